Source: an optimization exercise on an open RTL-to-GDS flow (aim: small area). Production flows keep margins and buffers that such runs may drop.
RTL that was checked went through simulation tests only; none was proved equivalent to the original.
The runs stand in the order in which they began. Some may have run side by side, so a run need not build on the results above it, and the first need not be the original design.
Some runs may be left out. An edit can pass the tests and still lose a function that they never use.
Function not checked in run 2: the RTL went through the layout flow alone.
No driver is modelled on the clock port, so clock power and skew are understated where the tree is cut down; a real chip needs a root buffer or a tree.
No activity file was given, so power comes from the tool's default toggle rates.

$ cat flow/config.mk
export PLATFORM = sky130hd
export DESIGN_NAME = final_RRB
export DESIGN_NICKNAME = final_RRB
export VERILOG_FILES = /design/flow/design.v
export SDC_FILE = /design/flow/constraint.sdc
export NUM_CORES = 4
export LEC_CHECK = 0
export CAP_MARGIN = 20
export CORE_AREA = 5 5 145 145
export DIE_AREA = 0 0 150 150
export SLEW_MARGIN = 20
$ cat flow/run.sh
#!/bin/bash
# synth_recipe.tcl (not shown) runs the flow's synth.tcl, then flattens the netlist and writes it again
# the make line also repeats each setting of config.mk as NAME=value (left out here)
make -C /OpenROAD-flow-scripts/flow DESIGN_CONFIG=/design/flow/config.mk WORK_HOME=/design/flow/orfs CLKGATE_MAP_FILE= SYNTH_SCRIPT=/design/flow/synth_recipe.tcl finish
$ cat flow/constraint.sdc
create_clock -name core_clock -period 5.0 [get_ports {clk}]
set_input_delay 1.0000 -clock core_clock [delete_from_list [all_inputs] [get_ports {clk}]]
set_output_delay 1.0000 -clock core_clock [all_outputs]
set_load 0.01 [all_outputs]
$ cat flow/design.v
module MUX(
    reset,
    clk,
    sel_one_hot,
    data_in_bus,
    data_out
);
    parameter channels=8,width=32;
    input reset,clk;
    input [channels-1:0]sel_one_hot;
    input [channels*width-1:0]data_in_bus;
    output reg [width-1:0]data_out;
    integer i;
    always @(*)
    begin
        data_out=data_in_bus[width-1:0];
        for (i=0;i<channels;i=i+1)
            if(sel_one_hot[i])
                data_out=data_in_bus[i*width+:width];
    end
endmodule
module next_grant_pre_calculator(
    request,
    grant,
    next_grant,
    reset,
    clk,
    priorities
);
    parameter channels=8;
    input reset;
    input clk;
    input [channels-1:0]request;
    input [channels-1:0]grant;
    output reg [channels-1:0]next_grant;
    output reg [channels-1:0]priorities;
    parameter Reset=2'b01;
    parameter Next_grant=2'b10;
    reg [1:0]state;
    reg [channels-1:0]priorities_c;
    reg [channels-1:0]next_grant_c;
    always @(posedge clk)
    begin
        if(reset)
        begin
            state<=Reset;
        end
        else
        begin
            case(state)
                Reset:
                begin
                    state<=Next_grant;
                end
                Next_grant:
                begin
                    state<=state;
                end
                default:
                begin
                    state<=Reset;
                end
            endcase
        end
    end
    always @(*)
    begin
        priorities_c=(~{grant[channels-2:0],grant[channels-1]})+1'b1;
        if(priorities_c==0)
        begin
            priorities_c=~0;
        end
        next_grant_c=request&priorities_c;
        if((next_grant_c==0)&& (request!=0))
        begin
            next_grant_c=request;
        end
    end
    always @(posedge clk)
    begin
        if(reset)
        begin
            next_grant<=0;
            priorities<=0;
        end
        else
        begin
            case(state)
                Reset:
                begin
                    priorities<=~0;
                    next_grant<=0;
                end
                Next_grant:
                begin
                    priorities<=priorities_c;
                    next_grant<=next_grant_c;
                end
                default:
                begin
                    priorities<=priorities;
                    next_grant<=next_grant;
                end
            endcase
        end
    end
endmodule
module grant_request(
    request,
    next_grant,
    clk,
    reset,
    grant,
    priorities,
    weight
);
    parameter channels=8;
    parameter width=32;
    parameter max_weight=16;
    input reset;
    input clk;
    input [channels-1:0] request;
    input [channels-1:0] next_grant;
    input [channels-1:0] priorities;
    input [width-1:0] weight;
    output reg [channels-1:0]grant;
    reg [1:0]state;
    reg [channels-1:0] blk_request;
    reg [width-1:0] blk_weight;
    reg [width-1:0] blk_counting;
    parameter Reset=2'b00;
    parameter Granting_process=2'b01;
    parameter get_weight=2'b10;
    parameter counting=2'b11;
    always @(posedge clk)
    begin
        if(reset)
        begin
            blk_request<=0;
        end
        else
        begin
            blk_request<=request;
        end
    end
    always @(posedge clk)
    begin
        if(reset)
        begin
            state<=Reset;
        end
        else
        begin
            case(state)
                Reset:
                begin
                    state<=Granting_process;
                end
                Granting_process:
                begin
                    if(grant!=0)
                    begin
                        state<=get_weight;
                    end
                    else
                    begin
                        state<=state;
                    end
                end
                get_weight:
                begin
                    state<=counting;
                end
                counting:
                begin
                    if(blk_counting>=blk_weight)
                    begin
                        state<=Granting_process;
                    end
                    else if(blk_counting>=max_weight)
                    begin
                        state<=Granting_process;
                    end
                    else
                    begin
                        state<=state;
                    end
                end
                default:
                begin
                    state<=Reset;
                end
            endcase
        end
    end
    always @(posedge clk)
    begin
        if(reset)
        begin
            grant<=0;
        end
        else
        begin
            case(state)
                Reset:
                begin
                    grant<=0;
                    blk_counting<=0;
                    blk_weight<=0;
                end
                Granting_process:
                begin
                    grant<=request&next_grant&(~next_grant+1'b1);
                    blk_counting<=32'd2;
                end 
                get_weight:
                begin
                    blk_weight<=weight;
                end
                counting:
                begin
                    blk_counting<=blk_counting+1;
                    grant<=grant;
                end
                default:
                begin
                    blk_counting<=blk_counting;
                    grant<=grant;
                end
            endcase
        end
    end
endmodule
module final_RRB(
    reset,
    clk,
    request,
    weight,
    grant
);
    parameter width=32;
    parameter channels=8;
    input reset;
    input clk;
    input [channels-1:0] request;
    input[channels*width-1:0]weight;
    output wire [channels-1:0] grant;
    wire [width-1:0]get_weight;
    wire [channels-1:0] next_grant;
    wire [channels-1:0] priorities;
    MUX m0(
        .reset(reset),
        .clk(clk),
        .sel_one_hot(grant),
        .data_in_bus(weight),
        .data_out(get_weight)
    );
    next_grant_pre_calculator N0(
        .reset(reset),
        .clk(clk),
        .request(request),
        .grant(grant),
        .next_grant(next_grant),
        .priorities(priorities)
    );
    grant_request g0(
        .reset(reset),
        .clk(clk),
        .request(request),
        .grant(grant),
        .next_grant(next_grant),
        .priorities(priorities),
        .weight(get_weight)
    );
endmodule
==> summary.txt, run 1 <==
Status
  • Status: finished clean

Place
  • Global placer's final weighted congestion: 0.919
  • Count of input and output buffers: 273
  • Final HPWL DP: 21.5 mm
  • # placed instances: 1,389

Final layout
  • Fillers: 1,856
  • Area grow syn2layout: 42.8%
  • Layout cell share with drive strength beyond 1: 7.28%
  • Area of the multi-input gates: 0.00460 sq mm
  • FF+latch area: 0.00233 sq mm
  • Nets: 1,445
  • Most frequent cells in the layout: 273 x clkdlybuf4s50_1, 115 x inv_1, 83 x a21oi_1
  • Commonest non-fill, non-tap cell in the layout: clkdlybuf4s50_1
  • Fin util: 55.9%
  • Finished Layout Cells: 1,406

Global route
  • First-pass GRT wire length: 39.8 mm
  • GRT Total Usage: 23.0%
  • Largest net degree at the start of global routing: 54
  • Vias in the first global route: 7,152
  • Antenna violations before repair: 3
  • GRT overflow: 0

Setup path
  • Reg2Reg Setup Slack: 2.22 ns
  • CP Launch Type: flop
  • Worst Path Required: 4.00 ns
  • Critical Path End Type: primary output
  • Arr. time, crit path: 1.98 ns
  • Cells along the critical path: clkdlybuf4s50_1
  • CP peak stage delay: 0.94 ns
  • Slowest library cell on the worst path: dfxtp_2
  • Crit-path max FO: 39
  • Worst path buffer plus inverter count: 1
  • Top delay family on crit path: flip-flops
  • Crit Path Class: reg -> out

Drt
  • Final WL: 26.5 mm
  • Initial DRC count: 386
  • DRC: 0
  • Vias per std cell: 5.24
  • Drt pass-1 iters: 5
  • Vias: 7,365
  • Final ANT Viol Nets: 0
  • Wire length per cell: 18.9 um

Timing
  • Final min period: 2.98 ns
  • Final hold violation count: 0
  • FMAX: 335 MHz
  • Setup tns final: 0 ns
  • Final Skew: 0.00865 ns
  • Measured slew at the worst slew-check pin: 0.920 ns
  • RSZ-0062 raised after global routing: no
  • Fin crit share: 59.7%
  • Slew Limit Fails: 0
  • Headroom to the max-slew limit: 38.7%
  • Hold WS: 0.509 ns
  • Final setup violation count: 0

Clock network
  • Hold-fix buffers at CTS: 0
  • Reg clk slew, reported paths: 0.07 ns
  • CTS root buf: clkbuf_16
  • Clock sinks: 84
  • Worst-Skew Late Latency: 0.34 ns
  • Cts bufs inserted: 9
  • Post-CTS Setup Bufs: 0
  • Post_cts resized: 0
  • CTS Buffer Depth: 2
  • CTS tree: done
  • H-tree levels: 3

Floorplan
  • Die Ht: 150 um
  • Cell Rows: 51
  • Initial Util: 39.1%
  • Die X-Extent: 150 um
  • Die area: 0.0225 sq mm
  • I/O Pins: 274
  • Core Box Area: 0.0194 sq mm

Yosys
  • Synth Instances: 900
  • Netlist cell types: 63
  • Top FF cell, synth: edfxtp_1
  • Ys Warns: 3
  • Number of synthesized flops with an enable pin: 64
  • Synthesized net count: 1,210
  • Register area share after synthesis: 30.6%
  • Synth async-reset ratio: 0%
  • Yosys reg bits: 84
  • Post-Syn Area: 0.00759 sq mm
  • Avg Cell Area, Syn: 8.44 sq um

Power
  • PwrDens: 253 mW/mm^2
  • LEAKAGE: 4.08 nW
  • VDD IR max: 135 uV

Run
  • Max-cap violation count: 0

Worst hold path
  • Hold Crit Class: reg -> reg
[synth_stat cells, types with 4 or more instances]
master	number	area [sq um]
a211oi_1	8	60.1
a21boi_0	4	30.0
a21o_1	6	45.0
a21oi_1	83	415
a221oi_1	34	298
a22oi_1	7	52.6
and2_1	57	357
and4_1	5	43.8
buf_1	7	26.3
buf_2	6	30.0
clkbuf_1	44	165
dfxtp_1	20	400
edfxtp_1	64	1920
ha_1	44	551
inv_1	115	432
mux2_2	33	372
mux2i_1	34	340
nand2_1	54	203
nand2b_1	5	31.3
nand3_1	13	65.1
nand4_1	18	113
nor2_1	29	109
nor2b_1	6	37.5
nor3_1	7	35.0
nor4_1	8	50.1
o21a_1	34	255
o21ai_0	69	345
xnor2_1	23	201
xor2_1	10	87.6
[cell families (layout without fill, tap and decap cells)]
family,after synthesis,in the layout,synth area share [%]
flops,84,84,30.6
fa+ha+maj,44,44,7.25
xor+xnor,33,33,3.81
simple gates,228,228,17.2
other cells,0,1,0
compound gates,269,269,22.8
mux,67,67,9.38
buf+inv,175,415,8.95
[worst register-to-register path: cells and delay by family (launching register included)]
kind            cells  cell delay (ns)
buf+inv             1             0.45
flops               1             0.78
compound gates      4             0.79
mux                 2             0.51
[per-layer routing]
metal	part of all wire, %	GRT usage, %	up-vias
met1	41	28.9	3414
li1	-	-	3687
met5	0.12	0	-
met3	7.5	6.69	27
met2	50	38.8	233
met4	1.6	5.63	4
[power by group]
group / internal, W / switching, W
combinational: 0.000468 / 0.000442
sequential: 0.000949 / 0.000135
clock: 0.000456 / 0.000289
total: 0.00187 / 0.000866
[cell type report]
type                    instances  area share (%)
multi-input cells             641            42.4
repair buffers                284            26.0
flip-flops and latches         84            21.5
inverters                     115            3.98
well taps                     265            3.06
clock buffers                  10            2.20
clock inverters                 6           0.866
diodes                          1          0.0231
[path summary, 6_finish.rpt]
kind | cells past startpoint | start | endpoint
worst min register to register | 1 | N0.state[0] | N0.state[0]
worst max-delay path | 1 | g0.grant[3] | grant[3]
worst max register to register | 7 | g0.grant[1] | g0.blk_weight[4]
worst min-delay path | 1 | N0.state[0] | N0.state[0]
[state kept, by name (all words and copies together), names as in the netlist]
register and cells:
g0.grant 8, N0.next_grant 8, N0.state 2, g0.blk_counting 32
g0.state 2, g0.blk_weight 32
[metrics by stage]
stage	power [W]	worst slack, ns	area (sq um)
final	0.00274	2.02	10800
after global routing	0.00292	1.93	10800
after CTS	0.00276	1.98	10800
after detailed placement	0.00202	1.85	10500
after global placement	0.00200	1.89	10500
after floorplan	0.00159	2.00	7590
==> inputs of run 2 (changes only) <==
==> flow/design.v (replaced) <==
module final_RRB(
    reset,
    clk,
    request,
    weight,
    grant
);
    parameter width=32;
    parameter channels=8;
    input reset;
    input clk;
    input [channels-1:0] request;
    input [channels*width-1:0] weight;
    output reg [channels-1:0] grant;
    reg       m;
    reg [3:0] x;
    reg       gv;
    reg [2:0] gi;
    reg [7:0] mask;
    reg [2:0] lo_idx, hi_idx, ni;
    reg       hi_any;
    wire      nv = |request;
    integer i;
    always @(*) begin
        for (i=0;i<8;i=i+1)
            mask[i] = gv && (i > gi);
        lo_idx = 3'd0;
        for (i=7;i>=0;i=i-1)
            if (request[i]) lo_idx = i;
        hi_idx = 3'd0;
        hi_any = 1'b0;
        for (i=7;i>=0;i=i-1)
            if (request[i] & mask[i]) begin hi_idx = i; hi_any = 1'b1; end
        ni = hi_any ? hi_idx : lo_idx;
    end
    reg [7:0] big;
    reg [3:0] wlo;
    reg       whi;
    reg [3:0] wload;
    always @(*) begin
        for (i=0;i<8;i=i+1)
            big[i] = |weight[i*width+4 +: width-4];
        wlo = weight[gi*width +: 4];
        whi = big[gi];
        if (whi)
            wload = 4'd0;
        else if (wlo <= 4'd2)
            wload = 4'd2;
        else
            wload = wlo;
    end
    wire x_is1 = (x == 4'd1);
    wire req_sel = request[x[2:0]];
    wire new_gv = x[3] & req_sel;
    always @(posedge clk) begin
        if (reset) begin
            m  <= 1'b0;
            x  <= 4'd1;
            gv <= 1'b0;
            gi <= 3'd0;
        end else if (!m) begin
            gv <= new_gv;
            gi <= new_gv ? x[2:0] : 3'd0;
            m  <= gv;
            if (gv)
                x <= 4'd1;
            else if (x_is1)
                x <= 4'd0;
            else
                x <= {nv, ni};
        end else begin
            if (x_is1)
                x <= wload;
            else if (x == 4'd2) begin
                m <= 1'b0;
                x <= {nv, ni};
            end else
                x <= x - 4'd1;
        end
    end
    always @(*) begin
        grant = 8'd0;
        grant[gi] = gv;
    end
endmodule
==> run 2 against run 1 <==
Compared with the run above: core utilization down 31 points; non-clock buffer count down 10; global-route usage fell by 12 points; still clean on timing, DRC and antenna; total power down 80%; combinational power is 66% lower; clock power fell by 81%; highest routed layer is now met4; worst hold slack better by 0.15 ns; design area decreased by 55%; largest cell class is now buffers; area after synthesis shrank 77%.
==> summary.txt, run 2 <==
Status
  • Status: finished clean

Setup path
  • Worst path buffer plus inverter count: 2
  • Slowest library cell on the worst path: dfxtp_1
  • CP Launch Type: flop
  • Critical Path End Type: primary output
  • Worst Path Required: 4.00 ns
  • Crit-path max FO: 14
  • Reg2Reg Setup Slack: 2.39 ns
  • RR Endpoint: x[1]
  • CP peak stage delay: 0.76 ns
  • Crit path depth: 5
  • Reg-to-Reg Start: gi[2]
  • CP endpoint: grant[5]
  • Worst Setup SP: gi[2]
  • Arr. time, crit path: 2.86 ns
  • Crit Path Class: reg -> out
  • Top delay family on crit path: buffers and inverters
  • R2R depth: 8
  • Cells along the critical path: clkinv_1 > ha_1 > nand2b_1 > nor2_1 > clkdlybuf4s50_1

Timing
  • Setup tns final: 0 ns
  • FMAX: 259 MHz
  • Final setup violation count: 0
  • Measured slew at the worst slew-check pin: 1.04 ns
  • Final min period: 3.86 ns
  • Final hold violation count: 0
  • Worst Setup Slack, final: 1.14 ns
  • Slew Limit Fails: 0
  • Headroom to the max-slew limit: 30.2%
  • Final Skew: 0.00349 ns
  • Fin crit share: 77.2%
  • RSZ-0062 raised after global routing: no

Clock network
  • CTS tree: done
  • Hold-fix buffers at CTS: 0
  • CTS root buf: clkbuf_16
  • H-tree levels: 1
  • Worst-Skew Late Latency: 0.24 ns
  • Post_cts resized: 0
  • Clock sinks: 9
  • Cts bufs inserted: 3
  • Reg clk slew, reported paths: 0.04 ns
  • Post-CTS Setup Bufs: 0
  • CTS Buffer Depth: 2

Yosys
  • Synth Instances: 247
  • Synthesized net count: 521
  • Yosys reg bits: 9
  • Ys Warns: 1
  • Top FF cell, synth: dfxtp_1
  • Synth async-reset ratio: 0%
  • Synth top area share: 16.5%
  • Avg Cell Area, Syn: 7.21 sq um
  • Register area share after synthesis: 10.1%
  • Netlist cell types: 45
  • Number of synthesized flops with an enable pin: 0
  • Post-Syn Area: 0.00178 sq mm
  • Area contributors post-synth: nor4_1 17%, mux4_2 13%, dfxtp_1 10%, nand4_1 7.7%, nor2_1 7.6%
  • Top-count cell post-synth: nor4_1
  • Synth top cells by count: 47 x nor4_1, 36 x nor2_1, 22 x nand4_1
  • Area leader, netlist: nor4_1

Place
  • # placed instances: 776
  • Dpl ws: 1.32 ns
  • Global placer's final weighted congestion: 0.865
  • Count of input and output buffers: 273
  • Final HPWL DP: 11.8 mm

Drt
  • Initial DRC count: 78
  • DRC: 0
  • Wire length per cell: 16.7 um
  • Final ANT Viol Nets: 0
  • Vias: 3,131
  • Drt pass-1 iters: 4
  • Final WL: 13.0 mm
  • Vias per std cell: 4.01

Final layout
  • Area grow syn2layout: 174%
  • Max reg flops: 4
  • Fillers: 2,109
  • Commonest non-fill, non-tap cell in the layout: clkdlybuf4s50_1
  • Finished Layout Cells: 780
  • Layout cell share with drive strength beyond 1: 3.69%
  • Most frequent cells in the layout: 273 x clkdlybuf4s50_1, 47 x nor4_1, 36 x nor2_1
  • Diodes inserted: 0
  • Nets: 790
  • Reg with most FFs: x
  • Largest regs: x x4, gi x3

Floorplan
  • Die X-Extent: 150 um
  • Core Box Area: 0.0194 sq mm
  • Initial Util: 9.18%
  • Die Ht: 150 um
  • Die area: 0.0225 sq mm
  • Cell Rows: 51
  • I/O Pins: 274

Global route
  • GRT overflow: 0
  • Antenna violations before repair: 0
  • Vias in the first global route: 3,378
  • First-pass GRT wire length: 18.9 mm
  • Largest net degree at the start of global routing: 19
  • GRT Total Usage: 11.0%

Power
  • VDD IR max: 78.2 uV
  • LEAKAGE: 1.57 nW
  • PwrDens: 111 mW/mm^2

Worst hold path
  • Hold Crit Class: reg -> reg
  • HP Start: x[1]

Run
  • Max-cap violation count: 0
==> run 2: cell types whose count changed in the layout (fill, tap and decap cells not counted), moves of 40 or more <==
cell / previous run / this run
and2_1: 57 / 0
inv_1: 115 / 8
o21ai_0: 69 / 6
nand2_1: 54 / 14
edfxtp_1: 64 / 0
a21oi_1: 83 / 7
==> run 2: cell type report <==
cell class / count / area [sq um] / area share [%]
clock inverter: 1 / 5.00 / 0.102
timing repair buffer: 274 / 2740 / 56.1
inverter: 9 / 33.8 / 0.692
multi-input combinational: 219 / 1520 / 31.1
tap: 265 / 332 / 6.79
clock buffer: 3 / 75.1 / 1.54
sequential: 9 / 180 / 3.69
==> run 2: layer usage <==
metal,part of all wire [%],vias up,global-route usage [%]
met3,9.2,4,3.33
li1,-,1547,-
met1,40,1420,12.8
met2,50,160,20.5
met4,0.31,0,0.686
met5,0,-,0
==> run 2: worst min path at each step <==
| stage | end | cells after the start |
|---|---|---|
| finish | gi[1] | 2 |
| global route | gi[0] | 2 |
| CTS | gi[0] | 2 |
| detailed placement | gi[0] | 2 |
| global placement | gi[0] | 2 |
| floorplan | gi[1] | 2 |
==> run 2: logic make-up (layout without fill, tap and decap cells) <==
kind of cell,Yosys count,count (layout),synth area share (%)
and+or+nand+nor,159,159,49.4
AOI/OAI and AO/OA,37,37,14.9
buffers and inverters,19,287,4.63
muxes,14,14,14.9
DFF,9,9,10.1
adders and majority gates,8,8,5.62
xor gates and xnor gates,1,1,0.492
==> run 2: power by group <==
| group | switching [W] | internal, W | total (W) | leakage [nW] |
|---|---|---|---|---|
| logic | 0.0000866 | 0.000223 | 0.000310 | 1.46 |
| registers | 0.0000115 | 0.0000764 | 0.0000879 | 0.0731 |
| clock network | 0.0000371 | 0.000106 | 0.000143 | 0.0409 |
==> run 2: through the flow <==
step | total power [W] | hold slack (ns) | utilization [%] | instance area [sq um]
2_1_floorplan | 0.000162 | 0.586 | - | 1780
3_3_place_gp | 0.000398 | 0.655 | 24.8 | 4800
3_5_place_dp | 0.000399 | 0.649 | 24.8 | 4800
4_1_cts | 0.000544 | 0.664 | 25.2 | 4880
5_1_grt | 0.000570 | 0.696 | 25.2 | 4880
6_report | 0.000540 | 0.657 | 25.2 | 4880
==> run 2: worst reg2reg max path: cells and delay by family, from the launching register on <==
family	cells	cell delay, ns
AOI/OAI and AO/OA	4	0.47
adders and majority gates	1	0.34
buffers and inverters	1	0.49
DFF	1	0.76
and+or+nand+nor	2	0.42
==> inputs of run 3 (changes only) <==
==> flow/design.v (replaced) <==
module final_RRB(
    reset,
    clk,
    request,
    weight,
    grant
);
    parameter width=32;
    parameter channels=8;
    input reset;
    input clk;
    input [channels-1:0] request;
    input [channels*width-1:0] weight;
    output wire [channels-1:0] grant;
    reg       m;
    reg [3:0] x;
    reg       gv;
    reg [2:0] gi;
    integer i;
    wire [7:0] t;
    assign t[0] = ~gi[2] & ~gi[1] & ~gi[0];
    assign t[1] = ~gi[2] & ~gi[1] &  gi[0];
    assign t[2] = ~gi[2] &  gi[1] & ~gi[0];
    assign t[3] = ~gi[2] &  gi[1] &  gi[0];
    assign t[4] =  gi[2] & ~gi[1] & ~gi[0];
    assign t[5] =  gi[2] & ~gi[1] &  gi[0];
    assign t[6] =  gi[2] &  gi[1] & ~gi[0];
    assign t[7] =  gi[2] &  gi[1] &  gi[0];
    assign grant = t & {8{gv}};
    wire [7:0] above;
    assign above[0] = 1'b0;
    genvar k;
    generate
        for (k=1;k<8;k=k+1) begin : g_above
            assign above[k] = above[k-1] | grant[k-1];
        end
    endgenerate
    wire [7:0] rh = request & above;
    wire       hi_any = |rh;
    wire [7:0] rs = hi_any ? rh : request;
    reg  [2:0] ni;
    always @(*) begin
        ni = 3'd0;
        for (i=7;i>=0;i=i-1)
            if (rs[i]) ni = i;
    end
    wire nv = |request;
    reg [7:0] big;
    reg [3:0] wlo;
    reg       whi;
    always @(*) begin
        wlo = 4'd0;
        whi = 1'b0;
        for (i=0;i<8;i=i+1) begin
            big[i] = |weight[i*width+4 +: width-4];
            wlo = wlo | (weight[i*width +: 4] & {4{t[i]}});
            whi = whi | (big[i] & t[i]);
        end
    end
    wire wsmall = ~wlo[3] & ~wlo[2] & ~(wlo[1] & wlo[0]);
    wire [3:0] wload = {~whi & wlo[3], ~whi & wlo[2],
                        ~whi & (wlo[1] | wsmall), ~whi & wlo[0] & ~wsmall};
    wire [3:0] xdec = {x[3] ^ ~(x[2] | x[1] | x[0]),
                       x[2] ^ ~(x[1] | x[0]),
                       x[1] ^ ~x[0],
                       ~x[0]};
    wire x_is1 = (x == 4'd1);
    wire x_is2 = (x == 4'd2);
    wire req_sel = request[x[2:0]];
    wire new_gv = x[3] & req_sel;
    always @(posedge clk) begin
        if (reset) begin
            m  <= 1'b0;
            x  <= 4'd1;
            gv <= 1'b0;
            gi <= 3'd0;
        end else if (!m) begin
            gv <= new_gv;
            gi <= x[2:0] & {3{new_gv}};
            m  <= gv;
            if (gv)
                x <= 4'd1;
            else if (x_is1)
                x <= 4'd0;
            else
                x <= {nv, ni};
        end else begin
            if (x_is1)
                x <= wload;
            else if (x_is2) begin
                m <= 1'b0;
                x <= {nv, ni};
            end else
                x <= xdec;
        end
    end
endmodule
==> flow/flow/run.sh (new file) <==
#!/bin/bash
# Standard ORFS layout, with the smallest buffer (buf_1) on every input and output port
# instead of the one buffer_ports picks by default.
set -euo pipefail
bash standard.sh 'BUFFER_PORTS_ARGS=-buffer_cell sky130_fd_sc_hd__buf_1' finish > standard.log 2>&1
==> flow/standard.sh (new file) <==
#!/bin/bash
# synth_recipe.tcl (not shown) runs the flow's synth.tcl, then flattens the netlist and writes it again
# the make line also repeats each setting of config.mk as NAME=value (left out here)
make -C /OpenROAD-flow-scripts/flow DESIGN_CONFIG=/design/flow/config.mk WORK_HOME=/design/flow/orfs CLKGATE_MAP_FILE= SYNTH_SCRIPT=/design/flow/synth_recipe.tcl "${@:-finish}"
--- a/flow/config.mk
+++ b/flow/config.mk
@@ -8,4 +8,5 @@
 export CAP_MARGIN = 20
-export CORE_AREA = 5 5 145 145
-export DIE_AREA = 0 0 150 150
+export CORE_AREA = 3 3 97 97
+export CTS_BUF_LIST = sky130_fd_sc_hd__clkbuf_1 sky130_fd_sc_hd__clkbuf_2
+export DIE_AREA = 0 0 100 100
 export SLEW_MARGIN = 20
removed: flow/run.sh
==> run 3 against run 2 <==
Compared with the run above: sequential power is 22% higher; total power is 28% lower; critical path depth is 1 lower; highest routed layer unchanged; design area is 41% lower.
==> summary.txt, run 3 <==
Yosys
  • Area contributors post-synth: nor4_1 21%, dfxtp_1 10%, nor2_1 4.0%, nand3_1 3.7%, nand4_1 3.5%
  • Register area share after synthesis: 10.2%
  • Number of synthesized flops with an enable pin: 0
  • Avg Cell Area, Syn: 7.09 sq um
  • Synth top cells by count: 59 x nor4_1, 19 x nor2_1, 13 x nand2_1, 13 x nand3_1
  • Synth top area share: 20.9%
  • Top-count cell post-synth: nor4_1
  • Synth Instances: 249
  • Post-Syn Area: 0.00177 sq mm
  • Synth async-reset ratio: 0%
  • Ys Warns: 1
  • Area leader, netlist: nor4_1
  • Top FF cell, synth: dfxtp_1
  • Synthesized net count: 518
  • Netlist cell types: 56
  • Yosys reg bits: 9

Setup path
  • Critical Path End Type: primary output
  • Reg-to-Reg Start: gi[1]
  • Crit-path max FO: 17
  • Worst Setup SP: gi[0]
  • Reg2Reg Setup Slack: 2.43 ns
  • R2R depth: 7
  • CP endpoint: grant[1]
  • Arr. time, crit path: 2.06 ns
  • CP Launch Type: flop
  • Crit Path Class: reg -> out
  • Worst Path Required: 4.00 ns
  • RR Endpoint: x[3]

Final layout
  • Layout cell share with drive strength beyond 1: 3.11%
  • Largest regs: x x4, gi x3
  • Commonest non-fill, non-tap cell in the layout: buf_1
  • Area grow syn2layout: 62.4%
  • Diodes inserted: 0
  • Reg with most FFs: x
  • Max reg flops: 4
  • Finished Layout Cells: 620
  • Most frequent cells in the layout: 273 x buf_1, 59 x nor4_1, 19 x nor2_1
  • Nets: 785

Drt
  • Vias per std cell: 5.18
  • Initial DRC count: 130
  • DRC: 0
  • Wire length per cell: 17.4 um
  • Final ANT Viol Nets: 0
  • Drt pass-1 iters: 4
  • Final WL: 10.8 mm
  • Vias: 3,210

Run
  • Max-cap violation count: 0

Clock network
  • Cts bufs inserted: 3
  • Hold-fix buffers at CTS: 0
  • Worst-Skew Late Latency: 0.26 ns
  • CTS tree: done
  • CTS root buf: clkbuf_2
  • H-tree levels: 1
  • CTS Buffer Depth: 2
  • Reg clk slew, reported paths: 0.10 ns
  • Post_cts resized: 0
  • Clock sinks: 9
  • Post-CTS Setup Bufs: 0

Worst hold path
  • Hold Crit Class: reg -> reg

Global route
  • First-pass GRT wire length: 15.7 mm
  • Antenna violations before repair: 0
  • GRT overflow: 0
  • Vias in the first global route: 3,208
  • Largest net degree at the start of global routing: 34
  • GRT Total Usage: 20.0%

Place
  • # placed instances: 616
  • Dpl ws: 2.14 ns
  • Global placer's final weighted congestion: 0.886
  • Final HPWL DP: 9.72 mm
  • Count of input and output buffers: 273

Floorplan
  • Die X-Extent: 100 um
  • Initial Util: 21.1%
  • Core Box Area: 0.00838 sq mm
  • Cell Rows: 33
  • Die Ht: 100 um
  • I/O Pins: 274
  • Die area: 0.0100 sq mm

Power
  • Clk pwr share: 12.3%
  • VDD IR max: 63.1 uV
  • Sequential share of power: 27.6%
  • Sw frac: 44.9%
  • PwrDens: 135 mW/mm^2
  • Combinational share of power: 60.1%
  • LEAKAGE: 0.851 nW
  • Switching power total: 0.000174 W
  • Pint: 0.000214 W

Status
  • Status: finished clean

Timing
  • Slew Limit Fails: 0
  • RSZ-0062 raised after global routing: no
  • Fin crit share: 61.3%
  • Final min period: 3.06 ns
  • Setup tns final: 0 ns
  • Final hold violation count: 0
  • Final setup violation count: 0
  • Final Skew: 0.00631 ns
  • Headroom to the max-slew limit: 50.8%
  • FMAX: 326 MHz
  • Measured slew at the worst slew-check pin: 0.737 ns
  • Worst Setup Slack, final: 1.94 ns
## run 3: cell types whose count changed after synthesis, sizes merged, moves of 7 or more
cell / before / now
mux4: 10 / 2
nand3: 6 / 13
nand4: 22 / 10
nor2: 36 / 20
nor3: 12 / 2
nor4: 48 / 59
## run 3: cell type report
class,count,area (sq um)
clock buffer,4,18.8
fill,943,5510
multi-input combinational,220,1480
sequential,9,181
inverter,9,33.8
timing repair buffer,273,1020
tap,105,131
## run 3: power groups by stage
stage                     combinational, W  sequential [W]  clock (W)
after floorplan                   0.000129       0.0000925          0
after global placement            0.000231        0.000109          0
after detailed placement          0.000231        0.000109          0
after CTS                         0.000234        0.000107  0.0000485
after global routing              0.000260        0.000111  0.0000535
final                             0.000234        0.000107  0.0000476
## run 3: critical path, cell delays in order, from the launching register on
cell,delay (ns)
dfxtp_1,0.72
nor2b_1,0.53
nor2b_1,0.25
and2_1,0.14
buf_1,0.16
## run 3: metrics by stage
step / util [%] / power [W] / hold slack (ns) / area (sq um)
global route: 34.2 / 0.000424 / 0.702 / 2870
finish: 34.2 / 0.000389 / 0.669 / 2870
global placement: 34.0 / 0.000341 / 0.655 / 2850
detailed placement: 34.0 / 0.000340 / 0.659 / 2850
floorplan: - / 0.000222 / 0.579 / 1770
CTS: 34.2 / 0.000389 / 0.676 / 2870
## run 3: cell families (layout without fill, tap and decap cells)
group           count (synthesis)  in the layout  synth area share, %
compound gates                 62             62                 27.4
xor+xnor                        2              2                0.992
fa+ha+maj                       3              3                 2.13
buf+inv                        20            286                 6.09
flops                           9              9                 10.2
mux                             9              9                 7.09
simple gates                  144            144                 46.1
## run 3: worst min-delay path by stage
stage | from | to | cells past startpoint
floorplan | x[1] | gi[1] | 2
global placement | x[1] | gi[1] | 2
detailed placement | x[1] | gi[1] | 2
CTS | x[1] | gi[1] | 2
global route | x[1] | gi[1] | 2
finish | x[1] | gi[1] | 2
## run 3: routing by layer
layer	track usage (%)	wire (um)	vias to the layer above	share of wire, %
met3	1.60	949	9	8.8
met1	22.5	3900	1448	36
li1	-	-	1557	-
met4	2.49	89	0	0.83
met2	41.1	5830	196	54
met5	0	0	-	0
==> inputs of run 4 (changes only) <==
--- a/flow/design.v
+++ b/flow/design.v
@@ -28,11 +28,8 @@
     assign t[7] =  gi[2] &  gi[1] &  gi[0];
-    assign grant = t & {8{gv}};
-    wire [7:0] above;
-    assign above[0] = 1'b0;
-    genvar k;
-    generate
-        for (k=1;k<8;k=k+1) begin : g_above
-            assign above[k] = above[k-1] | grant[k-1];
-        end
-    endgenerate
+    assign grant = {t[7] & gv, t[6:0]};
+    wire [7:0] u = {t[7] & gv, t[6:1], t[0] | ~gv};
+    reg [7:0] above;
+    always @(*)
+        for (i=0;i<8;i=i+1)
+            above[i] = (i > gi);
     wire [7:0] rh = request & above;
@@ -55,4 +52,4 @@
             big[i] = |weight[i*width+4 +: width-4];
-            wlo = wlo | (weight[i*width +: 4] & {4{t[i]}});
-            whi = whi | (big[i] & t[i]);
+            wlo = wlo | (weight[i*width +: 4] & {4{u[i]}});
+            whi = whi | (big[i] & u[i]);
         end
@@ -75,6 +72,6 @@
             gv <= 1'b0;
-            gi <= 3'd0;
+            gi <= 3'd7;
         end else if (!m) begin
             gv <= new_gv;
-            gi <= x[2:0] & {3{new_gv}};
+            gi <= x[2:0] | {3{~new_gv}};
             m  <= gv;
@@ -82,6 +79,4 @@
                 x <= 4'd1;
-            else if (x_is1)
-                x <= 4'd0;
             else
-                x <= {nv, ni};
+                x <= {nv & ~x_is1, ni[2:1], ni[0] & ~x_is1};
         end else begin
==> flow/flow/run.sh (replaced) <==
#!/bin/bash
# Standard ORFS layout with three changes:
#  - synthesis maps the logic with area-oriented ABC scripts (flow/synth.tcl),
#    and without Yosys's half/full-adder extraction (ADDER_MAP_FILE empty);
#  - every input and output port gets the smallest buffer, buf_1, instead of
#    the one buffer_ports picks by default.
set -euo pipefail
export MY_FLOW_DIR=$PWD/flow
bash standard.sh SYNTH_SCRIPT=$PWD/flow/synth.tcl ADDER_MAP_FILE= \
  'BUFFER_PORTS_ARGS=-buffer_cell sky130_fd_sc_hd__buf_1' finish > standard.log 2>&1
==> flow/flow/abc_1.script (new file) <==
strash
&get -n
&st
&dch -f
&nf -a -R 1000
&put
==> flow/flow/abc_2.script (new file) <==
strash
&get -n
&st
&deepsyn -T 20
&dch -f
&nf -a -R 1000
&put
==> flow/flow/abc_3.script (new file) <==
strash
&get -n
&st
&deepsyn -T 20 -S 7
&dch -f
&nf -a -R 1000
&put
==> flow/flow/abc_4.script (new file) <==
strash
ifraig
dc2
dch -f
map -a
==> flow/flow/synth.tcl (new file) <==
# The standard flow's synthesis script (synth_recipe.tcl), except that the combinational
# mapping step (yosys abc) is run with several area-oriented ABC scripts,
# flow/abc_*.script, and the smallest result is kept. Registers are not
# touched by abc, so their names and cells are those of the standard synthesis.
proc synth {args} { yosys synth -nofsm -noshare {*}$args }
proc abc {args} {
  set i [lsearch -exact $args -script]
  if { $i < 0 || ![info exists ::env(MY_FLOW_DIR)] } {
    yosys abc {*}$args
    return
  }
  yosys design -save pre_abc
  set best_area -1
  set best ""
  foreach sc [lsort [glob $::env(MY_FLOW_DIR)/abc_*.script]] {
    yosys design -load pre_abc
    lset args [expr {$i + 1}] $sc
    yosys abc {*}$args
    set rpt $::env(RESULTS_DIR)/[file rootname [file tail $sc]].stat
    yosys tee -q -o $rpt stat {*}$::lib_args
    set fh [open $rpt r]
    set txt [read $fh]
    close $fh
    if { [regexp {Chip area for module[^:]*:\s*([0-9.]+)} $txt -> area] } {
      puts "abc script [file tail $sc]: area $area"
      if { $best_area < 0 || $area < $best_area } {
        set best_area $area
        set best $sc
        yosys design -save best_abc
      }
    }
  }
  puts "abc: keeping [file tail $best] (area $best_area)"
  yosys design -load best_abc
}
source $::env(SCRIPTS_DIR)/synth.tcl
# left out here: clear keep_hierarchy, flatten, clean up, hide names made inside functions, write 1_2_yosys.v
==> run 4 against run 3 <==
Compared with the run above: still clean; fmax down 2.3%; final cell count decreased by 6.0%; core utilization shrank 4.9 points; critical path depth shrank 1; design area fell by 14%; clock-buffer cell count stayed put; sequential share of layout area grew 1.0 points; sequential power grew 23%; worst setup slack got worse by 0.071 ns; critical endpoint is now grant[4]; largest power group unchanged.
==> summary.txt, run 4 <==
Floorplan
  • Die area: 0.0100 sq mm
  • Core Box Area: 0.00838 sq mm
  • Die Ht: 100 um
  • Cell Rows: 33
  • Initial Util: 15.2%
  • I/O Pins: 274
  • Die X-Extent: 100 um

Final layout
  • Commonest non-fill, non-tap cell in the layout: buf_1
  • Reg with most FFs: x
  • Most frequent cells in the layout: 273 x buf_1, 57 x nor4_1, 19 x o21ai_0
  • Fillers: 965
  • Nets: 743
  • Largest regs: x x4, gi x3
  • Max reg flops: 4
  • Layout cell share with drive strength beyond 1: 0.840%
  • Area grow syn2layout: 93.3%

Worst hold path
  • HP Start: gv
  • Hold Crit Class: reg -> reg
  • Hold depth: 2
  • Hold path endpoint: gv

Clock network
  • CTS tree: done
  • Reg clk slew, reported paths: 0.09 ns
  • Post_cts resized: 0
  • CTS Buffer Depth: 2
  • CTS root buf: clkbuf_2
  • Cts bufs inserted: 3
  • Worst-Skew Late Latency: 0.26 ns
  • Hold-fix buffers at CTS: 0
  • H-tree levels: 1
  • Post-CTS Setup Bufs: 0
  • Clock sinks: 9

Timing
  • Hold WS: 0.538 ns
  • Final setup violation count: 0
  • RSZ-0062 raised after global routing: no
  • Slew Limit Fails: 0
  • Fin crit share: 62.7%
  • FMAX: 319 MHz
  • Setup tns final: 0 ns
  • Final min period: 3.14 ns
  • Final Skew: 0.0117 ns
  • Final hold violation count: 0
  • Headroom to the max-slew limit: 26.9%
  • Measured slew at the worst slew-check pin: 1.09 ns

Drt
  • Final WL: 9.88 mm
  • Initial DRC count: 159
  • Final ANT Viol Nets: 0
  • Vias per std cell: 5.02
  • Vias: 2,927
  • DRC: 0
  • Wire length per cell: 16.9 um
  • Drt pass-1 iters: 4

Power
  • VDD IR max: 75.9 uV
  • PwrDens: 217 mW/mm^2
  • LEAKAGE: 0.653 nW

Yosys
  • Post-Syn Area: 0.00127 sq mm
  • Area contributors post-synth: nor4_1 28%, dfxtp_1 14%, o21ai_0 7.5%, nand3_1 5.1%, a21oi_1 4.7%
  • Synth top area share: 28.0%
  • Yosys reg bits: 9
  • Synth top cells by count: 57 x nor4_1, 19 x o21ai_0, 16 x nor2_1
  • Ys Warns: 1
  • Number of synthesized flops with an enable pin: 0
  • Avg Cell Area, Syn: 6.43 sq um
  • Area leader, netlist: nor4_1
  • Top-count cell post-synth: nor4_1
  • Netlist cell types: 28
  • Register area share after synthesis: 14.2%
  • Top FF cell, synth: dfxtp_1
  • Synth Instances: 198
  • Synth async-reset ratio: 0%
  • Synthesized net count: 464

Setup path
  • Arr. time, crit path: 2.14 ns
  • Critical Path End Type: primary output
  • Crit-path max FO: 8
  • RR Endpoint: x[1]
  • CP Launch Type: flop
  • Reg-to-Reg Start: gi[2]
  • Reg2Reg Setup Slack: 2.27 ns
  • Crit Path Class: reg -> out
  • Worst Path Required: 4.00 ns
  • R2R depth: 8

Place
  • Final HPWL DP: 9.10 mm
  • Count of input and output buffers: 273
  • Global placer's final weighted congestion: 0.897

Status
  • Status: finished clean

Run
  • Max-cap violation count: 0

Global route
  • GRT Total Usage: 18.1%
  • First-pass GRT wire length: 14.2 mm
  • Largest net degree at the start of global routing: 10
  • Antenna violations before repair: 1
  • Vias in the first global route: 2,917
  • GRT overflow: 0
-- run 4: cell types whose count changed after synthesis, moves of 4 or more --
cell      previous run  this run
a21oi_1              5        12
a222oi_1             0         4
a22o_1               0         4
a22oi_1              7         2
and2_1               4         0
and3_1               5         1
buf_6                4         0
clkbuf_1             4         0
clkinv_1             0         5
inv_1                9         0
mux2i_1              5         0
nor2b_1              6         0
nor3_1               2         8
o21ai_0             10        19
-- run 4: worst max path at each step --
stage                      startpoint       end  slack, ns  cells after the start
after detailed placement   weight[93]      x[1]       1.90                      9
after global placement     weight[93]      x[1]       1.90                      9
after CTS                       gi[2]  grant[4]       1.86                      3
final                           gi[2]  grant[4]       1.86                      3
after global routing            gi[2]  grant[4]       1.73                      3
after floorplan           weight[205]      x[1]       2.62                      8
-- run 4: metrics by stage --
step	area (sq um)	utilization [%]	instances	setup WS (ns)	total power (W)
final	2460	29.3	583	1.86	0.000534
after global routing	2460	29.3	582	1.73	0.000588
after CTS	2450	29.3	581	1.86	0.000532
after detailed placement	2440	29.1	577	1.90	0.000486
after global placement	2440	29.1	577	1.90	0.000489
after floorplan	1270	-	198	2.62	0.000317
-- run 4: cell type report --
class,count,area (sq um),share of cell area (%)
multi-input combinational,184,1070,43.6
sequential,9,180,7.32
timing repair buffer,274,1030,42.0
antenna,2,5.00,0.203
tap,105,131,5.34
clock buffer,4,18.8,0.763
inverter,5,18.8,0.763
-- run 4: routing by layer --
| metal | vias to the layer above | GRT usage, % | wire [um] |
|---|---|---|---|
| met3 | 14 | 1.11 | 907 |
| met4 | 0 | 5.18 | 246 |
| li1 | 1400 | - | - |
| met2 | 206 | 34.8 | 4940 |
| met1 | 1307 | 21.5 | 3790 |
| met5 | - | 0 | 0 |
-- run 4: kinds of logic (layout without fill, tap and decap cells) --
| family | after synthesis | in the layout | share of synthesized area (%) |
|---|---|---|---|
| and+or+nand+nor | 125 | 125 | 54.0 |
| AOI/OAI and AO/OA | 57 | 57 | 29.0 |
| DFF | 9 | 9 | 14.2 |
| buffers and inverters | 5 | 283 | 1.48 |
| xor gates and xnor gates | 2 | 2 | 1.38 |
| other | 0 | 2 | 0 |
-- run 4: critical path, cell delays in order (launching register included) --
cell	delay [ns]
dfxtp_1	0.52
clkinv_1	0.23
nor3_1	0.92
buf_1	0.23
-- run 4: power breakdown --
group	internal, W	switching (W)
Clock	0.0000194	0.0000277
Combinational	0.000150	0.000204
Sequential	0.0000955	0.0000365
Total	0.000265	0.000269
==> inputs of run 5 (changes only) <==
==> flow/flow/run.sh (replaced) <==
#!/bin/bash
# Standard ORFS layout with these changes:
#  - synthesis maps the logic with area-oriented ABC scripts (flow/synth.tcl),
#    and without Yosys's half/full-adder extraction (ADDER_MAP_FILE empty);
#  - every input and output port gets the smallest buffer, buf_1, instead of
#    the one buffer_ports picks by default;
#  - after CTS, the registers are all driven by the root clock buffer
#    (flow/cts_post.tcl), since there are only a few of them.
set -euo pipefail
export MY_FLOW_DIR=$PWD/flow
bash standard.sh SYNTH_SCRIPT=$PWD/flow/synth.tcl ADDER_MAP_FILE= \
  'BUFFER_PORTS_ARGS=-buffer_cell sky130_fd_sc_hd__buf_1' \
  POST_CTS_TCL=$PWD/flow/cts_post.tcl finish > standard.log 2>&1
==> flow/flow/cts_post.tcl (new file) <==
# After CTS: the design has only a few registers, so drive all of them from
# the root clock buffer (made a clkbuf_4) and remove the buffers CTS put
# below it (and any dummy load cells). The clock port still feeds only the
# root buffer.
set block [ord::get_db_block]
set clk_net [$block findNet clk]
set root ""
foreach it [$clk_net getITerms] {
  set inst [$it getInst]
  if { [string match "sky130_fd_sc_hd__clkbuf_*" [[$inst getMaster] getName]] } {
    set root $inst
  }
}
if { $root ne "" } {
  set root_net [[$root findITerm X] getNet]
  set changed 1
  while { $changed } {
    set changed 0
    foreach it [$root_net getITerms] {
      set inst [$it getInst]
      if { [$inst getName] eq [$root getName] } { continue }
      if { ![string match "sky130_fd_sc_hd__clkbuf_*" [[$inst getMaster] getName]] } { continue }
      set xo [$inst findITerm X]
      set leaf_net [$xo getNet]
      $it disconnect
      if { $leaf_net ne "NULL" } {
        foreach s [$leaf_net getITerms] {
          if { [[$s getInst] getName] ne [$inst getName] } {
            $s disconnect
            $s connect $root_net
          }
        }
        $xo disconnect
        odb::dbNet_destroy $leaf_net
      }
      puts "cts_post: removed [$inst getName]"
      odb::dbInst_destroy $inst
      set changed 1
      break
    }
  }
  set db [ord::get_db]
  $root swapMaster [$db findMaster sky130_fd_sc_hd__clkbuf_4]
  puts "cts_post: [$root getName] drives [llength [$root_net getITerms]] pins"
  # the larger buffer may overlap its neighbours: legalize again
  detailed_placement
  check_placement -verbose
}
--- a/flow/config.mk
+++ b/flow/config.mk
@@ -9,3 +9,3 @@
 export CORE_AREA = 3 3 97 97
-export CTS_BUF_LIST = sky130_fd_sc_hd__clkbuf_1 sky130_fd_sc_hd__clkbuf_2
+export CTS_BUF_LIST = sky130_fd_sc_hd__clkbuf_2
 export DIE_AREA = 0 0 100 100
==> run 5 against run 4 <==
Compared with the run above: fmax grew 2.3%; die area is the same; sequential power is essentially flat; register-to-register slack lost 0.03 ns; largest cell class unchanged; largest power group unchanged.
==> summary.txt, run 5 <==
Yosys
  • Ys Warns: 1
  • Synth async-reset ratio: 0%
  • Netlist cell types: 28
  • Number of synthesized flops with an enable pin: 0
  • Area leader, netlist: nor4_1
  • Synth top area share: 28.0%
  • Synthesized net count: 464
  • Register area share after synthesis: 14.2%
  • Top-count cell post-synth: nor4_1
  • Synth top cells by count: 57 x nor4_1, 19 x o21ai_0, 16 x nor2_1
  • Area contributors post-synth: nor4_1 28%, dfxtp_1 14%, o21ai_0 7.5%, nand3_1 5.1%, a21oi_1 4.7%
  • Top FF cell, synth: dfxtp_1
  • Synth Instances: 198
  • Avg Cell Area, Syn: 6.43 sq um
  • Yosys reg bits: 9
  • Post-Syn Area: 0.00127 sq mm

Drt
  • Initial DRC count: 225
  • Final ANT Viol Nets: 0
  • Vias: 2,923
  • Wire length per cell: 17.0 um
  • Drt pass-1 iters: 4
  • DRC: 0
  • Vias per std cell: 5.05
  • Final WL: 9.86 mm

Timing
  • Final setup violation count: 0
  • Headroom to the max-slew limit: 24.2%
  • Final min period: 3.07 ns
  • Final hold violation count: 0
  • Fin crit share: 61.3%
  • Final Skew: 0.000836 ns
  • RSZ-0062 raised after global routing: no
  • Slew Limit Fails: 0
  • Setup tns final: 0 ns
  • FMAX: 326 MHz
  • Measured slew at the worst slew-check pin: 1.13 ns

Final layout
  • Layout cell share with drive strength beyond 1: 0.423%
  • Area grow syn2layout: 92.2%
  • Reg with most FFs: x
  • Commonest non-fill, non-tap cell in the layout: buf_1
  • Nets: 741
  • Largest regs: x x4, gi x3
  • Most frequent cells in the layout: 273 x buf_1, 57 x nor4_1, 19 x o21ai_0
  • Max reg flops: 4

Run
  • Max-cap violation count: 0

Floorplan
  • I/O Pins: 274
  • Cell Rows: 33
  • Die area: 0.0100 sq mm
  • Die Ht: 100 um
  • Core Box Area: 0.00838 sq mm
  • Die X-Extent: 100 um
  • Initial Util: 15.2%

Status
  • Status: finished clean

Setup path
  • CP endpoint: grant[4]
  • Crit-path max FO: 8
  • Reg-to-Reg Start: gi[2]
  • Critical Path End Type: primary output
  • RR Endpoint: x[1]
  • Cells along the critical path: clkinv_1 > nor3_1 > buf_1
  • Worst Setup SP: gi[2]
  • Arr. time, crit path: 2.07 ns
  • Worst Path Required: 4.00 ns
  • CP peak stage delay: 0.95 ns
  • Reg2Reg Setup Slack: 2.24 ns
  • CP Launch Type: flop
  • Slowest library cell on the worst path: nor3_1
  • Crit Path Class: reg -> out
  • R2R depth: 8

Clock network
  • Worst-Skew Late Latency: 0.16 ns
  • Clock sinks: 9
  • Reg clk slew, reported paths: 0.10 ns

Global route
  • Antenna violations before repair: 0
  • M1 GR Usage: 21.7%
  • GRT overflow: 0
  • Vias in the first global route: 2,910
  • Met2 usage: 35.5%
  • Routing usage on met3: 1.04%
  • Largest net degree at the start of global routing: 10
  • GRT Total Usage: 18.3%
  • First-pass GRT wire length: 14.1 mm
  • Most crowded layer after global routing: met2

Worst hold path
  • Hold depth: 2
  • Hold Crit Class: reg -> reg

Power
  • Tot Pwr: 0.000513 W
  • LEAKAGE: 0.644 nW
  • VDD IR max: 74.1 uV
  • PwrDens: 210 mW/mm^2

Place
  • Final HPWL DP: 9.10 mm
  • Global placer's final weighted congestion: 0.897
  • Count of input and output buffers: 273
==> run 5: stage by stage <==
stage               utilization [%]  hold slack, ns  worst slack [ns]  area, sq um  std cells
floorplan                         -           0.470              2.62         1270        198
global placement               29.1           0.502              1.90         2440        577
finish                         29.2           0.526              1.93         2450        579
detailed placement             29.1           0.508              1.90         2440        577
global route                   29.2           0.563              1.82         2440        578
==> run 5: worst max-delay path, delay by kind of cell (launching register included) <==
kind	cells	cell delay, ns
buf+inv	2	0.45
simple gates	1	0.95
flops	1	0.50
==> run 5: per-layer routing <==
metal / vias to the layer above / part of all wire, %
met4: 0 / 2.3
li1: 1395 / -
met2: 211 / 50
met5: - / 0
met1: 1301 / 38
met3: 16 / 9.5
==> run 5: logic make-up (layout without fill, tap and decap cells) <==
family	count (synthesis)	in the layout	share of synthesized area, %
flip-flops	9	9	14.2
AO/OA/AOI/OAI	57	57	29.0
buffers and inverters	5	280	1.48
other	0	1	0
XOR/XNOR	2	2	1.38
AND/OR/NAND/NOR	125	125	54.0
==> run 5: final cells by class <==
cell class | count | area (sq um)
timing repair buffer | 274 | 1030
antenna | 1 | 2.50
tap | 105 | 131
fill | 967 | 5940
inverter | 5 | 18.8
sequential | 9 | 180
multi-input combinational | 184 | 1070
clock buffer | 1 | 7.51
==> run 5: report_power, final <==
group	total, W	switching, W	internal [W]
clock	0.0000285	0.0000189	0.00000959
sequential	0.000131	0.0000358	0.0000955
combinational	0.000354	0.000203	0.000150
total	0.000513	0.000258	0.000255
==> run 5: worst min path at each step <==
stage          from  end  slack, ns
2_1_floorplan    gv   gv       0.47
3_3_place_gp     gv   gv       0.50
3_5_place_dp     gv   gv       0.51
5_1_grt          gv   gv       0.56
6_report         gv   gv       0.53
==> inputs of run 6 (changes only) <==
==> flow/flow/abc_2.script (replaced) <==
strash
&get -n
&st
&deepsyn -T 20
&dch -f
&nf -a -R 1000 -C 32
&put
==> flow/flow/abc_3.script (replaced) <==
strash
&get -n
&st
&deepsyn -T 20 -S 3
&dch -f
&nf -a -R 1000 -C 32
&put
==> flow/flow/abc_4.script (replaced) <==
strash
&get -n
&st
&deepsyn -T 20
&dch -f
&nf -a -p -R 1000 -C 32
&put
==> flow/flow/abc_5.script (new file) <==
strash
&get -n
&st
&deepsyn -T 20
&dch -f
&nf -a -R 1000
&put
==> run 6 against run 5 <==
Compared with the run above: combinational power about the same; synthesized cell count shrank 3.0%; area after synthesis is 1.6% lower; critical endpoint is now x[1].
==> summary.txt, run 6 <==
Floorplan
  • Die area: 0.0100 sq mm
  • I/O Pins: 274
  • Core Box Area: 0.00838 sq mm
  • Cell Rows: 33
  • Die Ht: 100 um
  • Die X-Extent: 100 um
  • Initial Util: 14.9%

Place
  • # placed instances: 573
  • Global placer's final weighted congestion: 0.907
  • Placed instance area: 0.00243 sq mm
  • Count of input and output buffers: 273
  • Final HPWL DP: 9.14 mm

Drt
  • Vias: 2,859
  • Final ANT Viol Nets: 0
  • Final WL: 9.93 mm
  • Wire length per cell: 17.3 um
  • Drt pass-1 iters: 5
  • Vias per std cell: 4.98
  • Initial DRC count: 189
  • DRC: 0

Setup path
  • CP peak stage delay: 0.74 ns
  • Crit Path Class: in -> reg
  • Arr. time, crit path: 3.56 ns
  • Worst Path Required: 5.10 ns
  • Crit-path max FO: 4
  • R2R depth: 11
  • Cells along the critical path: buf_1 > nor4_1 > nand3_1 > o21ai_0 > nand2_1 > nor4_1 > o21ai_0 > and3_1 > o22ai_1
  • Critical Path End Type: flop
  • Worst path buffer plus inverter count: 1
  • Top delay family on crit path: simple AND/OR/NAND/NOR gates
  • Reg2Reg Setup Slack: 2.23 ns
  • Slowest library cell on the worst path: nor4_1
  • CP Launch Type: primary input
  • RR Endpoint: x[0]
  • Reg-to-Reg Start: gi[2]

Yosys
  • Netlist cell types: 27
  • Area leader, netlist: nor4_1
  • Synthesized net count: 458
  • Area contributors post-synth: nor4_1 29%, dfxtp_1 14%, o21ai_0 7.2%, a222oi_1 6.4%, nand3_1 6.0%
  • Synth top cells by count: 58 x nor4_1, 18 x o21ai_0, 17 x nor2_1
  • Synth Instances: 192
  • Yosys reg bits: 9
  • Top FF cell, synth: dfxtp_1
  • Register area share after synthesis: 14.4%
  • Post-Syn Area: 0.00125 sq mm
  • Number of synthesized flops with an enable pin: 0
  • Avg Cell Area, Syn: 6.52 sq um
  • Synth top area share: 29.0%
  • Top-count cell post-synth: nor4_1
  • Synth async-reset ratio: 0%
  • Ys Warns: 1

Timing
  • Fin crit share: 69.3%
  • Final setup violation count: 0
  • Setup tns final: 0 ns
  • Final min period: 3.46 ns
  • Measured slew at the worst slew-check pin: 0.863 ns
  • Headroom to the max-slew limit: 42.2%
  • Slew Limit Fails: 0
  • Final Skew: 0.000584 ns
  • FMAX: 289 MHz
  • RSZ-0062 raised after global routing: no
  • Final hold violation count: 0

Final layout
  • Finished Layout Cells: 574
  • Area grow syn2layout: 94.7%
  • Nets: 737
  • Reg with most FFs: x
  • Design area: 0.00244 sq mm
  • Largest regs: x x4, gi x3
  • Commonest non-fill, non-tap cell in the layout: buf_1
  • Layout cell share with drive strength beyond 1: 0.853%
  • Diodes inserted: 0
  • Max reg flops: 4
  • Most frequent cells in the layout: 273 x buf_1, 58 x nor4_1, 18 x o21ai_0

Worst hold path
  • HP Start: gv
  • Hold path endpoint: gv
  • Hold Crit Class: reg -> reg
  • Hold depth: 2

Global route
  • Vias in the first global route: 2,968
  • Largest net degree at the start of global routing: 10
  • Antenna violations before repair: 0
  • First-pass GRT wire length: 14.2 mm
  • GRT overflow: 0
  • GRT Total Usage: 18.5%

Power
  • PwrDens: 210 mW/mm^2
  • VDD IR max: 98.9 uV
  • LEAKAGE: 0.653 nW

Clock network
  • Clock sinks: 9
  • Reg clk slew, reported paths: 0.11 ns
  • Worst-Skew Late Latency: 0.16 ns

Run
  • Max-cap violation count: 0

Status
  • Status: finished clean
==> run 6: where the power goes <==
part,internal (W),leakage [nW],switching (W)
combinational,0.000151,0.574,0.000202
clock,0.00000961,0.00460,0.0000206
sequential,0.0000951,0.0740,0.0000337
==> run 6: kinds of logic (layout without fill, tap and decap cells) <==
family	count (synthesis)	after routing	share of synthesized area [%]
AO/OA/AOI/OAI	53	53	28.5
XOR/XNOR	2	2	1.40
buffers and inverters	5	282	1.50
flip-flops	9	9	14.4
AND/OR/NAND/NOR	123	123	54.2
==> run 6: through the flow <==
stage / utilization [%] / hold WS [ns] / power, W / setup WS (ns)
6_report: 29.1 / 0.525 / 0.000512 / 1.54
5_1_grt: 29.1 / 0.542 / 0.000568 / 1.26
3_5_place_dp: 29.0 / 0.503 / 0.000488 / 1.26
3_3_place_gp: 29.0 / 0.506 / 0.000495 / 1.31
2_1_floorplan: - / 0.470 / 0.000311 / 2.52
==> run 6: layout make-up <==
cell class,instances,area [sq um]
fill,983,5940
timing repair buffer,276,1050
inverter,5,18.8
sequential,9,180
clock buffer,1,7.51
tap,105,131
multi-input combinational,178,1050
==> run 6: worst max path at each step <==
| stage | depth (start not counted) | start | slack [ns] | to |
|---|---|---|---|---|
| after floorplan | 8 | weight[205] | 2.52 | x[1] |
| after global placement | 9 | weight[92] | 1.31 | x[1] |
| after detailed placement | 9 | weight[92] | 1.26 | x[1] |
| after global routing | 9 | weight[92] | 1.26 | x[1] |
| final | 9 | weight[92] | 1.54 | x[1] |
==> run 6: worst min-delay path: stages, from the launching register on <==
cell and delay (ns):
dfxtp_1 0.35, clkinv_1 0.06, o21ai_0 0.08
==> run 6: routing by layer <==
layer | GRT usage (%) | part of all wire (%) | up-vias
met1 | 19.8 | 36 | 1266
met2 | 36.2 | 50 | 190
met4 | 5.28 | 3.2 | 0
li1 | - | - | 1385
met3 | 3.68 | 11 | 18
met5 | 0 | 0 | -
==> inputs of run 7 (changes only) <==
--- a/flow/flow/run.sh
+++ b/flow/flow/run.sh
@@ -7,3 +7,5 @@
 #  - after CTS, the registers are all driven by the root clock buffer
-#    (flow/cts_post.tcl), since there are only a few of them.
+#    (flow/cts_post.tcl), since there are only a few of them;
+#  - the buffers timing-driven global placement adds are removed before
+#    the resize step, which adds back the ones needed (flow/resize_pre.tcl).
 set -euo pipefail
@@ -12,2 +14,2 @@
   'BUFFER_PORTS_ARGS=-buffer_cell sky130_fd_sc_hd__buf_1' \
-  POST_CTS_TCL=$PWD/flow/cts_post.tcl finish > standard.log 2>&1
+  PRE_RESIZE_TCL=$PWD/flow/resize_pre.tcl POST_CTS_TCL=$PWD/flow/cts_post.tcl finish > standard.log 2>&1
==> flow/flow/resize_pre.tcl (new file) <==
# Before the resize step: remove the buffers that timing-driven global
# placement added while cells were still spread out (named place*); the
# resize step's repair_design adds back any that the placed design needs.
set bufs [get_cells -quiet place*]
puts "resize_pre: removing [llength $bufs] placement buffers"
if { [llength $bufs] > 0 } {
  remove_buffers $bufs
}
==> run 7 against run 6 <==
Compared with the run above: still clean; core utilization down 12 points; combinational power down 23%; global-route usage down 1.4 points; flip-flop and latch count unchanged; clock skew about the same; final cell count down 48%; fmax up 3.1%; sequential power about the same; design area down 42%; clock-buffer cell count unchanged; critical path type unchanged.
==> summary.txt, run 7 <==
Status
  • Status: finished clean

Yosys
  • Synth top cells by count: 58 x nor4_1, 18 x o21ai_0, 17 x nor2_1
  • Number of synthesized flops with an enable pin: 0
  • Synth Instances: 192
  • Yosys reg bits: 9
  • Avg Cell Area, Syn: 6.52 sq um
  • Area contributors post-synth: nor4_1 29%, dfxtp_1 14%, o21ai_0 7.2%, a222oi_1 6.4%, nand3_1 6.0%
  • Area leader, netlist: nor4_1
  • Register area share after synthesis: 14.4%
  • Netlist cell types: 27
  • Ys Warns: 1
  • Top FF cell, synth: dfxtp_1
  • Top-count cell post-synth: nor4_1
  • Post-Syn Area: 0.00125 sq mm
  • Synth async-reset ratio: 0%
  • Synth top area share: 29.0%
  • Synthesized net count: 458

Place
  • Global placer's final weighted congestion: 0.907
  • Final HPWL DP: 8.57 mm
  • Count of input and output buffers: 273
  • # placed instances: 298

Power
  • Switching power total: 0.000227 W
  • Tot Pwr: 0.000432 W
  • Sequential share of power: 30.0%
  • PwrDens: 306 mW/mm^2
  • LEAKAGE: 0.323 nW
  • VDD IR max: 71.1 uV
  • Pint: 0.000206 W
  • Combinational share of power: 63.2%
  • Sw frac: 52.4%
  • Clk pwr share: 6.7%

Setup path
  • Reg2Reg Setup Slack: 2.18 ns
  • Slowest library cell on the worst path: nor4_1
  • Worst Path Required: 5.10 ns
  • Worst Setup SP: weight[93]
  • CP Launch Type: primary input
  • Critical Path End Type: flop
  • CP peak stage delay: 0.73 ns
  • Arr. time, crit path: 3.46 ns
  • Crit Path Class: in -> reg
  • Reg-to-Reg Start: gi[1]
  • Cells along the critical path: nor4_1 > nand3_1 > o21ai_0 > nand2_1 > nor4_1 > o21ai_0 > and3_1 > o22ai_1
  • Crit-path max FO: 4

Worst hold path
  • HP Start: gv
  • Hold Crit Class: reg -> reg

Drt
  • Final ANT Viol Nets: 0
  • Initial DRC count: 114
  • Final WL: 9.27 mm
  • DRC: 0
  • Vias per std cell: 6.47
  • Wire length per cell: 31.0 um
  • Vias: 1,935
  • Drt pass-1 iters: 6

Run
  • Max-cap violation count: 0

Final layout
  • Commonest non-fill, non-tap cell in the layout: nor4_1
  • Diodes inserted: 0
  • Reg with most FFs: x
  • Area grow syn2layout: 12.9%
  • Layout cell share with drive strength beyond 1: 2.58%
  • Finished Layout Cells: 299
  • Nets: 462
  • Fin util: 16.9%
  • Most frequent cells in the layout: 58 x nor4_1, 18 x o21ai_0, 17 x nor2_1
  • Max reg flops: 4
  • Largest regs: x x4, gi x3

Floorplan
  • Cell Rows: 33
  • Core Box Area: 0.00838 sq mm
  • Die Ht: 100 um
  • I/O Pins: 274
  • Die X-Extent: 100 um
  • Initial Util: 14.9%
  • Die area: 0.0100 sq mm

Global route
  • First-pass GRT wire length: 12.3 mm
  • GRT Total Usage: 17.0%
  • Largest net degree at the start of global routing: 10
  • Vias in the first global route: 2,073
  • Antenna violations before repair: 0
  • GRT overflow: 0

Timing
  • Final hold violation count: 0
  • Headroom to the max-slew limit: 29.0%
  • Slew Limit Fails: 0
  • Final setup violation count: 0
  • Fin crit share: 67.2%
  • RSZ-0062 raised after global routing: no
  • Measured slew at the worst slew-check pin: 1.06 ns
  • Hold WS: 0.555 ns
  • Final Skew: 0.000734 ns
  • Final min period: 3.36 ns
  • Setup tns final: 0 ns
  • FMAX: 298 MHz

Clock network
  • Reg clk slew, reported paths: 0.10 ns
  • Clock sinks: 9
  • Worst-Skew Late Latency: 0.16 ns
run 7: cell counts after synthesis:
No cell type changed its count.
run 7: cell families after synthesis:
logic type / share of synthesized area (%)
compound gates: 28.5
xor+xnor: 1.40
buf+inv: 1.50
flops: 14.4
simple gates: 54.2
run 7: power groups by stage:
| stage | Clock (W) | Sequential, W | Combinational (W) |
|---|---|---|---|
| 2_1_floorplan | 0 | 0.000120 | 0.000191 |
| 3_3_place_gp | 0 | 0.000130 | 0.000365 |
| 3_5_place_dp | 0 | 0.000131 | 0.000277 |
| 5_1_grt | 0.0000334 | 0.000134 | 0.000305 |
| 6_report | 0.0000291 | 0.000130 | 0.000273 |
run 7: worst paths after layout:
| kind | to | cells past startpoint |
|---|---|---|
| max | x[1] | 8 |
| min | gv | 2 |
| max reg2reg | x[2] | 9 |
| min reg2reg | gv | 2 |
run 7: worst max-delay path: cells and delay by family:
family / cells / cell delay (ns)
AO/OA/AOI/OAI: 3 / 0.55
AND/OR/NAND/NOR: 5 / 1.90
run 7: area by class of cell:
cell class | count | area, sq um
Inverter | 5 | 18.8
Tap cell | 105 | 131
Sequential cell | 9 | 180
Timing Repair Buffer | 1 | 7.51
Multi-Input combinational cell | 178 | 1070
Clock buffer | 1 | 7.51
Fill cell | 974 | 6970
run 7: metal layers:
metal	track usage, %	share of wire [%]	up-vias
met1	18.9	35	905
li1	-	-	836
met2	34.0	54	184
met4	2.18	1.5	0
met3	3.34	10	10
met5	0	0	-
run 7: metrics by stage:
| stage | worst slack, ns | cell area [sq um] |
|---|---|---|
| detailed placement | 1.42 | 1410 |
| finish | 1.64 | 1410 |
| floorplan | 2.52 | 1250 |
| global placement | 1.31 | 2430 |
| global route | 1.50 | 1410 |
==> inputs of run 8 (changes only) <==
==> flow/flow/resize_pre.tcl (replaced) <==
# Before the resize step: remove the buffers that timing-driven global
# placement added while cells were still spread out (named place*); the
# resize step's repair_design adds back any that the placed design needs.
# Port buffers are not touched.
set block [ord::get_db_block]
set n 0
foreach inst [$block getInsts] {
  set name [$inst getName]
  if { ![string match "place*" $name] } { continue }
  if { ![string match "sky130_fd_sc_hd__buf_*" [[$inst getMaster] getName]] } { continue }
  set in_net [[$inst findITerm A] getNet]
  set xo [$inst findITerm X]
  set out_net [$xo getNet]
  if { $in_net eq "NULL" || $out_net eq "NULL" } { continue }
  if { [llength [$out_net getBTerms]] > 0 } { continue }
  $xo disconnect
  foreach it [$out_net getITerms] {
    $it disconnect
    $it connect $in_net
  }
  [$inst findITerm A] disconnect
  odb::dbInst_destroy $inst
  odb::dbNet_destroy $out_net
  incr n
}
puts "resize_pre: removed $n placement buffers"
==> run 8 against run 7 <==
Compared with the run above: still clean; non-clock buffer count increased by 272; final cell count increased by 91%; die area unchanged; worst hold slack got worse by 0.0071 ns; critical path type unchanged; critical endpoint unchanged; highest routed layer unchanged.
==> summary.txt, run 8 <==
Power
  • LEAKAGE: 0.640 nW
  • PwrDens: 212 mW/mm^2
  • VDD IR max: 73.9 uV

Timing
  • Final hold violation count: 0
  • Headroom to the max-slew limit: 38.8%
  • RSZ-0062 raised after global routing: no
  • Final Skew: 0.000235 ns
  • FMAX: 295 MHz
  • Final min period: 3.38 ns
  • Slew Limit Fails: 0
  • Fin crit share: 67.7%
  • Final setup violation count: 0
  • Measured slew at the worst slew-check pin: 0.915 ns
  • Hold WS: 0.548 ns
  • Setup tns final: 0 ns

Global route
  • Vias in the first global route: 2,882
  • GRT overflow: 0
  • Largest net degree at the start of global routing: 10
  • GRT Total Usage: 18.5%
  • First-pass GRT wire length: 14.0 mm
  • Antenna violations before repair: 0

Final layout
  • Nets: 734
  • Commonest non-fill, non-tap cell in the layout: buf_1
  • Reg with most FFs: x
  • Most frequent cells in the layout: 273 x buf_1, 58 x nor4_1, 18 x o21ai_0
  • Layout cell share with drive strength beyond 1: 0.858%
  • Area grow syn2layout: 94.1%
  • Diodes inserted: 0
  • Max reg flops: 4
  • Largest regs: x x4, gi x3

Drt
  • DRC: 0
  • Initial DRC count: 203
  • Drt pass-1 iters: 5
  • Final ANT Viol Nets: 0
  • Final WL: 9.95 mm
  • Vias: 2,912
  • Wire length per cell: 17.4 um
  • Vias per std cell: 5.10

Run
  • Max-cap violation count: 0

Clock network
  • Worst-Skew Late Latency: 0.16 ns
  • Clock sinks: 9
  • Reg clk slew, reported paths: 0.11 ns

Yosys
  • Top-count cell post-synth: nor4_1
  • Synth top cells by count: 58 x nor4_1, 18 x o21ai_0, 17 x nor2_1
  • Area leader, netlist: nor4_1
  • Avg Cell Area, Syn: 6.52 sq um
  • Netlist cell types: 27
  • Top FF cell, synth: dfxtp_1
  • Ys Warns: 1
  • Number of synthesized flops with an enable pin: 0
  • Synth top area share: 29.0%
  • Post-Syn Area: 0.00125 sq mm
  • Register area share after synthesis: 14.4%
  • Synthesized net count: 458
  • Area contributors post-synth: nor4_1 29%, dfxtp_1 14%, o21ai_0 7.2%, a222oi_1 6.4%, nand3_1 6.0%
  • Yosys reg bits: 9
  • Synth async-reset ratio: 0%
  • Synth Instances: 192

Setup path
  • Cells along the critical path: buf_1 > nor4_1 > nand3_1 > o21ai_0 > nand2_1 > nor4_1 > o21ai_0 > and3_1 > o22ai_1
  • CP peak stage delay: 0.69 ns
  • Crit Path Class: in -> reg
  • CP Launch Type: primary input
  • Arr. time, crit path: 3.49 ns
  • Slowest library cell on the worst path: nor4_1
  • Worst Path Required: 5.10 ns
  • Crit-path max FO: 4
  • Critical Path End Type: flop

Place
  • Final HPWL DP: 9.06 mm
  • Global placer's final weighted congestion: 0.907
  • Count of input and output buffers: 273

Floorplan
  • Die area: 0.0100 sq mm
  • Core Box Area: 0.00838 sq mm
  • Initial Util: 14.9%
  • Cell Rows: 33
  • I/O Pins: 274
  • Die X-Extent: 100 um
  • Die Ht: 100 um

Worst hold path
  • Hold Crit Class: reg -> reg

Status
  • Status: finished clean
==> run 8: cell families after synthesis <==
kind of cell / count (synthesis) / synth area share, %
flip-flops: 9 / 14.4
AND/OR/NAND/NOR: 123 / 54.2
buffers and inverters: 5 / 1.50
XOR/XNOR: 2 / 1.40
AO/OA/AOI/OAI: 53 / 28.5
==> run 8: final cells by class <==
cell class / instances / area, sq um
Tap cell: 105 / 131
Fill cell: 952 / 5950
Clock buffer: 1 / 7.51
Sequential cell: 9 / 180
Timing Repair Buffer: 273 / 1020
Inverter: 5 / 18.8
Multi-Input combinational cell: 178 / 1070
==> run 8: through the flow <==
stage               cell area, sq um  power (W)  worst slack [ns]  instances  util [%]
floorplan                       1250   0.000311              2.52        192         -
global placement                2430   0.000495              1.31        573      29.0
detailed placement              2420   0.000487              1.33        570      28.9
global route                    2430   0.000569              1.42        571      29.0
finish                          2430   0.000515              1.62        571      29.0
==> run 8: critical path, delay by kind of cell <==
family	cells	cell delay, ns
compound gates	3	0.52
buf+inv	1	0.13
simple gates	5	1.84
==> run 8: power by group <==
| group | internal, W | switching (W) |
|---|---|---|
| registers | 0.0000951 | 0.0000353 |
| logic | 0.000147 | 0.000207 |
| clock network | 0.00000961 | 0.0000207 |
==> run 8: routing by layer <==
| metal | wire length (um) | share of wire (%) | GRT usage (%) | vias to the layer above |
|---|---|---|---|---|
| met4 | 203 | 2.0 | 4.46 | 0 |
| met2 | 5130 | 52 | 36.2 | 198 |
| met1 | 3520 | 35 | 20.6 | 1321 |
| li1 | - | - | - | 1380 |
| met5 | 0 | 0 | 0 | - |
| met3 | 1090 | 11 | 2.92 | 13 |
==> run 8: worst paths after layout <==
kind	cells past startpoint	slack (ns)	from	to
worst min register to register	2	0.55	gv	gv
worst max-delay path	9	1.62	weight[92]	x[1]
worst max register to register	10	2.29	gi[2]	x[0]
worst min-delay path	2	0.55	gv	gv
==> inputs of run 9 (changes only) <==
--- a/flow/flow/run.sh
+++ b/flow/flow/run.sh
@@ -14,2 +14,2 @@
   'BUFFER_PORTS_ARGS=-buffer_cell sky130_fd_sc_hd__buf_1' \
-  PRE_RESIZE_TCL=$PWD/flow/resize_pre.tcl POST_CTS_TCL=$PWD/flow/cts_post.tcl finish > standard.log 2>&1
+  'PLACE_PINS_ARGS=-min_distance 1 -min_distance_in_tracks' PRE_RESIZE_TCL=$PWD/flow/resize_pre.tcl POST_CTS_TCL=$PWD/flow/cts_post.tcl finish > standard.log 2>&1
--- a/flow/config.mk
+++ b/flow/config.mk
@@ -8,5 +8,5 @@
 export CAP_MARGIN = 20
-export CORE_AREA = 3 3 97 97
+export CORE_AREA = 3 3 67 67
 export CTS_BUF_LIST = sky130_fd_sc_hd__clkbuf_2
-export DIE_AREA = 0 0 100 100
+export DIE_AREA = 0 0 70 70
 export SLEW_MARGIN = 20
==> run 9 against run 8 <==
Compared with the run above: clock skew about the same; via count increased by 1.4%; register-to-register slack got worse by 0.10 ns; final cell count decreased by 9.8%; synthesized cell count unchanged; design area decreased by 3.3%; combinational power decreased by 7.6%; sequential share of layout area increased by 0.26 points; still clean on timing, DRC and antenna; clock power increased by about 10%; non-clock buffer count unchanged.
==> summary.txt, run 9 <==
Timing
  • Slew Limit Fails: 0
  • FMAX: 343 MHz
  • Worst Setup Slack, final: 2.08 ns
  • Final hold violation count: 0
  • Setup tns final: 0 ns
  • Measured slew at the worst slew-check pin: 1.01 ns
  • Final setup violation count: 0
  • Final min period: 2.92 ns
  • Fin crit share: 58.4%
  • RSZ-0062 raised after global routing: no
  • Headroom to the max-slew limit: 32.8%
  • Final Skew: 0.000673 ns

Drt
  • Final WL: 8.01 mm
  • Initial DRC count: 180
  • Drt pass-1 iters: 5
  • Vias: 2,952
  • DRC: 0
  • Vias per std cell: 5.73
  • Wire length per cell: 15.5 um
  • Final ANT Viol Nets: 0

Final layout
  • Max reg flops: 4
  • Reg with most FFs: x
  • Area grow syn2layout: 87.6%
  • Layout cell share with drive strength beyond 1: 0.428%
  • Commonest non-fill, non-tap cell in the layout: buf_1
  • Most frequent cells in the layout: 273 x buf_1, 58 x nor4_1, 18 x o21ai_0
  • Finished Layout Cells: 515
  • Largest regs: x x4, gi x3
  • Fin util: 61.9%
  • Nets: 734
  • Diodes inserted: 0

Setup path
  • CP peak stage delay: 0.85 ns
  • Crit-path max FO: 8
  • Reg-to-Reg Start: gi[2]
  • Arr. time, crit path: 1.92 ns
  • RR Endpoint: x[0]
  • R2R depth: 10
  • Critical Path End Type: primary output
  • Crit Path Class: reg -> out
  • Reg2Reg Setup Slack: 2.19 ns
  • CP Launch Type: flop
  • Worst Path Required: 4.00 ns
  • Slowest library cell on the worst path: nor3b_1
  • Cells along the critical path: clkinv_1 > nor3b_1 > buf_1

Place
  • Final HPWL DP: 7.25 mm
  • Count of input and output buffers: 273
  • # placed instances: 513
  • Dpl ws: 2.08 ns
  • Global placer's final weighted congestion: 1.01

Yosys
  • Netlist cell types: 27
  • Top FF cell, synth: dfxtp_1
  • Yosys reg bits: 9
  • Area leader, netlist: nor4_1
  • Top-count cell post-synth: nor4_1
  • Synth top cells by count: 58 x nor4_1, 18 x o21ai_0, 17 x nor2_1
  • Avg Cell Area, Syn: 6.52 sq um
  • Synth async-reset ratio: 0%
  • Ys Warns: 1
  • Number of synthesized flops with an enable pin: 0
  • Synth Instances: 192
  • Area contributors post-synth: nor4_1 29%, dfxtp_1 14%, o21ai_0 7.2%, a222oi_1 6.4%, nand3_1 6.0%
  • Synthesized net count: 458
  • Post-Syn Area: 0.00125 sq mm
  • Synth top area share: 29.0%
  • Register area share after synthesis: 14.4%

Worst hold path
  • HP Start: gv
  • Hold Crit Class: reg -> reg
  • Hold depth: 2
  • Hold path endpoint: gv

Floorplan
  • Initial Util: 33.0%
  • Die Ht: 70 um
  • Cell Rows: 22
  • Die area: 0.00490 sq mm
  • I/O Pins: 274
  • Core Box Area: 0.00380 sq mm
  • Die X-Extent: 70 um

Global route
  • First-pass GRT wire length: 11.9 mm
  • GRT Total Usage: 29.9%
  • Antenna violations before repair: 0
  • Largest net degree at the start of global routing: 11
  • Vias in the first global route: 2,824
  • GRT overflow: 0

Clock network
  • Reg clk slew, reported paths: 0.11 ns
  • Clock sinks: 9
  • Worst-Skew Late Latency: 0.17 ns

Run
  • Max-cap violation count: 0

Power
  • VDD IR max: 102 uV
  • PwrDens: 207 mW/mm^2
  • LEAKAGE: 0.641 nW

Status
  • Status: finished clean
[run 9: final cells by class]
type                    count  area, sq um
fillers                   403         1450
flip-flops and latches      9          180
clock buffers               1         7.51
well taps                  48         60.1
clock inverters             1         5.00
inverters                   5         18.8
multi-input cells         178         1050
repair buffers            273         1020
[run 9: worst max-delay path by stage]
stage          slack (ns)  endpoint  cells after the start        start
5_1_grt              1.94      x[0]                     10        gi[2]
6_report             2.08  grant[5]                      3        gi[2]
3_3_place_gp         2.14      x[1]                      9   weight[56]
3_5_place_dp         2.08      x[1]                      9   weight[53]
2_1_floorplan        2.52      x[1]                      8  weight[205]
[run 9: layer usage]
metal  track usage, %  share of wire (%)  up-vias
met5                0                  0        -
met2             51.5                 43      282
met1             30.3                 35     1232
met4             18.1                6.4        0
li1                 -                  -     1382
met3             11.2                 16       56
[run 9: report_power, final]
part | internal (W) | leakage (nW) | total, W | switching (W)
Sequential | 0.0000951 | 0.0740 | 0.000126 | 0.0000308
Combinational | 0.000145 | 0.558 | 0.000327 | 0.000181
Clock | 0.0000114 | 0.00851 | 0.0000334 | 0.0000220
[run 9: cell families after synthesis]
group / synth area share (%)
compound gates: 28.5
xor+xnor: 1.40
buf+inv: 1.50
flops: 14.4
simple gates: 54.2
[run 9: stage by stage]
step / hold WS [ns] / power [W] / instance area (sq um)
3_5_place_dp: 0.502 / 0.000450 / 2340
5_1_grt: 0.579 / 0.000537 / 2350
3_3_place_gp: 0.500 / 0.000451 / 2340
6_report: 0.522 / 0.000486 / 2350
2_1_floorplan: 0.470 / 0.000311 / 1250
[run 9: critical path: cells and delay by family, from the launching register on]
kind	cells	cell delay (ns)
buf+inv	2	0.41
flops	1	0.48
simple gates	1	0.85

what the ideal ports hide:
The flow's constraints put no driver on any port. The routed layouts listed below were extracted and timed again, unchanged, in two steps. Step 1 assumes that a clkbuf_16 drives the clock port and a buf_2 every other input. Step 2 also shifts input and output timing later by t, the mid clock arrival at the registers, as if the neighbouring blocks saw the same clock. a / b / c = no drivers / after step 1 / after step 2; a / b = the first two.
run	shift t [ns]	setup slack, ns	worst slew at a driven data input, ns	pins driven straight from the clock port
run 1	0.382	2.016 / 1.973 / 1.804	0.10	1
run 2	0.267	1.139 / 1.107 / 1.374	0.06	1
run 3	0.278	1.935 / 1.911 / 2.072	0.07	1
run 4	0.269	1.864 / 1.844 / 1.975	0.08	1
run 5	0.180	1.934 / 1.912 / 1.970	0.08	1
run 6	0.183	1.536 / 1.519 / 1.335	0.07	1
run 7	0.183	1.640 / 1.594 / 1.411	0.12	1
run 8	0.185	1.615 / 1.606 / 1.421	0.07	1
run 9	0.188	2.081 / 2.063 / 2.095	0.06	1
After both steps setup and hold are still met in every run listed. For run 7, which loses most, drivers alone change the setup slack by -0.046 ns; drivers and shift together by -0.229 ns.
